From an optimization exercise on the open Yosys and OpenROAD flow, aimed at small area; shortcuts taken in it are not production practice. In this exercise RTL edits were held to simulation tests only and were not proved equivalent to the original. Order is by start time. A run may have started before the one above it ended, and the first run may already hold edits. Some runs may be left out. An edit can pass the tests and still lose a function that they never use. Power and IR drop assume default switching activity.

**flow/config.mk**
```make
export PLATFORM = sky130hd
export DESIGN_NAME = vga_game_top
export DESIGN_NICKNAME = vga_game_top
export VERILOG_FILES = /design/flow/design.v
export SDC_FILE = /design/flow/constraint.sdc
export NUM_CORES = 4
export LEC_CHECK = 0
export CAP_MARGIN = 20
export CORE_MARGIN = 2
export CORE_UTILIZATION = 40
export SLEW_MARGIN = 20
export SYNTH_MEMORY_MAX_BITS = 65536
```
**flow/constraint.sdc**
```tcl
create_clock -name core_clock -period 10.0 [get_ports {clk}]
set_input_delay 2.0000 -clock core_clock [delete_from_list [all_inputs] [get_ports {clk}]]
set_output_delay 2.0000 -clock core_clock [all_outputs]
set_load 0.01 [all_outputs]
```
**flow/design.v**
```verilog
module SEG7	
 ( input	   logic[3:0]  iDIG, 
    output  logic [6:0]	oSEG	
  ) ;
always_comb
begin
		case(iDIG)
		4'h1: oSEG = 7'b1111001;	 
		4'h2: oSEG = 7'b0100100; 	 
		4'h3: oSEG = 7'b0110000; 	 
		4'h4: oSEG = 7'b0011001; 	 
		4'h5: oSEG = 7'b0010010; 	 
		4'h6: oSEG = 7'b0000010; 	 
		4'h7: oSEG = 7'b1111000; 	 
		4'h8: oSEG = 7'b0000000; 	 
		4'h9: oSEG = 7'b0011000; 	 
		4'ha: oSEG = 7'b0001000;
		4'hb: oSEG = 7'b0000011;
		4'hc: oSEG = 7'b1000110;
		4'hd: oSEG = 7'b0100001;
		4'he: oSEG = 7'b0000110;
		4'hf: oSEG = 7'b0001110;
		4'h0: oSEG = 7'b1000000;
		endcase
end
endmodule
module	VGA_Controller	(	 
					input		logic	[7:0]		RGBIn,
					output	logic	[10:0]	PixelX,
					output	logic	[10:0]	PixelY,
					output	logic			startOfFrame,
						output logic [28:0] oVGA,
						output logic [18:0] address ,
					input		logic	clk,
					input		logic	resetN	);
logic			[10:0]	H_Cont;
logic			[10:0]	V_Cont;
logic      oVGA_HS;
logic      oVGA_HS_d;
logic      oVGA_VS;
const int	H_FRONT	=	24;
const int	H_SYNC	=	40;
const int	H_BACK	=	128;
const int	H_ACT	=	640;
const int	H_BLANK	=	H_FRONT+H_SYNC+H_BACK;
const int	H_TOTAL	=	H_FRONT+H_SYNC+H_BACK+H_ACT;
const int	V_FRONT	=	9;
const int	V_SYNC	=	3;
const int	V_BACK	=	28;
const int	V_ACT	=	480;
const int	V_BLANK	=	V_FRONT+V_SYNC+V_BACK;
const int	V_TOTAL	=	V_FRONT+V_SYNC+V_BACK+V_ACT;
logic VGA_VS_pulse;
logic VGA_VS_d;
int VGA_VS_pulse_cnt;
logic			timer_done;
assign	oVGA		=   	{{~clk},{~((H_Cont<H_BLANK)||(V_Cont<V_BLANK))},{1'b1},{oVGA_VS},{oVGA_HS},
							 {RGBIn[1:0], {6{RGBIn[1]}}},     {RGBIn[4:2], {5{RGBIn[4]}}},      {RGBIn[7:5], {5{RGBIn[7]}}}};  
assign	PixelX	=	(H_Cont>=H_BLANK)	?	H_Cont-H_BLANK	:	11'h0	;
assign	PixelY	=	(V_Cont>=V_BLANK)	?	V_Cont-V_BLANK	:	11'h0	;
assign   address =PixelY*640+PixelX;
always_ff@(posedge clk or negedge resetN)
begin
	if(!resetN)
	begin
		H_Cont		<=	11'b0;
		 oVGA_HS		<=	1'b1;
		oVGA_HS_d		<=	11'b1;
	end
	else
	begin
		if(H_Cont<H_TOTAL) 			
					H_Cont	<=	H_Cont+1'b1;
		else
		H_Cont	<=	11'b0;
		if(H_Cont==H_FRONT-1'b1)			 
			oVGA_HS	<=	1'b0;
		if(H_Cont==H_FRONT+H_SYNC-1'b1)	 
			oVGA_HS	<=	1'b1;
		oVGA_HS_d <= oVGA_HS;
	end
end
always_ff@(posedge clk or negedge resetN)
begin
	if(!resetN)
	begin
		  V_Cont		<=	11'b0;
		  oVGA_VS	<=	1'b1;
		   VGA_VS_d	<= 1'b0;
	end
	else begin
		if (!oVGA_HS_d && oVGA_HS)     
	   begin
			if(V_Cont<V_TOTAL)
				V_Cont	<=	V_Cont+1'b1;
			else
				V_Cont	<=	11'b0;
			if(V_Cont==V_FRONT-1'b1)			 
				oVGA_VS	<=	1'b0;
			if(V_Cont==V_FRONT+V_SYNC-1'b1)	 
				oVGA_VS	<=	1'b1;
	   end
		VGA_VS_d	<= oVGA_VS;
	end
end
assign startOfFrame	= !oVGA_VS && VGA_VS_d; 
endmodule
module keyPad_decoder 	
 ( 
   input	   logic  clk,
	input	   logic  resetN, 
   input  logic [8:0]	keyCode,	
   input  logic 	make,	
   input  logic 	brakee,   
   output  logic [9:0] 	NumberKey,	
   output  logic plus,Back,slash,del,enter,minus , star, num ,
	output  logic [3:0]	key,
   output  logic 	keyIsValid	 
  ) ;
  localparam NUM_OF_KEYS  = 18 ;
 logic[0:(NUM_OF_KEYS-1)][8:0] KEYS_ENCODEING =   
  {9'h070, 9'h069, 9'h072, 9'h07A, 9'h06B, 9'h073, 9'h074, 9'h06C, 9'h075, 9'h07D,  9'h079 , 9'h066, 9'h14A,  9'h071, 9'h15A,  9'h07B , 9'h07C,   9'h077 } ; 
	 logic [NUM_OF_KEYS:0] 	keyIsPressed ;  
always_ff @(posedge clk or negedge resetN) begin
 	if (resetN == 1'b0) begin 
			key <= 4'b0000 ; 	
			keyIsValid	<= 0 ; 
			keyIsPressed <= '0 ; 
		end 
		else begin 
				for(int i = 0 ;i < 10 ; i++) begin  
					if (keyCode  == KEYS_ENCODEING[i] ) begin 
							if (make == 1'b1) begin ;   
							      keyIsPressed[i] <=1'b1;
									keyIsValid <= 1'b1 ;
									key <= i	; 
							end ; 
							if (brakee == 1'b1) begin  
								keyIsPressed[i] <=1'b0;
								keyIsValid <= 1'b0 ;  
							end 
					end 
				for(int i = 10 ;i < NUM_OF_KEYS ; i++) begin  
					if (keyCode  == KEYS_ENCODEING[i] ) begin 
							if (make == 1'b1) begin ;   
							   keyIsPressed[i] <=1'b1;
							end ; 
							if (brakee == 1'b1) begin  
								keyIsPressed[i] <=1'b0;
							end 
					end 
				end
		end 
    end 
end 
assign   plus = keyIsPressed [10] ; 
assign   Back = keyIsPressed [11] ; 
assign   slash = keyIsPressed [12] ; 
assign   del = keyIsPressed [13] ; 
assign   enter = keyIsPressed [14] ; 
assign   minus = keyIsPressed [15] ; 
assign   star = keyIsPressed [16] ; 
assign   num = keyIsPressed [17] ; 
assign   NumberKey [9:0]= keyIsPressed [9:0] ; 
endmodule
module	back_ground_draw	(	
					input	logic	clk,
					input	logic	resetN,
					input 	logic	[10:0]	pixelX,
					input 	logic	[10:0]	pixelY,
					output	logic	[7:0]	BG_RGB,
					output	logic		boardersDrawReq 
);
const int	xFrameSize	=	635;
const int	yFrameSize	=	475;
const int	bracketOffset =	32;
const int   COLOR_MARTIX_SIZE  = 16*8 ;  
logic [2:0] redBits;
logic [2:0] greenBits;
logic [1:0] blueBits;
logic [10:0] shift_pixelX;
localparam logic [2:0] DARK_COLOR = 3'b111 ; 
localparam logic [2:0] LIGHT_COLOR = 3'b000 ; 
localparam  int RED_TOP_Y  = 156 ;
localparam  int RED_LEFT_X  = 256 ;
localparam  int GREEN_RIGHT_X  = 32 ;
localparam  int BLUE_BOTTOM_Y  = 300 ;
localparam  int BLUE_RIGHT_X  = 200 ;
parameter  logic [10:0] COLOR_MATRIX_TOP_Y  = 100 ; 
parameter  logic [10:0] COLOR_MATRIX_LEFT_X = 100 ;
always_ff@(posedge clk or negedge resetN)
begin
	if(!resetN) begin
				redBits <= DARK_COLOR ;	
				greenBits <= DARK_COLOR  ;	
				blueBits <= DARK_COLOR ;	 
				boardersDrawReq <= 1'b0 ;
				shift_pixelX <= 11'b0 ;
	end 
	else begin
		greenBits <= 3'b111 ; 
		redBits <= 3'b000 ;
		blueBits <= 2'b11; 
		boardersDrawReq <= 	1'b0 ; 
		if (        ((pixelX <= bracketOffset) && (pixelX >=(bracketOffset- bracketOffset/4))) ||
						((pixelY <= bracketOffset) && (pixelY >= (bracketOffset- bracketOffset/4))) ||
						((pixelX >= (xFrameSize-bracketOffset))&&(pixelX <= (xFrameSize-(bracketOffset- bracketOffset/4)))) || 
						((pixelY >= (yFrameSize-bracketOffset))&&(pixelY <= (yFrameSize-(bracketOffset- bracketOffset/4))))) 
			begin 
					redBits <= LIGHT_COLOR ;	
					greenBits <= DARK_COLOR  ;	
					blueBits <= DARK_COLOR ;
					 boardersDrawReq <= 	1'b1;
			end
		if (( pixelY > 4 ) && (pixelY < 20 ) && (pixelX >30 )&& (pixelX <542 ))
		 begin
		        shift_pixelX<= pixelX-29;
             blueBits <= shift_pixelX[8:7] ; 
				 greenBits <= shift_pixelX[3:1] ; 
				 redBits <= shift_pixelX[6:4];       
				 boardersDrawReq <= 	1'b1;
		 end 
	BG_RGB <=  { blueBits, redBits, greenBits } ;  
	end; 	
end 
endmodule
module	smiley_move	(	
					input	 logic clk,
					input	 logic resetN,
					input	 logic startOfFrame,       
					input	 logic Y_direction_key,    
					input	 logic toggle_x_key,       
					input  logic collision,          
					input  logic [3:0] HitEdgeCode,  
					output logic signed 	[10:0] topLeftX,  
					output logic signed	[10:0] topLeftY   
);
parameter int INITIAL_X = 280;
parameter int INITIAL_Y = 185;
parameter int INITIAL_X_SPEED = 40;
parameter int INITIAL_Y_SPEED = 20;
parameter int Y_ACCEL = -10;
const int MAX_Y_SPEED = 500;
const int	FIXED_POINT_MULTIPLIER = 64;  
const int   OBJECT_WIDTH_X = 64;
const int   OBJECT_HIGHT_Y = 64;
const int	SafetyMargin   =	2;
const int	x_FRAME_LEFT	=	(SafetyMargin)* FIXED_POINT_MULTIPLIER; 
const int	x_FRAME_RIGHT	=	(639 - SafetyMargin - OBJECT_WIDTH_X)* FIXED_POINT_MULTIPLIER; 
const int	y_FRAME_TOP		=	(SafetyMargin) * FIXED_POINT_MULTIPLIER;
const int	y_FRAME_BOTTOM	=	(479 -SafetyMargin - OBJECT_HIGHT_Y ) * FIXED_POINT_MULTIPLIER;  
enum  logic [2:0] {IDLE_ST,         	 
						 MOVE_ST, 				 
						 START_OF_FRAME_ST, 	           
						 POSITION_CHANGE_ST,  
						 POSITION_LIMITS_ST   
						}  SM_Motion ;
int Xspeed  ;  
int Yspeed  ; 
int Xposition ;  
int Yposition ;  
logic toggle_x_key_D ;
logic [15:0] hit_reg;   
always_ff @(posedge clk or negedge resetN)
begin : fsm_sync_proc
	if (resetN == 1'b0) begin 
		SM_Motion <= IDLE_ST ; 
		Xspeed <= 0   ; 
		Yspeed <= 0  ; 
		Xposition <= 0  ; 
		Yposition <= 0   ; 
		toggle_x_key_D <= 0 ;
		hit_reg <= 16'b0 ;	
	end 	
	else begin
		toggle_x_key_D <= toggle_x_key ;   
		case(SM_Motion)
			IDLE_ST: begin
				Xspeed  <= INITIAL_X_SPEED ; 
				Yspeed  <= INITIAL_Y_SPEED  ; 
				Xposition <= INITIAL_X*FIXED_POINT_MULTIPLIER; 
				Yposition <= INITIAL_Y*FIXED_POINT_MULTIPLIER; 
				if (startOfFrame) 
					SM_Motion <= MOVE_ST ;
			end
			MOVE_ST:  begin      
				if (Y_direction_key && (Yspeed > 0 ) ) 
					Yspeed <= -Yspeed; 
				if (toggle_x_key & !toggle_x_key_D)  
					Xspeed <= -Xspeed ;  
				if (collision) begin
					hit_reg[HitEdgeCode]<=1'b1;
				end
				if (startOfFrame )
					SM_Motion <= START_OF_FRAME_ST ; 
		end 
			START_OF_FRAME_ST:  begin       
			case (hit_reg)
				16'h0000:   
					begin
							Yspeed <= Yspeed ;
							Xspeed <= Xspeed ;
					end
				16'h1000,16'h0040,16'h0008,16'h0200:	 
				  begin
							Yspeed <= -Yspeed ;
							Xspeed <= -Xspeed ;
					end
				16'h0100,16'h1100,16'h0300,16'h1200,16'h1300:   
				  begin
							if (Xspeed < 0)
							  Xspeed <= -Xspeed ;
				  end
				16'h0010,16'h1010,16'h0050, 16'h1040 , 16'h1050 :  
				  begin 
							if (Yspeed < 0)
							  Yspeed <= -Yspeed-1 ;
				  end
				16'h0004,16'h0044,16'h000C, 16'h0048 , 16'h004C:  
				 begin
								if (Xspeed > 0)
									Xspeed <= -Xspeed ;
			  end
				16'h0002,16'h0202,16'h000A,16'h0028 ,16'h002A:  
				  begin
							if (Yspeed > 0)
							  Yspeed <= -Yspeed+1 ;
				  end
				 default:   
				  begin
							Yspeed <= -Yspeed ;
							Xspeed <= -Xspeed ;
					end
				 endcase
				hit_reg <= 16'h0000;   
				SM_Motion <= POSITION_CHANGE_ST ; 
			end 
			POSITION_CHANGE_ST : begin   
				Xposition <= Xposition + Xspeed ; 
				Yposition <= Yposition + Yspeed ;
				if (Yspeed < MAX_Y_SPEED )  
   				Yspeed <= Yspeed - Y_ACCEL ;  
				SM_Motion <= POSITION_LIMITS_ST ; 
			end
			POSITION_LIMITS_ST : begin   
		if (Xposition < x_FRAME_LEFT) 
						Xposition <= x_FRAME_LEFT ; 
		if (Xposition > x_FRAME_RIGHT)
						Xposition <= x_FRAME_RIGHT ; 
		if (Yposition < y_FRAME_TOP) 
						Yposition <= y_FRAME_TOP ; 
		if (Yposition > y_FRAME_BOTTOM) 
						Yposition <= y_FRAME_BOTTOM ; 
				SM_Motion <= MOVE_ST ; 
			end
		endcase   
	end 
end  
assign 	topLeftX = Xposition / FIXED_POINT_MULTIPLIER ;    
assign 	topLeftY = Yposition / FIXED_POINT_MULTIPLIER ;    
endmodule	
module	square_object	(	
					input		logic	clk,
					input		logic	resetN,
					input 	logic signed	[10:0] pixelX, 
					input 	logic signed	[10:0] pixelY,
					input 	logic signed	[10:0] topLeftX,  
					input 	logic	signed [10:0] topLeftY,    
					output 	logic	[10:0] offsetX, 
					output 	logic	[10:0] offsetY,
					output	logic	drawingRequest,  
					output	logic	[7:0]	 RGBout  
);
parameter  int OBJECT_WIDTH_X = 100;
parameter  int OBJECT_HEIGHT_Y = 100;
parameter  logic [7:0] OBJECT_COLOR = 8'h5b ; 
localparam logic [7:0] TRANSPARENT_ENCODING = 8'hFF ; 
int rightX ;  
int bottomY ;
logic insideBracket ; 
assign rightX	= (topLeftX + OBJECT_WIDTH_X);
assign bottomY	= (topLeftY + OBJECT_HEIGHT_Y);
assign	insideBracket  = 	 ( (pixelX  >= topLeftX) &&  (pixelX < rightX)  
						   && (pixelY  >= topLeftY) &&  (pixelY < bottomY) )  ;  
always_ff@(posedge clk or negedge resetN)
begin
	if(!resetN) begin
		RGBout			<=	8'b0;
		drawingRequest	<=	1'b0;
	end
	else begin 
	      RGBout <= TRANSPARENT_ENCODING ;  
			drawingRequest <= 1'b0 ; 
			offsetX	<= 0;  
			offsetY	<= 0;  
		if (insideBracket)  
		begin 
			RGBout  <= OBJECT_COLOR ;	 
			drawingRequest <= 1'b1 ;
			offsetX	<= (pixelX - topLeftX);  
			offsetY	<= (pixelY - topLeftY);
		end 
	end
end 
endmodule 
module	smileyBitMap	(	
					input	logic	clk,
					input	logic	resetN,
					input logic	[10:0] offsetX, 
					input logic	[10:0] offsetY,
					input	logic	InsideRectangle,  
					output	logic	drawingRequest,  
					output	logic	[7:0] RGBout,   
					output   logic	[3:0] HitEdgeCode  
 ) ;
localparam  int OBJECT_NUMBER_OF_Y_BITS = 5;   
localparam  int OBJECT_NUMBER_OF_X_BITS = 6;   
localparam  int OBJECT_HEIGHT_Y = 1 <<  OBJECT_NUMBER_OF_Y_BITS ;
localparam  int OBJECT_WIDTH_X = 1 <<  OBJECT_NUMBER_OF_X_BITS;
localparam  int OBJECT_HEIGHT_Y_DIVIDER = OBJECT_NUMBER_OF_Y_BITS - 3;  
localparam  int OBJECT_WIDTH_X_DIVIDER =  OBJECT_NUMBER_OF_X_BITS - 3;  
localparam logic [7:0] TRANSPARENT_ENCODING = 8'hFF ; 
logic [7:0] object_colors [0:OBJECT_HEIGHT_Y*OBJECT_WIDTH_X-1] ;
initial $readmemh("smiley_bitmap.hex", object_colors) ;
logic [0:7] [0:7] [3:0] hit_colors = 
		  {32'hC4444446,     
			32'h8C444462,    
			32'h88C44622,    
			32'h888C6222,    
			32'h88893222,    
			32'h88911322,    
			32'h89111132,    
			32'h91111113};
logic [OBJECT_NUMBER_OF_Y_BITS-1:0] bm_y ;
logic [0:7] [3:0] hit_row ;
assign bm_y    = OBJECT_NUMBER_OF_Y_BITS'(OBJECT_HEIGHT_Y - 1) - offsetY[OBJECT_NUMBER_OF_Y_BITS-1:0] ;
assign hit_row = hit_colors[offsetY[OBJECT_NUMBER_OF_Y_BITS-1:OBJECT_HEIGHT_Y_DIVIDER]] ;
always_ff@(posedge clk or negedge resetN)
begin
	if(!resetN) begin
		RGBout <=	8'h00;
		HitEdgeCode <= 4'h0;
	end
	else begin
		RGBout <= TRANSPARENT_ENCODING ;  
		HitEdgeCode <= 4'h0;
		if (InsideRectangle == 1'b1 ) 
		begin  
			RGBout <= object_colors[{bm_y, offsetX[OBJECT_NUMBER_OF_X_BITS-1:0]}];
			HitEdgeCode <= hit_row[offsetX[OBJECT_NUMBER_OF_X_BITS-1:OBJECT_WIDTH_X_DIVIDER]];	 
		end  	
	end
end
assign drawingRequest = (RGBout != TRANSPARENT_ENCODING ) ? 1'b1 : 1'b0 ;  
endmodule
module NumbersBitMap	(	
					input		logic	clk,
					input		logic	resetN,
					input 	logic	[10:0] offsetX, 
					input 	logic	[10:0] offsetY,
						input		logic	InsideRectangle,  
					input 	logic	[3:0] digit,  
					output	logic				drawingRequest,  
					output	logic	[7:0]		RGBout
);
parameter  logic	[7:0] digit_color = 8'hff ;  
logic [15:0] number_bitmap [0:511] ;
initial $readmemh("numbers_bitmap.hex", number_bitmap) ; 
logic [15:0] digit_row ;
assign digit_row = number_bitmap[{digit, offsetY[4:0]}] ;
always_ff@(posedge clk or negedge resetN)
begin
	if(!resetN) begin
		drawingRequest <=	1'b0;
	end
	else begin
		drawingRequest <=	1'b0;
		if (InsideRectangle == 1'b1 )
			drawingRequest <= (digit_row[4'd15 - offsetX[3:0]]);	 
	end 
end
assign RGBout = digit_color ;  
endmodule
module random 	
 ( 
	input	logic  clk,
	input	logic  resetN, 
	input	logic	 rise,
	output logic unsigned [SIZE_BITS-1:0] dout	
  ) ;
parameter SIZE_BITS = 8;
parameter unsigned MIN_VAL = 0;   
parameter unsigned MAX_VAL = 255;
	logic unsigned  [SIZE_BITS-1:0] counter ;
	logic rise_d  ;
always_ff @(posedge clk or negedge resetN) begin
		if (!resetN) begin
			dout <= (MAX_VAL+MIN_VAL)/2;
			counter <= MIN_VAL;
			rise_d <= 1'b0;
		end
		else begin
			counter <= counter+1;
			if ( counter >= MAX_VAL )  
				counter <=  MIN_VAL ;  
			rise_d <= rise;
			if (rise && !rise_d)  
				dout <= counter;
		end
	end
endmodule
module	HartsMatrixBitMap	(	
					input	logic	clk,
					input	logic	resetN,
					input logic	[10:0] offsetX, 
					input logic	[10:0] offsetY,
					input	logic	InsideRectangle,  
					input logic random_hart,
					input smiley_hart_collision,
					output	logic	drawingRequest,  
					output	logic	[7:0] RGBout   
 ) ;
localparam logic [7:0] TRANSPARENT_ENCODING = 8'hFF ; 
logic [0:15] [0:15] [3:0]  MazeBitMapMask ;  
logic [0:15] [0:15] [3:0]  MazeDefaultBitMapMask=  
{{64'h0001110000011100},
 {64'h0010002102100010},
 {64'h0010000010000010},
 {64'h0001000000000100},
 {64'h0001000000000100},
 {64'h0000100000001000},
 {64'h0000010000010000},
 {64'h0000001000100000},
 {64'h0000000101000000},
 {64'h0000000010000000},
 {64'h0000000000000000},
 {64'h0002000000002000},
 {64'h0000000000000000},
 {64'h0000000000000000},
 {64'h0000000000000000},
 {64'h0000000000000000}};
 logic [7:0] object_colors [0:2047] ;
 initial $readmemh("hart_bitmap.hex", object_colors) ;
logic [0:15] [3:0] maze_row ;
logic [3:0] maze_cell ;
assign maze_row  = MazeBitMapMask[offsetY[8:5]] ;
assign maze_cell = maze_row[offsetX[8:5]] ;
always_ff@(posedge clk or negedge resetN)
begin
	if(!resetN) begin
		RGBout <=	8'h00;
		MazeBitMapMask  <=  MazeDefaultBitMapMask ;   
	end
	else begin
		RGBout <= TRANSPARENT_ENCODING ;  
             if (smiley_hart_collision == 1'b1)
						for (int i = 0; i < 16; i++)
							for (int j = 0; j < 16; j++)
								if ((offsetY[8:5] == i) && (offsetX[8:5] == j))
									MazeBitMapMask[i][j] <= 4'h0;
		if (InsideRectangle == 1'b1 )	
			begin 
		   	case (maze_cell)
					 4'h0 : RGBout <= TRANSPARENT_ENCODING ;
					 4'h1 : RGBout <= object_colors[{random_hart, offsetY[4:0], offsetX[4:0]}]; 
					 4'h2 : RGBout <= object_colors[{1'b1, offsetY[4:0], offsetX[4:0]}] ; 
					 default:  RGBout <= TRANSPARENT_ENCODING ; 
				endcase
			end 
	end 
end
assign drawingRequest = (RGBout != TRANSPARENT_ENCODING ) ? 1'b1 : 1'b0 ;  
endmodule
module	objects_mux	(	
					input		logic	clk,
					input		logic	resetN,
					input		logic	smileyDrawingRequest,  
					input		logic	[7:0] smileyRGB, 
					input		logic box_drawingRequest,
					input		logic [7:0] boxRGB,
					input    logic HartDrawingRequest,  
					input		logic	[7:0] hartRGB,
					input		logic	[7:0] backGroundRGB, 
					input		logic	BGDrawingRequest, 
					input		logic	[7:0] RGB_MIF, 
				   output	logic	[7:0] RGBOut
);
always_ff@(posedge clk or negedge resetN)
begin
	if(!resetN) begin
			RGBOut	<= 8'b0;
	end
	else begin
		if (smileyDrawingRequest == 1'b1 )   begin
			RGBOut <= smileyRGB;   
		 end
	else if (box_drawingRequest == 1'b1) begin
			RGBOut <= boxRGB;  
		end
 		else if (HartDrawingRequest == 1'b1) begin
				RGBOut <= hartRGB;
		end
		else if (BGDrawingRequest == 1'b1) begin
				RGBOut <= backGroundRGB ;
		end
		else RGBOut <= RGB_MIF ; 
		end ; 
	end
endmodule
module	game_controller	(	
			input	logic	clk,
			input	logic	resetN,
			input	logic	startOfFrame,   
			input	logic	drawing_request_smiley,
			input	logic	drawing_request_boarders,
			input logic numberDrawingRequest,
			input	logic	drawing_request_hart,
			output logic collision,  
			output logic SingleHitPulse,  
			output logic collision_Smiley_Hart  
);
assign collision = (drawing_request_smiley && drawing_request_boarders) || (drawing_request_smiley && numberDrawingRequest) || ( drawing_request_smiley && drawing_request_hart ); 
logic flag ;  
logic collision_smiley_number;
always_ff@(posedge clk or negedge resetN)
begin
	if(!resetN)
	begin 
		flag	<= 1'b0;
		SingleHitPulse <= 1'b0 ; 
		collision_smiley_number <= 1'b0 ;
		collision_Smiley_Hart <= 1'b0 ;
	end 
	else begin 
	collision_smiley_number <= drawing_request_smiley && numberDrawingRequest;
	collision_Smiley_Hart <= drawing_request_smiley && drawing_request_hart;
			SingleHitPulse <= 1'b0 ;  
			if(startOfFrame) 
				flag <= 1'b0 ;  
if ( (collision_smiley_number || collision_Smiley_Hart) && (flag == 1'b0)) begin 
			flag	<= 1'b1;  
			SingleHitPulse <= 1'b1 ; 
		end ; 
	end 
end
endmodule
module vga_game_top (
	input  logic        clk,
	input  logic        resetN,
	input  logic [8:0]  keyCode,
	input  logic        make,
	input  logic        brakee,
	output logic [18:0] bg_address,
	input  logic [7:0]  bg_data,
	output logic [27:0] oVGA,
	output logic [6:0]  HEX0,
	output logic [7:0]  BG_RGB,
	output logic        boardersDrawReq
);
	logic [10:0] pixelX, pixelY;
	logic        startOfFrame;
	logic [28:0] oVGA_full;
	logic [7:0]  RGB;
	logic [3:0]  keyPad;
	logic        keypadValid;
	logic [9:0]  keyIsPressed;
	logic        kp_plus, kp_back, kp_slash, kp_del, kp_enter, kp_minus, kp_star, kp_num;
	logic        collision, singleHit, collision_Smiley_Hart;
	logic        smileyDR, numberDrawingRequest, HartDrawingRequest;
	logic [7:0]  smileyRGB, RGBNum, hartRGB;
	logic [10:0] box_topLeftY;
	VGA_Controller inst (
		.RGBIn(RGB), .PixelX(pixelX), .PixelY(pixelY), .startOfFrame(startOfFrame),
		.oVGA(oVGA_full), .address(bg_address), .clk(clk), .resetN(resetN));
	assign oVGA = oVGA_full[27:0];
	keyPad_decoder kbd (
		.clk(clk), .resetN(resetN), .keyCode(keyCode), .make(make), .brakee(brakee),
		.NumberKey(keyIsPressed), .plus(kp_plus), .Back(kp_back), .slash(kp_slash),
		.del(kp_del), .enter(kp_enter), .minus(kp_minus), .star(kp_star), .num(kp_num),
		.key(keyPad), .keyIsValid(keypadValid));
	SEG7 inst10 (.iDIG(keyPad), .oSEG(HEX0));
	back_ground_draw #(.COLOR_MATRIX_TOP_Y(30), .COLOR_MATRIX_LEFT_X(30)) inst4 (
		.clk(clk), .resetN(resetN), .pixelX(pixelX), .pixelY(pixelY),
		.BG_RGB(BG_RGB), .boardersDrawReq(boardersDrawReq));
	logic [10:0] SmileyTLX, SmileyTLY, smileyOffsetX, smileyOffsetY;
	logic        smileyRecDR;
	logic [7:0]  smiley_sq_rgb;
	logic [3:0]  HitEdgeCode;
	smiley_move #(.INITIAL_X(280), .INITIAL_Y(32), .INITIAL_X_SPEED(60),
	              .INITIAL_Y_SPEED(50), .Y_ACCEL(-2)) smiley_mv (
		.clk(clk), .resetN(resetN), .startOfFrame(startOfFrame),
		.Y_direction_key(keyIsPressed[8]), .toggle_x_key(kp_enter),
		.collision(collision), .HitEdgeCode(HitEdgeCode),
		.topLeftX(SmileyTLX), .topLeftY(SmileyTLY));
	square_object #(.OBJECT_WIDTH_X(64), .OBJECT_HEIGHT_Y(32), .OBJECT_COLOR(8'h00)) smiley_sq (
		.clk(clk), .resetN(resetN), .pixelX(pixelX), .pixelY(pixelY),
		.topLeftX(SmileyTLX), .topLeftY(SmileyTLY),
		.offsetX(smileyOffsetX), .offsetY(smileyOffsetY),
		.drawingRequest(smileyRecDR), .RGBout(smiley_sq_rgb));
	smileyBitMap smiley_bm (
		.clk(clk), .resetN(resetN), .offsetX(smileyOffsetX), .offsetY(smileyOffsetY),
		.InsideRectangle(smileyRecDR), .drawingRequest(smileyDR), .RGBout(smileyRGB),
		.HitEdgeCode(HitEdgeCode));
	logic [10:0] box_offsetX, box_offsetY;
	logic        box_drawingRequest;
	logic [7:0]  box_RGBout;
	square_object #(.OBJECT_WIDTH_X(16), .OBJECT_HEIGHT_Y(32), .OBJECT_COLOR(8'h75)) inst13 (
		.clk(clk), .resetN(resetN), .pixelX(pixelX), .pixelY(pixelY),
		.topLeftX(11'd300), .topLeftY(box_topLeftY),
		.offsetX(box_offsetX), .offsetY(box_offsetY),
		.drawingRequest(box_drawingRequest), .RGBout(box_RGBout));
	NumbersBitMap #(.digit_color(8'he0)) inst15 (
		.clk(clk), .resetN(resetN), .offsetX(box_offsetX), .offsetY(box_offsetY),
		.InsideRectangle(box_drawingRequest), .digit(keyPad),
		.drawingRequest(numberDrawingRequest), .RGBout(RGBNum));
	random #(.SIZE_BITS(11), .MIN_VAL(0), .MAX_VAL(236)) inst17 (
		.clk(clk), .resetN(resetN), .rise(singleHit), .dout(box_topLeftY));
	logic [10:0] hart_offsetX, hart_offsetY;
	logic        boxHartDrawingRequest;
	logic [7:0]  hart_sq_rgb;
	square_object #(.OBJECT_WIDTH_X(512), .OBJECT_HEIGHT_Y(416), .OBJECT_COLOR(8'h5b)) hart_sq (
		.clk(clk), .resetN(resetN), .pixelX(pixelX), .pixelY(pixelY),
		.topLeftX(11'd32), .topLeftY(11'd32),
		.offsetX(hart_offsetX), .offsetY(hart_offsetY),
		.drawingRequest(boxHartDrawingRequest), .RGBout(hart_sq_rgb));
	HartsMatrixBitMap hart_bm (
		.clk(clk), .resetN(resetN), .offsetX(hart_offsetX), .offsetY(hart_offsetY),
		.InsideRectangle(boxHartDrawingRequest), .random_hart(keypadValid),
		.smiley_hart_collision(1'b0),
		.drawingRequest(HartDrawingRequest), .RGBout(hartRGB));
	objects_mux inst19 (
		.clk(clk), .resetN(resetN),
		.smileyDrawingRequest(smileyDR), .smileyRGB(smileyRGB),
		.box_drawingRequest(numberDrawingRequest), .boxRGB(RGBNum),
		.HartDrawingRequest(HartDrawingRequest), .hartRGB(hartRGB),
		.backGroundRGB(BG_RGB), .BGDrawingRequest(boardersDrawReq),
		.RGB_MIF(bg_data), .RGBOut(RGB));
	game_controller inst20 (
		.clk(clk), .resetN(resetN), .startOfFrame(startOfFrame),
		.drawing_request_smiley(smileyDR), .drawing_request_boarders(boardersDrawReq),
		.numberDrawingRequest(numberDrawingRequest), .drawing_request_hart(HartDrawingRequest),
		.collision(collision), .SingleHitPulse(singleHit),
		.collision_Smiley_Hart(collision_Smiley_Hart));
endmodule
```
**flow/hart_bitmap.hex**
```
ff
ff
ff
ff
ff
ff
ff
ff
ff
ff
ff
ff
ff
ff
ff
ff
ff
ff
ff
ff
ff
ff
ff
ff
ff
ff
ff
ff
ff
ff
ff
ff
ff
ff
ff
ff
ff
ff
ff
ff
ff
ff
ff
ff
ff
ff
ff
ff
ff
ff
ff
ff
ff
ff
ff
ff
ff
ff
ff
ff
ff
ff
ff
ff
ff
ff
ff
ff
ff
ff
ff
ff
ff
ff
ff
ff
ff
ff
ff
ff
ff
ff
ff
ff
ff
ff
ff
ff
ff
ff
ff
ff
ff
ff
ff
ff
ff
ff
ff
ff
ff
ff
ff
ff
ff
ff
ff
ff
ff
ff
ff
ff
ff
ff
ff
ff
ff
ff
ff
ff
ff
ff
ff
ff
ff
ff
ff
ff
ff
ff
ff
ff
ff
ff
ff
ff
ff
d6
6d
b2
b6
b6
ff
ff
ff
ff
ff
ff
ff
ff
ff
ff
ff
ff
ff
ff
ff
ff
ff
ff
ff
ff
ff
ff
ff
ff
ff
ff
b6
20
6d
b2
92
92
6d
db
ff
ff
ff
fb
ff
ff
ff
ff
ff
ff
ff
ff
ff
ff
ff
ff
ff
ff
ff
ff
ff
ff
ff
fb
84
60
85
8d
6d
92
69
89
ff
d2
d2
d2
b2
b2
ff
ff
ff
ff
ff
ff
ff
ff
ff
ff
ff
ff
ff
ff
ff
ff
ff
d2
c0
e0
e0
c0
ad
69
49
85
a5
cd
d2
f2
f2
cd
ad
fb
ff
ff
ff
ff
ff
ff
ff
ff
ff
ff
ff
ff
ff
ff
ff
cd
c0
e0
e0
e0
e0
a0
69
cd
a0
a9
ad
cd
cd
f2
cd
ad
ff
ff
ff
ff
ff
ff
ff
ff
ff
ff
ff
ff
ff
ff
ff
a9
c0
e0
e0
e0
e0
e0
cd
c4
c0
a0
a0
a5
a9
84
a4
80
d2
ff
ff
ff
ff
ff
ff
ff
ff
ff
ff
ff
ff
ff
ff
a9
e0
e0
e0
e0
e0
e0
e5
e0
e0
c0
c0
a0
a0
a0
80
a0
a5
ff
ff
ff
ff
ff
ff
ff
ff
ff
ff
ff
ff
ff
ff
cd
e0
e0
e0
e0
e0
c0
c0
e0
e0
e0
e0
e0
c0
c0
c0
a0
a0
fa
ff
ff
ff
ff
ff
ff
ff
ff
ff
ff
ff
ff
ff
d2
e0
e0
e0
e0
e0
e0
e0
e0
e0
e0
e0
e0
e0
c0
e0
e0
c0
b6
ff
ff
ff
ff
ff
ff
ff
ff
ff
ff
ff
ff
ff
fb
a4
e0
e0
e0
e0
e0
e0
e0
e0
e0
e0
e0
e0
c0
e0
e0
80
b6
ff
ff
ff
ff
ff
ff
ff
ff
ff
ff
ff
ff
ff
ff
8d
a0
e0
e0
e0
e0
e0
e0
e0
e0
e0
e0
e0
e0
e0
c0
64
da
ff
ff
ff
ff
ff
ff
ff
ff
ff
ff
ff
ff
ff
ff
d6
64
a0
e0
e0
e0
e0
e0
e0
e0
e0
e0
e0
e0
c0
80
89
ff
ff
ff
ff
ff
ff
ff
ff
ff
ff
ff
ff
ff
ff
ff
ff
cd
60
c0
e0
e0
e0
e0
e0
e0
e0
e0
e0
e0
c0
80
b2
ff
ff
ff
ff
ff
ff
ff
ff
ff
ff
ff
ff
ff
ff
ff
ff
fb
a4
60
c0
e0
e0
e0
e0
e0
e0
e0
e0
e0
c0
a5
db
ff
ff
ff
ff
ff
ff
ff
ff
ff
ff
ff
ff
ff
ff
ff
ff
ff
d6
80
80
e0
e0
e0
e0
e0
e0
e0
e0
e0
c0
d6
ff
ff
ff
ff
ff
ff
ff
ff
ff
ff
ff
ff
ff
ff
ff
ff
ff
ff
ff
ed
80
a0
e0
e0
e0
e0
e0
e0
e0
60
92
ff
ff
ff
ff
ff
ff
ff
ff
ff
ff
ff
ff
ff
ff
ff
ff
ff
ff
fb
fb
f6
a9
60
c0
e0
e0
e0
c0
80
64
92
ff
ff
ff
ff
ff
ff
ff
ff
ff
ff
ff
ff
ff
ff
ff
ff
ff
ff
fb
fb
fa
f6
d2
84
60
a0
c0
80
64
8d
db
ff
ff
ff
ff
ff
ff
ff
ff
ff
ff
ff
ff
ff
ff
ff
ff
ff
ff
ff
fb
fb
f6
f6
d6
8d
40
60
85
ad
f6
fa
fb
fb
fb
ff
ff
ff
ff
ff
ff
ff
ff
ff
ff
ff
ff
ff
ff
ff
ff
ff
fb
fa
f6
d6
d2
b2
89
cd
d2
d2
f2
f6
f6
fa
fb
fb
ff
ff
ff
ff
ff
ff
ff
ff
ff
ff
ff
ff
ff
ff
ff
ff
fb
fb
fa
d6
d6
d2
d2
d2
cd
d2
d2
d2
d6
f6
f6
fb
fb
ff
ff
ff
ff
ff
ff
ff
ff
ff
ff
ff
ff
ff
ff
ff
fb
fb
fa
f6
f6
f6
f2
d2
d2
d2
d2
d2
d2
d6
f6
fa
fb
ff
ff
ff
ff
ff
ff
ff
ff
ff
ff
ff
ff
ff
ff
ff
fb
fb
fb
fa
f6
f6
f6
f6
d2
d2
d2
d2
d6
d6
f6
fa
fb
fb
ff
ff
ff
ff
ff
ff
ff
ff
ff
ff
ff
ff
ff
ff
fb
fb
fb
fa
fa
f6
f6
f6
f6
d6
d6
d6
d6
d6
f6
fa
fb
fb
ff
ff
ff
ff
ff
ff
ff
ff
ff
ff
ff
ff
ff
ff
ff
fb
fb
fb
fa
fa
f6
f6
f6
f6
d6
d6
d6
f6
fa
fb
fb
fb
ff
ff
ff
ff
ff
ff
ff
ff
ff
ff
ff
ff
ff
ff
ff
ff
fb
fb
fb
fb
fa
fa
fa
f6
f6
d6
fa
fa
fb
fb
fb
fb
ff
ff
ff
ff
ff
ff
ff
ff
ff
ff
ff
ff
ff
ff
ff
ff
fb
fb
fb
fb
fb
fb
fb
fa
fa
fa
fb
fb
fb
fb
fb
ff
ff
ff
ff
ff
ff
ff
ff
ff
ff
ff
ff
ff
ff
ff
ff
ff
ff
fb
fb
fb
fb
fb
fb
fb
fb
fb
fb
fb
fb
fb
ff
ff
ff
ff
ff
ff
ff
ff
ff
ff
ff
ff
ff
ff
ff
ff
cd
ac
cd
ff
ff
ff
ff
ff
ff
ff
ff
ff
c5
c1
c1
c5
ff
ff
ff
ff
ff
ff
ff
ff
ff
ff
ff
ff
ff
ff
ff
b0
78
3c
1c
55
cd
ff
ff
ff
ff
ff
a9
62
87
c7
e7
e3
c2
ff
ff
ff
ff
ff
ff
ff
ff
ff
ff
ff
ff
ff
d1
9c
7c
3c
3c
1d
39
ad
ff
ff
ff
a9
26
47
87
c3
e7
e7
e7
c6
ff
ff
ff
ff
ff
ff
ff
ff
ff
ff
ff
ff
d4
bc
7c
3c
1c
3d
1e
3a
ad
ff
ce
26
27
67
83
c7
e7
e7
e3
e2
ff
ff
ff
ff
ff
ff
ff
ff
ff
ff
ff
ff
d8
bc
7c
5c
3c
1d
3e
1e
3a
cd
4e
0b
27
47
87
a3
e7
e7
e7
e6
ee
ff
ff
ff
ff
ff
ff
ff
ff
ff
ff
f1
dc
bc
7c
5c
3c
3d
1d
1e
1f
52
2f
0b
27
47
87
a7
e7
e7
e7
e7
ea
ff
ff
ff
ff
ff
ff
ff
ff
ff
ff
f1
fc
bc
9c
5c
3c
1d
3d
1e
1f
1b
13
0b
27
47
86
a6
e7
e7
e7
e3
e6
ff
ff
ff
ff
ff
ff
ff
ff
ff
ff
f0
fc
bc
9c
5c
3c
3d
1d
1e
1f
1b
13
0f
27
47
a0
a0
c6
e7
e7
e7
e6
ff
ff
ff
ff
ff
ff
ff
ff
ff
ff
f0
fc
bc
9c
5c
3c
1d
3d
3a
3e
3b
13
0f
07
47
a0
c0
c6
e7
e7
e3
e6
ff
ff
ff
ff
ff
ff
ff
ff
ff
ff
f0
fc
dc
9c
5c
3c
1c
68
6d
56
85
4e
0f
07
27
81
a1
c7
e7
e7
e7
e6
ff
ff
ff
ff
ff
ff
ff
ff
ff
ff
f0
fc
dc
9c
7c
3c
6c
c0
84
51
c0
85
0f
0b
27
66
86
a1
c2
e7
e7
ea
ff
ff
ff
ff
ff
ff
ff
ff
ff
ff
d1
f8
dc
9c
7c
3c
50
c0
a4
56
c0
69
2e
26
46
81
82
a0
c1
e7
e3
ea
ff
ff
ff
ff
ff
ff
ff
ff
ff
ff
f1
f8
dc
bc
7c
74
54
84
89
3e
6d
4e
a0
65
61
a0
a0
c0
c1
c7
e7
f2
ff
ff
ff
ff
ff
ff
ff
ff
ff
ff
ff
f4
dc
bc
94
a0
a0
51
39
1e
1f
69
c0
81
80
c0
c0
c0
c1
c7
e2
ff
ff
ff
ff
ff
ff
ff
ff
ff
ff
ff
ff
f4
fc
bc
98
a0
a0
88
1d
3a
4d
69
c0
85
80
c0
c0
c0
c1
c6
e6
ff
ff
ff
ff
ff
ff
ff
ff
ff
ff
ff
ff
d1
fc
ac
88
c0
c0
84
3d
55
c0
69
89
66
80
c0
c0
c0
c1
c3
ea
ff
ff
ff
ff
ff
ff
ff
ff
ff
ff
ff
ff
f1
d8
a0
c0
c0
c0
84
51
69
c0
69
17
2f
65
a0
c0
c0
a1
c2
ff
ff
ff
ff
ff
ff
ff
ff
ff
ff
ff
ff
ff
ff
d0
c4
c0
c0
c0
84
84
c0
c0
89
17
0f
26
80
c0
c0
c6
e6
ff
ff
ff
ff
ff
ff
ff
ff
ff
ff
ff
ff
ff
ff
d1
c8
c0
c0
c0
88
88
c0
c0
89
33
2e
45
61
a0
c0
c2
ee
ff
ff
ff
ff
ff
ff
ff
ff
ff
ff
ff
ff
ff
ff
ff
ac
c4
c0
c0
8c
70
c0
c0
89
69
65
a0
81
66
a1
c6
ff
ff
ff
ff
ff
ff
ff
ff
ff
ff
ff
ff
ff
ff
ff
ff
ad
90
c0
c0
6c
1d
6d
a4
6d
a4
c0
c0
80
47
83
ca
ff
ff
ff
ff
ff
ff
ff
ff
ff
ff
ff
ff
ff
ff
ff
ff
ff
94
74
88
54
1d
1e
3e
3a
85
c0
c0
81
47
82
ff
ff
ff
ff
ff
ff
ff
ff
ff
ff
ff
ff
ff
ff
ff
ff
ff
ff
d1
7c
5c
1c
1d
3d
69
6d
4e
a0
c0
61
43
aa
ff
ff
ff
ff
ff
ff
ff
ff
ff
ff
ff
ff
ff
ff
ff
ff
ff
ff
ff
94
5c
3c
1d
39
c0
89
37
84
c0
46
66
ff
ff
ff
ff
ff
ff
ff
ff
ff
ff
ff
ff
ff
ff
ff
ff
ff
ff
ff
ff
d1
58
3c
1d
3d
a4
6d
1b
52
85
27
aa
ff
ff
ff
ff
ff
ff
ff
ff
ff
ff
ff
ff
ff
ff
ff
ff
ff
ff
ff
ff
ff
90
3c
1d
1d
3a
3a
1b
13
0f
66
ff
ff
ff
ff
ff
ff
ff
ff
ff
ff
ff
ff
ff
ff
ff
ff
ff
ff
ff
ff
ff
ff
ff
54
1c
3d
1e
1e
3b
17
2a
ff
ff
ff
ff
ff
ff
ff
ff
ff
ff
ff
ff
ff
ff
ff
ff
ff
ff
ff
ff
ff
ff
ff
ff
b1
3c
1d
1e
1e
1b
17
8d
ff
ff
ff
ff
ff
ff
ff
ff
ff
ff
ff
ff
ff
ff
ff
ff
ff
ff
ff
ff
ff
ff
ff
ff
ff
70
1d
3e
3e
1f
6e
ff
ff
ff
ff
ff
ff
ff
ff
ff
ff
ff
ff
ff
ff
ff
ff
ff
ff
ff
ff
ff
ff
ff
ff
ff
ff
ff
55
1e
1e
56
ff
ff
ff
ff
ff
ff
ff
ff
ff
ff
ff
ff
ff
ff
ff
ff
ff
ff
ff
ff
ff
ff
ff
ff
ff
ff
ff
ff
d1
39
3a
b1
ff
ff
ff
ff
ff
ff
ff
ff
ff
ff
ff
ff
ff
ff
ff
ff
ff
ff
ff
ff
ff
ff
ff
ff
ff
ff
ff
ff
ff
ad
ad
ff
ff
ff
ff
ff
ff
ff
ff
ff
ff
ff
ff
ff
ff
ff
```
**flow/numbers_bitmap.hex**
```
03e0
0ff8
0ff8
1ffc
3e7c
383e
781e
781e
f81f
f00f
f00f
f00f
f00f
f00f
f00f
f00f
f00f
f00f
f00f
f00f
f00f
f00f
f00f
f01e
f81e
7c3e
7c3c
3e7c
3ff8
1ff8
0ff0
07c0
00e0
01e0
07e0
0fe0
1fe0
3fe0
7ee0
78e0
70e0
20e0
00e0
00e0
00e0
00e0
00e0
00e0
00e0
00e0
00e0
00e0
00e0
00e0
00e0
00e0
00e0
00e0
00e0
00e0
7fff
7fff
7fff
7fff
0fe0
1ff0
7ff8
fff8
fcfc
f0fc
e07e
003e
003e
003e
003c
007c
007c
0078
00f8
00f8
00f8
00f0
00e0
01c0
03c0
0780
0f00
1f00
1f00
3e00
7c01
f803
ffff
ffff
ffff
ffff
0fe0
1ff8
7ff8
fff8
fcfc
f07c
e07c
003e
003c
003c
003c
007c
00f8
00f8
1ff0
1fc0
1ff8
1ff8
00fc
007e
003f
001f
001f
001f
001f
003f
e07e
f8fe
fffc
fff8
7ff8
1fc0
00f8
00f8
00f8
00f8
01f8
03f8
0378
0778
0778
0f78
1f78
1f78
1e78
3e78
3c78
7878
7878
f078
e078
e078
e078
ffff
ffff
ffff
0078
0078
0078
0078
0078
0078
0078
00fc
7fff
7fff
7ffe
7ffc
7800
7800
7800
7800
7800
7800
7800
7fe0
7ff8
7ff8
7ffc
20fe
007e
003f
001f
001f
000f
000f
000f
001f
001f
803e
c07e
f8fc
fff8
fff8
fff0
1fc0
01fc
07fe
0ffe
1fff
1f0f
3f01
3e00
7c00
7800
f800
f000
f000
f000
f3f8
fffc
fffe
ffff
ff7f
f81f
f00f
f007
f007
f007
f007
f80f
f80f
7c1f
7f7e
3ffe
1ffc
1ff8
07e0
ffff
ffff
ffff
ffff
c00f
801f
001f
001e
003e
003c
007c
0078
00f8
00f8
00f8
00f8
00f0
00f0
00e0
00e0
01e0
01e0
03c0
03c0
0780
0780
0f80
0f00
0f00
1f00
1f00
1f00
0ff0
1ff8
3ffc
7ffe
7efe
f83f
f81f
f00f
f00f
f00f
f81e
7c3e
7e7c
3ff8
1ff8
0fe0
0ff0
1ff8
3ffc
7e7e
f83f
f00f
e00f
e007
e007
f00f
f81f
fe7f
fffe
7ffe
3ff8
1ff0
0fe0
1ff8
3ff8
7ffc
fefc
f83e
f01e
f01f
e00f
e00f
e00f
e00f
f00f
f81f
feff
ffff
7fff
3fff
1fcf
000f
000f
000f
001e
001e
003e
007c
80fc
f0f8
fff8
fff0
ffe0
3f00
07e0
07e0
07e0
07e0
0ff0
0c38
0c38
0c38
1c3c
181c
381c
300c
700e
700e
700e
700e
700e
700e
700e
ffff
ffff
ffff
e007
e007
e007
e007
e007
e007
e007
e007
e007
f00f
fff0
fff8
fffc
fffe
70fe
703f
701f
700f
700f
700f
701e
703e
707c
7ff8
7ff8
7fe0
7ff0
7ff8
7ffc
707e
703f
700f
700f
7007
7007
700f
701f
707f
fffe
fffe
fff8
fff0
03f8
0ffc
0ffe
1fff
3e43
3801
7800
7800
f800
f000
f000
f000
f000
f000
f000
f000
f000
f000
f000
f000
f000
f000
f000
f000
f800
7c00
7c01
3e43
3fff
1ffe
0ffc
07f8
ffe0
fff8
fff8
fffc
707c
703e
701e
701e
701f
700f
700f
700f
700f
700f
700f
700f
700f
700f
700f
700f
700f
700f
700f
701e
701e
703e
703c
707c
fff8
fff8
fff0
ffc0
ffff
ffff
ffff
ffff
f003
f000
f000
f000
f000
f000
f000
f000
f000
f001
ffff
ffff
ffff
ffff
f001
f000
f000
f000
f000
f000
f000
f000
f000
f043
ffff
ffff
ffff
ffff
ffff
ffff
ffff
ffff
f003
f000
f000
f000
f000
f000
f000
f000
f000
f001
ffff
ffff
ffff
ffff
f001
f000
f000
f000
f000
f000
f000
f000
f000
f000
f000
f000
f000
f000
```
**flow/smiley_bitmap.hex**
```
ff
ff
ff
ff
ff
ff
ff
ff
ff
ff
ff
ff
ff
ff
ff
ff
ff
ff
f0
ec
fc
f8
f8
f8
f8
f8
f8
f8
f0
f0
ff
ff
ff
ff
ff
ff
ff
ff
ff
ff
ff
ff
ff
ff
ff
ff
ff
ff
ff
ff
ff
ff
f0
f0
f0
f0
ff
ff
ff
ff
ff
ff
ff
ff
ff
ff
ff
ff
ff
ff
ff
ff
ff
ff
ff
ff
ff
ff
f0
f8
f8
f8
f8
fe
ff
ff
ff
ff
ff
ff
ff
ff
ff
f8
f8
f8
fc
f0
ff
ff
ff
ff
ff
ff
ff
ff
ff
ff
ff
ff
ff
ff
ff
ff
f0
fe
fe
fd
fd
fd
f8
f8
ff
ff
ff
ff
ff
ff
ff
ff
ff
ff
ff
ff
ff
ff
ff
ff
ff
f0
f8
f8
f8
ff
ff
ff
ff
ff
ff
ff
ff
ff
ff
ff
ff
f8
00
00
00
00
00
f8
f8
f8
f0
ff
ff
ff
ff
ff
ff
ff
ff
ff
ff
ff
ff
f0
fe
fe
fe
fd
fd
fc
f8
f8
f8
ff
ff
ff
ff
ff
ff
ff
ff
ff
ff
ff
ff
ff
ff
f0
f8
fc
ff
ff
ff
ff
ff
ff
ff
ff
ff
ff
ff
ff
ff
ff
f8
00
da
da
da
da
df
00
f8
ff
fc
fc
f0
ff
ff
ff
ff
ff
ff
ff
ff
ff
ff
f8
fe
fd
fd
fd
fd
fd
fc
f8
f8
ff
ff
ff
ff
ff
ff
ff
ff
ff
ff
ff
ff
fe
fc
f8
ff
ff
fe
f8
f8
fe
ff
ff
ff
ff
ff
ff
ff
ff
ff
f4
00
da
da
da
da
da
da
da
6d
f8
da
da
da
f8
f0
ff
ff
ff
ff
ff
ff
ff
f0
f8
fd
fd
fd
fd
fd
fd
fc
f8
f0
ff
ff
ff
ff
ff
ff
ff
ff
ff
ff
ff
d0
f8
fc
ff
ff
f8
00
00
00
00
f8
ff
ff
ff
ff
ff
ff
ff
ff
f8
da
da
da
da
da
da
da
da
da
20
da
da
da
fe
f8
f0
ff
ff
ff
ff
ff
ff
d0
f8
f8
fc
fd
fd
fd
fc
fc
f8
ff
ff
ff
ff
ff
ff
ff
ff
ff
ff
ff
f8
f8
ff
ff
ff
f9
00
da
da
da
da
00
f8
ff
ff
ff
ff
ff
ff
fe
da
da
da
da
da
da
da
da
da
da
da
f8
da
da
da
da
f8
f8
ff
ff
ff
ff
ff
f0
f8
f8
f8
fc
fc
fc
f8
f8
ec
ff
ff
ff
ff
ff
ff
ff
ff
ff
ff
f8
f8
ff
ff
ff
f8
da
da
da
da
da
da
da
da
f8
ff
ff
ff
ff
ff
f8
da
da
da
da
da
01
33
00
da
da
da
f8
da
da
fe
fe
fe
f8
fc
ff
ff
ff
ff
ff
f8
f8
f8
f8
f8
f8
f8
f8
ff
ff
ff
ff
ff
ff
ff
ff
ff
ff
f8
f8
ff
ff
ff
f8
da
da
da
da
da
da
da
da
da
da
f8
ff
ff
ff
ff
8c
da
da
da
da
da
da
da
bb
6f
da
da
da
fe
fe
fe
fe
fe
fe
f8
f8
ff
ff
d0
f8
f8
fd
fd
fd
f8
f8
f8
f8
fe
ff
ff
ff
ff
ff
ff
ff
ff
f0
f8
fe
ff
ff
fe
f9
da
da
da
da
da
da
da
da
da
da
f8
fe
fe
fe
fe
da
da
da
da
da
da
00
00
00
df
b6
da
da
fe
fe
fe
fe
fe
fe
fe
f8
f8
fe
fe
fd
fd
fd
fc
f8
f8
f8
f8
f8
fe
fe
f0
ff
ff
ff
ff
ff
ff
f8
f8
fe
fe
fe
fe
da
da
da
da
da
da
73
00
da
da
da
df
fe
fe
fe
fe
da
da
da
da
00
da
00
00
00
df
00
da
da
fe
fe
fe
fe
fe
fe
fe
f8
fe
fd
fd
fd
fc
fc
f8
f8
f8
f8
f8
f8
f8
f8
fd
f8
ff
ff
ff
ff
fc
f8
fe
fe
fe
fe
f8
da
da
da
da
da
da
da
bf
2f
da
da
da
fe
fe
fe
fe
00
da
da
da
00
da
00
00
00
da
00
da
df
fe
fe
fe
fe
fe
fe
f8
fd
fd
fd
fd
fc
fc
fc
fc
fc
fc
fc
f8
f8
f8
f8
f8
fd
fc
ff
ff
ff
f8
f8
fe
fe
fe
fe
f8
da
da
da
da
da
da
00
00
df
00
da
da
fe
fe
fe
fe
f9
da
da
da
91
bb
00
00
da
da
da
da
d4
fe
fe
fe
fe
fe
cc
f8
f8
f8
f8
fc
fc
fc
fc
fc
fc
fc
fc
fc
fc
fc
f8
f8
f8
f8
f8
ff
f0
f8
f8
fe
fe
fe
fe
f8
da
da
da
da
da
00
00
00
00
73
da
da
fe
fe
fe
fe
fe
da
da
da
da
2e
97
bb
97
00
da
da
fe
fe
fe
fe
fe
fe
fe
f8
f0
f0
fc
fc
fc
fd
fd
fd
f4
f0
fd
fd
fc
fc
fc
f8
f8
f8
f8
f5
f4
f8
fe
fe
fe
fe
fe
fd
da
da
da
da
df
00
00
00
00
73
da
da
fe
fe
fe
fe
fe
f9
da
da
da
da
91
00
da
da
da
b6
fd
fd
fd
fd
fd
fd
cc
f8
fe
fe
fd
fd
fd
fc
f8
f8
fd
fd
fd
fd
fd
fc
fc
fc
f8
f8
f8
f8
f8
f8
fe
fe
fe
fe
fe
fe
da
da
da
da
97
00
00
da
da
00
da
da
fd
fd
fd
fd
fd
fd
da
da
da
da
da
da
da
da
df
fd
fd
fd
fd
fd
fd
f0
fe
fe
fd
fd
fd
fc
fc
f8
fd
fd
fd
fd
fd
fd
fd
fc
fc
fc
f8
f8
f8
f8
f8
f8
fd
fd
fd
fd
fd
fd
da
da
da
da
00
97
df
df
2f
da
da
b0
fd
fd
fd
fd
fd
fd
fd
da
da
da
da
da
da
ff
fd
fd
fd
fd
fd
fd
fd
f8
fd
fd
fd
fd
fc
fd
fd
fd
fd
fd
fd
fd
fd
fd
fd
fd
fc
fc
f8
f8
f8
f8
fc
f8
fd
fd
fd
fd
fd
fd
fd
da
da
da
da
00
2f
00
da
da
da
fd
fd
fd
fd
fd
fd
fd
fd
fd
fd
f9
96
b0
fd
fd
fd
fd
fd
fd
fd
fd
fd
f8
f8
f8
f8
fc
fc
fc
fd
fd
fd
fd
fd
fd
fd
fd
fd
fc
fc
fc
f8
f8
f8
f8
ec
f8
f8
fd
fd
fd
fd
fd
fd
24
da
da
da
da
da
da
da
da
fd
fd
fd
fd
fd
fd
fd
fd
fd
fd
fd
fd
fd
fd
fd
f0
fd
fd
f9
f0
f0
fd
fd
fd
f8
f8
f8
f8
cc
f0
f0
f0
f0
cc
fd
fd
fd
fd
fd
fc
fc
fc
f8
f8
f8
f0
f5
f8
f8
fd
fd
fd
fd
fd
fd
fd
00
da
da
da
da
da
da
f8
fd
fd
fd
fd
fd
fd
fd
fd
fd
fd
fd
fd
fd
fd
fd
f0
fd
fd
fd
fd
fd
fd
fd
fd
fd
f0
f8
fe
fd
fd
fd
fc
f8
fd
fd
fd
fd
fd
fc
fc
fc
f8
f8
f8
f8
ff
ff
f8
f8
fd
fd
fd
fd
fd
fd
fd
fd
fd
00
df
df
f8
fd
fd
fd
fd
fd
fd
fd
fd
fd
fd
fd
fd
fd
fd
f8
df
ff
80
fd
fd
fd
fc
fc
fc
fc
fc
fc
f8
fd
fd
fd
fc
fc
fc
fc
fc
fc
fc
fc
fc
fc
f8
f8
f8
f8
f8
f0
ff
ff
f0
f8
f8
fd
fd
fd
fd
fd
fd
fd
fd
fd
fd
fd
fd
fd
fd
fd
fd
fd
fd
fc
fc
fc
fc
fc
fc
d0
ff
ff
ff
60
80
fc
fc
fc
fc
fc
fc
fc
fc
fc
f8
f8
f8
f8
f8
f8
f8
fc
fc
fc
fc
fc
f8
f8
f8
f8
f8
f8
f0
ff
ff
ff
ff
fc
f8
f8
fd
fc
fc
fc
fc
fc
fc
fc
fc
fc
fc
fc
fc
fc
fc
fc
fc
fc
fc
fc
f0
ff
ff
ff
ff
ff
20
60
ec
fc
fc
fc
fc
fc
fc
fc
fc
fc
f8
f8
f8
f8
f8
f8
f8
f8
f8
f8
f8
f8
f8
f8
f8
f8
f8
f0
ff
ff
ff
ff
ff
ff
f8
f8
fc
fc
fc
fc
fc
fc
fc
fc
fc
fc
fc
fc
fc
fc
fc
fc
f4
f5
ff
ff
ff
ff
ff
ff
20
80
80
80
fc
fc
fc
fc
f8
f8
f8
f8
fc
f8
f8
d0
f0
f8
f8
f8
f8
f8
f8
f8
f8
f8
f8
f8
f8
ec
ff
ff
ff
ff
ff
ff
ff
ff
f0
f8
f8
fc
fc
fc
fc
fc
fc
fc
fc
fc
f0
80
80
80
80
ff
ff
ff
ff
ff
ff
8d
20
80
f5
f5
f5
ec
f8
f8
f8
f8
f8
f8
f8
f8
f8
f8
f0
ff
ff
ff
fe
f0
f0
f8
f8
f8
f8
f0
f0
fe
ff
ff
ff
ff
ff
ff
ff
ff
ff
ff
ff
f0
f8
f8
f8
fc
f8
fc
f8
f8
f8
f8
f8
80
80
80
80
80
80
60
60
20
e4
f1
ed
f5
f1
f1
ed
f8
f8
f8
f8
f8
f8
f8
f8
f8
f8
f0
ff
ff
ff
ff
ff
ff
ff
ff
ff
ff
ff
ff
ff
ff
ff
ff
ff
ff
ff
ff
ff
ff
ff
ff
ff
ff
ff
f8
f8
f8
f8
f8
f8
f8
f8
f8
f8
f8
80
80
80
80
80
80
60
ed
f5
ed
e4
ed
ec
ec
f0
f8
f8
f8
f8
f8
f8
f8
f8
f8
ff
ff
ff
ff
ff
ff
ff
ff
ff
ff
ff
ff
ff
ff
ff
ff
ff
ff
ff
ff
ff
ff
ff
ff
ff
ff
ff
ff
ff
ff
f8
f8
f8
f8
f8
f8
f8
f8
f8
f8
f8
80
80
80
80
80
c4
f1
e4
ed
ed
ed
ed
ec
f8
f8
f8
f8
f8
f8
f8
f8
f0
ff
ff
ff
ff
ff
ff
ff
ff
ff
ff
ff
ff
ff
ff
ff
ff
ff
ff
ff
ff
ff
ff
ff
ff
ff
ff
ff
ff
ff
ff
ff
ff
ff
f8
f8
f8
f8
f8
f8
f8
f8
f8
f8
80
80
80
80
e4
e4
ed
ed
ed
ed
ec
f8
f8
f8
f8
f8
f8
f8
f8
ff
ff
ff
ff
ff
ff
ff
ff
ff
ff
ff
ff
ff
ff
ff
ff
ff
ff
ff
ff
ff
ff
ff
ff
ff
ff
ff
ff
ff
ff
ff
ff
ff
ff
ff
ff
ff
fc
f8
f8
f8
f8
f8
f8
f8
f8
f0
80
80
ed
ed
ed
ed
ed
fc
f8
f8
f8
f8
f8
f8
f0
ff
ff
ff
ff
ff
ff
ff
ff
ff
ff
ff
ff
ff
ff
ff
ff
ff
ff
ff
ff
ff
ff
ff
ff
ff
ff
ff
ff
ff
ff
ff
ff
ff
ff
ff
ff
ff
ff
ff
ff
ff
f0
f8
f8
f8
f8
f8
f8
f8
f8
f0
ec
ec
f0
f8
f8
f8
f8
f8
f8
f8
ff
ff
ff
ff
ff
ff
ff
ff
ff
ff
ff
ff
ff
ff
ff
ff
ff
ff
ff
ff
ff
ff
ff
ff
ff
ff
ff
ff
ff
ff
ff
ff
ff
ff
ff
ff
ff
ff
ff
ff
ff
ff
ff
ff
ff
ff
ff
ff
f9
f0
fc
f8
f8
f8
f8
f8
f8
f8
f4
f0
ff
ff
ff
ff
ff
ff
ff
ff
ff
ff
ff
ff
ff
ff
ff
ff
ff
ff
ff
ff
ff
ff
ff
ff
ff
ff
ff
ff
ff
ff
ff
ff
ff
ff
ff
```
**flow/run.sh**
```bash
#!/bin/bash
# synth_recipe.tcl (not shown) runs the flow's synth.tcl, then flattens the netlist and writes it again
# the make line also repeats each setting of config.mk as NAME=value (left out here)
make -C /OpenROAD-flow-scripts/flow DESIGN_CONFIG=/design/flow/config.mk WORK_HOME=/design/flow/orfs CLKGATE_MAP_FILE= SYNTH_SCRIPT=/design/flow/synth_recipe.tcl finish
```
==> notes.md, run 1 <==
Status:
- The run finished with no timing, DRC or antenna violations.

STA:
- Dividing the final minimum period by the clock period gives 0.777.
- The minimum clock period is 7770 ps.
- The number of endpoints failing setup at the final stage is 0.
- The worst setup slack after layout is 2230 ps.
- The timing-limited maximum frequency is 129 MHz.
- The max-slew violation total from the final report came to 0.
- The headroom to the max-slew limit is 0.129.
- The final count of hold timing violations came to 0.
- The actual transition at the worst max-transition pin is 1310 ps.
- Summed over all failing endpoints, the final setup total negative slack is 0 ps.
- Setup repair after global routing left no endpoint under its margin.
- On the final layout, the worst clock skew is 45.3 ps.

Clock tree:
- The latest clock arrival within the worst-skew pair is 640 ps.
- The total of cells resized after clock tree synthesis is 0.
- The hold buffer count at cts is 0.
- The H-tree depth is 2.
- Counting the buffers created by CTS gives 41.
- The clock-pin slew on the worst setup and hold paths is 70 ps.
- The maximum count of clock buffers along a single path is 3.
- The number of clock sinks is 310.
- The buffer count from post-CTS setup fixing is 0.
- The library cell used as clock root buffer is clkbuf_16.
- The clock tree from TritonCTS is yes.

Power:
- Of the total power, the share spent switching nets is 0.362.
- For this design the static power due to leakage is 0.0191 uW.
- The power density normalized to cell area is 79.5 nW/um2.
- The overall power consumption is 3910 uW.
- The internal power of the cells totals 2490 uW.
- Of the total power, combinational logic draws 0.251.
- The share of total power dissipated in sequential elements is 0.337.
- Of the total power, the clock network draws 0.412.
- The maximum VDD drop is 0.123 mV.
- The net switching power figure is 1410 uW.

Critical path:
- For this design, the slowest cell found on the critical path is nor2_1.
- In this design, the stage delay of the slowest critical-path cell is 650 ps.
- The most numerous cell on the critical path is inv_1.
- The kind of capture point of the worst setup path is an output pin.
- The worst setup path is of the flop to output pin kind.
- The cell family contributing the most delay on the critical path is simple AND/OR/NAND/NOR gates.
- The critical-path maximum fanout is 10.
- The number of cells on the worst reg-to-reg path is 22.
- Traced cell by cell, the critical path runs through inv_1 -> ha_1 -> nor4bb_1 -> o21ai_1 -> and2_1 -> nor2_1 -> ha_1 -> inv_1 -> ha_1 -> inv_1 -> fa_1 -> inv_1 -> a21oi_1 -> o21ai_0 -> a21oi_1 -> o21bai_1 -> xor2_1 -> nand3b_1 -> xnor2_1 -> clkdlybuf4s50_1.
- The arrival time reported for the critical path endpoint is 5770 ps.
- The total number of cells along the worst setup path is 20.
- Together, buffers and inverters on the worst path number 5.
- STA classifies the critical path startpoint as a flop.
- STA puts the critical path data required time at 8000 ps.

Routing:
- The first-pass iteration count of the detailed router is 10.
- The number of violations reported at the end of detailed-routing iteration 0 is 10,600.
- Wires add up to 257,000 um.
- The total via count after detailed routing is 57,800.
- The via density per instance is 7.19.
- The detail route stage leaves a number of antenna-violating nets equal to 0.
- After detailed routing, the number of remaining DRC violations is 0.
- The post-detailed-route wirelength per cell is 32.0 um.

Synth:
- The most used flip-flop cell after synthesis is dfrtp_1.
- In this run the cell area of the synthesized design comes to 45,700 um2.
- The number of enable flip-flop cells after synthesis is 46.
- The warning count from the yosys run is 14.
- Yosys mapped the design onto 109 distinct sky130hd cell types.
- The share of async-settable or async-resettable flops after synthesis is 0.826.
- The post-synthesis cell count is 6,759.
- The share of the yosys chip area belonging to registers is 0.174.
- Counting flops and latches in the post-synthesis netlist gives 310.
- The per-instance average area after synthesis is 6.76 um2.

Global routing:
- In the global route stage, met3 resource usage came out at 0.177.
- The initial antenna violation count came to 19.
- The maximum number of pins on one net before global-route repair is 135.
- The wire length of the first global-routing pass is 371,000 um.
- The fraction of met2 tracks used by global routing is 0.573.
- In the global route stage, met1 resource usage came out at 0.567.
- The layer flagged by global routing as most heavily used is met2.
- For this run, the total global-route usage over all layers was measured as 0.420.
- The number of global-route vias before repair was 53,200.
- The sum of overflow across all layers after global routing is 0.

Placed design:
- The worst setup slack before clock tree synthesis is 2720 ps.
- The routability-driven placement congestion ratio is 1.09.
- Input and output buffers added on the ports amount to 82.
- The sum of net half-perimeters after detailed placement is 180,000 um.

Floorplan:
- The total die area is 117,000 um2.
- The total area inside the core boundary comes to 113,000 um2.
- The number of primary I/O pins is 84.
- The floorplan step set the die width to 342 um.
- In this run the core area contains 123 standard-cell rows.
- The die is 342 um tall.
- The initial cell density of the core is 0.405.

Final layout:
- The share of layout cells above drive strength 1 is 0.0641.
- Compared with the post-synthesis result, the final layout area differs by 7.60%.
- The largest registers in the layout are smiley_mv.Xposition (32), smiley_mv.Yposition (32), smiley_mv.Yspeed (32).
- Leaving out fill and tap cells, the most frequent cells in the layout are nand2_1, a21oi_1, o21ai_0, nor2_1, ha_1.
- Leaving out fill and tap cells, the most frequent cell in the layout is nand2_1.
- Measured on the finished design, the core utilization comes to 0.436.
- The final net count is 6,830.

Run:
- The tool flagged a number of max-cap violations equal to 0.

Min path:
- The classification of the worst-slack hold path is flop to flop.
- The worst hold path was traced through 0 stages.
-- metrics by stage --
step	instance area, um2	hold slack, ps	cells
detailed placement	47600	383	7950
global placement	47600	357	7949
global route	49100	419	8027
finish	49100	394	8039
CTS	49100	404	8026
floorplan	45700	355	6761
-- cell families (layout without fill, tap and decap cells) --
logic type      Yosys count  after routing  share of synthesized area
simple gates           2353           2353                      0.234
compound gates         2696           2696                      0.373
xor+xnor                237            237                     0.0456
buf+inv                 777            542                     0.0680
other cells               2             17                   0.000164
flops                   310            310                      0.174
fa+ha+maj               317            317                     0.0878
mux                      67             67                     0.0177
-- power by group through the flow --
| stage | Clock (uW) | Sequential [uW] | Combinational, uW |
|---|---|---|---|
| 2_1_floorplan | 0 | 1330 | 530 |
| 3_3_place_gp | 0 | 1340 | 928 |
| 3_5_place_dp | 0 | 1340 | 910 |
| 4_1_cts | 1640 | 1320 | 913 |
| 5_1_grt | 1690 | 1320 | 1000 |
| 6_report | 1610 | 1320 | 979 |
-- worst paths after layout --
kind                       slack (ps)                       to                   from
max                              2230           bg_address[17]         inst.V_Cont[0]
max in group asynchronous        7110               kbd.key[0]                 resetN
min in group asynchronous        1330  smiley_mv.Xposition[20]                 resetN
min reg2reg                       390            inst17.rise_d  inst20.SingleHitPulse
min                               390            inst17.rise_d  inst20.SingleHitPulse
max reg2reg                      2400                     flop         inst.H_Cont[2]
-- cell type report --
cell class              count  area (um2)
diodes                     13        32.5
clock buffers              55        1160
clock inverters            21         282
fillers                 12000       63700
inverters                 193         724
multi-input cells        5674       34800
flip-flops and latches    310        7970
well taps                1500        1880
repair buffers            273        2330
-- synth_stat cells (21+ instances only) --
library cell | n | area [um2]
nand2_1 | 784 | 2940
a21oi_1 | 753 | 3770
o21ai_0 | 714 | 3570
nor2_1 | 705 | 2650
clkbuf_1 | 415 | 1560
ha_1 | 310 | 3880
dfrtp_1 | 240 | 6010
nand3_1 | 227 | 1140
inv_1 | 173 | 649
nor3_1 | 166 | 831
a31oi_1 | 161 | 1010
xnor2_1 | 133 | 1160
xor2_1 | 103 | 902
o211ai_1 | 101 | 758
o22ai_1 | 97 | 607
a211oi_1 | 95 | 713
buf_1 | 89 | 334
nor2b_1 | 80 | 500
a21o_1 | 71 | 533
o31ai_1 | 60 | 450
o221ai_1 | 59 | 517
nand2b_1 | 57 | 357
a221oi_1 | 54 | 473
nand4_1 | 53 | 332
nor4_1 | 51 | 319
o311ai_0 | 50 | 438
buf_2 | 48 | 240
edfxtp_1 | 46 | 1380
and3_1 | 44 | 275
a311oi_1 | 43 | 377
or3_1 | 43 | 269
a22oi_1 | 40 | 300
mux2i_1 | 38 | 380
o2111ai_1 | 34 | 298
and2_1 | 33 | 206
a2111oi_0 | 31 | 272
o21a_1 | 27 | 203
buf_4 | 26 | 195
o21ai_1 | 26 | 130
o21bai_1 | 26 | 195
nor3b_1 | 23 | 173
a21boi_0 | 22 | 165
a221o_1 | 21 | 210
a22o_1 | 21 | 184
a32oi_1 | 21 | 184
-- layer usage --
metal	part of all wire	wire (um)
met1	0.40	104000
met2	0.38	98800
met3	0.15	39200
met4	0.059	15000
met5	0.00044	113
==> run 2: too many edits to list; what changed since run 1 <==
flow/design.v: 744 -> 5636 lines; modules unchanged: 0
  SEG7: edited, 26 -> 25 lines
  VGA_Controller: edited, 81 -> 33 lines
  keyPad_decoder: edited, 58 -> 56 lines
  back_ground_draw: edited, 61 -> 17 lines
  smiley_move: edited, 135 -> 114 lines
  smileyBitMap: edited, 50 -> 2138 lines, shown in part
  NumbersBitMap: edited, 28 -> 851 lines, not shown
  random: edited, 28 -> 18 lines
  HartsMatrixBitMap: edited, 62 -> 2258 lines, not shown
  objects_mux: edited, 36 -> 21 lines
  game_controller: edited, 37 -> 35 lines
  vga_game_top: edited, 98 -> 70 lines
  removed: square_object
==> module SEG7 as of run 2 <==
module SEG7 (
	input  logic [3:0] iDIG,
	output logic [6:0] oSEG
);
	always_comb begin
		case (iDIG)
			4'h1: oSEG = 7'b1111001;
			4'h2: oSEG = 7'b0100100;
			4'h3: oSEG = 7'b0110000;
			4'h4: oSEG = 7'b0011001;
			4'h5: oSEG = 7'b0010010;
			4'h6: oSEG = 7'b0000010;
			4'h7: oSEG = 7'b1111000;
			4'h8: oSEG = 7'b0000000;
			4'h9: oSEG = 7'b0011000;
			4'ha: oSEG = 7'b0001000;
			4'hb: oSEG = 7'b0000011;
			4'hc: oSEG = 7'b1000110;
			4'hd: oSEG = 7'b0100001;
			4'he: oSEG = 7'b0000110;
			4'hf: oSEG = 7'b0001110;
			default: oSEG = 7'b1000000;
		endcase
	end
endmodule
==> module VGA_Controller as of run 2 <==
module VGA_Controller (
	input  logic        clk,
	input  logic        resetN,
	output logic [9:0]  hx,
	output logic [9:0]  vy,
	output logic        startOfFrame,
	output logic        hblank,
	output logic        vblank,
	output logic        HS,
	output logic        VS,
	output logic [18:0] address
);
	assign hblank = hx[9] & hx[8];        
	assign vblank = vy[9];                
	always_ff @(posedge clk or negedge resetN) begin
		if (!resetN) begin
			hx <= 10'd832;
			vy <= 10'd984;
		end else begin
			hx <= (hx == 10'd640) ? 10'd832 : hx + 10'd1;
			if (hx == 10'd896)
				vy <= (vy == 10'd480) ? 10'd984 : vy + 10'd1;
		end
	end
	assign HS = !(hx >= 10'd856 && hx <= 10'd895);         
	assign VS = !(vy >= 10'd993 && vy <= 10'd995);         
	assign startOfFrame = (hx == 10'd897) && (vy == 10'd993);    
	logic [9:0] px;
	logic [8:0] py;
	assign px = hblank ? 10'd0 : hx;
	assign py = vblank ? 9'd0 : vy[8:0];
	assign address = {({3'b0, py} + {1'b0, py, 2'b0} + {9'b0, px[9:7]}), px[6:0]};
endmodule
==> module keyPad_decoder as of run 2 <==
module keyPad_decoder (
	input  logic       clk,
	input  logic       resetN,
	input  logic [8:0] keyCode,
	input  logic       make,
	input  logic       brakee,
	output logic       key8,
	output logic       enter,
	output logic [3:0] key,
	output logic       keyIsValid
);
	logic       isDigit;
	logic [3:0] digit;
	always_comb begin
		isDigit = 1'b1;
		digit = 4'd0;
		case (keyCode)
			9'h070: digit = 4'd0;
			9'h069: digit = 4'd1;
			9'h072: digit = 4'd2;
			9'h07A: digit = 4'd3;
			9'h06B: digit = 4'd4;
			9'h073: digit = 4'd5;
			9'h074: digit = 4'd6;
			9'h06C: digit = 4'd7;
			9'h075: digit = 4'd8;
			9'h07D: digit = 4'd9;
			default: isDigit = 1'b0;
		endcase
	end
	always_ff @(posedge clk or negedge resetN) begin
		if (!resetN) begin
			key <= 4'd0;
			keyIsValid <= 1'b0;
			key8 <= 1'b0;
			enter <= 1'b0;
		end else begin
			if (isDigit) begin
				if (make) begin
					keyIsValid <= 1'b1;
					key <= digit;
				end
				if (brakee)
					keyIsValid <= 1'b0;
			end
			if (keyCode == 9'h075) begin
				if (make)   key8 <= 1'b1;
				if (brakee) key8 <= 1'b0;
			end
			if (keyCode == 9'h15A) begin
				if (make)   enter <= 1'b1;
				if (brakee) enter <= 1'b0;
			end
		end
	end
endmodule
==> module back_ground_draw as of run 2 <==
module back_ground_draw (
	input  logic [9:0] hx,
	input  logic [9:0] vy,
	output logic [7:0] BG_RGB,
	output logic       boardersDrawReq
);
	logic xb, yb, yb_prev, band1, band2;
	assign xb = (hx >= 10'd25 && hx <= 10'd33) || (hx >= 10'd604 && hx <= 10'd612);
	assign yb      = (vy >= 10'd24 && vy <= 10'd32) || (vy >= 10'd443 && vy <= 10'd451);
	assign yb_prev = (vy >= 10'd25 && vy <= 10'd33) || (vy >= 10'd444 && vy <= 10'd452);
	assign band1 = (vy >= 10'd5 && vy <= 10'd19) && (hx >= 10'd32 && hx <= 10'd542);
	assign boardersDrawReq = xb || ((hx == 10'd897) ? yb_prev : yb) || band1;
	assign band2 = (vy >= 10'd5 && vy <= 10'd19) && (hx >= 10'd33 && hx <= 10'd543);
	logic [8:0] sx;
	assign sx = hx[8:0] - 9'd32;    
	assign BG_RGB = band2 ? sx[8:1] : 8'hC7;
endmodule
==> module smiley_move as of run 2 <==
module smiley_move (
	input  logic        clk,
	input  logic        resetN,
	input  logic        startOfFrame,
	input  logic        Y_direction_key,
	input  logic        toggle_x_key,
	input  logic        collision,
	input  logic [3:0]  HitEdgeCode,
	output logic [9:0]  topLeftX,      
	output logic [9:0]  topLeftY       
);
	localparam logic [2:0] IDLE_ST = 3'd0, MOVE_ST = 3'd1, START_OF_FRAME_ST = 3'd2,
	                       POSITION_CHANGE_ST = 3'd3, POSITION_LIMITS_ST = 3'd4;
	localparam int XOFS = 128;
	localparam int XLEFT = (2*64 + XOFS) / 4, XRIGHT = (573*64 + XOFS) / 4;
	logic [2:0]  state;
	logic        xneg;             
	logic signed [10:0] yspeed;
	logic [13:0] xq;
	logic signed [15:0] ypos;
	logic        toggle_d;
	logic h1, h2, h3, h4, h6, h8, h9, hC;
	always_ff @(posedge clk or negedge resetN) begin
		if (!resetN) state <= IDLE_ST;
		else case (state)
			IDLE_ST:            if (startOfFrame) state <= MOVE_ST;
			MOVE_ST:            if (startOfFrame) state <= START_OF_FRAME_ST;
			START_OF_FRAME_ST:  state <= POSITION_CHANGE_ST;
			POSITION_CHANGE_ST: state <= POSITION_LIMITS_ST;
			default:            state <= MOVE_ST;
		endcase
	end
	always_ff @(posedge clk)
		toggle_d <= toggle_x_key;
	always_ff @(posedge clk) begin
		if (state == IDLE_ST || state == START_OF_FRAME_ST)
			{h1, h2, h3, h4, h6, h8, h9, hC} <= 8'b0;
		else if (state == MOVE_ST && collision) begin
			if (HitEdgeCode == 4'h1) h1 <= 1'b1;
			if (HitEdgeCode == 4'h2) h2 <= 1'b1;
			if (HitEdgeCode == 4'h3) h3 <= 1'b1;
			if (HitEdgeCode == 4'h4) h4 <= 1'b1;
			if (HitEdgeCode == 4'h6) h6 <= 1'b1;
			if (HitEdgeCode == 4'h8) h8 <= 1'b1;
			if (HitEdgeCode == 4'h9) h9 <= 1'b1;
			if (HitEdgeCode == 4'hC) hC <= 1'b1;
		end
	end
	logic [7:0] hits;
	assign hits = {hC, h9, h8, h6, h4, h3, h2, h1};
	logic b_none, b_left, b_top, b_right, b_bottom, b_both;
	always_comb begin
		b_none = 1'b0; b_left = 1'b0; b_top = 1'b0; b_right = 1'b0; b_bottom = 1'b0; b_both = 1'b0;
		case (hits)
			8'b00000000: b_none = 1'b1;
			8'b10000000, 8'b00010000, 8'b00000100, 8'b01000000: b_both = 1'b1;
			8'b00100000, 8'b10100000, 8'b01100000, 8'b11000000, 8'b11100000: b_left = 1'b1;
			8'b00001000, 8'b10001000, 8'b00011000, 8'b10010000, 8'b10011000: b_top = 1'b1;
			8'b00000010, 8'b00010010, 8'b00000110, 8'b00010100, 8'b00010110: b_right = 1'b1;
			8'b00000001, 8'b01000001, 8'b00000101: b_bottom = 1'b1;
			default: b_both = 1'b1;
		endcase
	end
	logic        yneg, yload;
	logic [1:0]  yk;
	always_comb begin
		yneg = 1'b0; yk = 2'd0; yload = 1'b0;
		case (state)
			MOVE_ST:
				if (Y_direction_key && yspeed > 0) begin yneg = 1'b1; yk = 2'd1; yload = 1'b1; end
			START_OF_FRAME_ST: begin
				if (b_both) begin yneg = 1'b1; yk = 2'd1; yload = 1'b1; end
				if (b_top && yspeed < 0) begin yneg = 1'b1; yk = 2'd0; yload = 1'b1; end
				if (b_bottom && yspeed > 0) begin yneg = 1'b1; yk = 2'd2; yload = 1'b1; end
			end
			POSITION_CHANGE_ST:
				if (yspeed < 11'sd500) begin yk = 2'd2; yload = 1'b1; end
			default: ;
		endcase
	end
	logic signed [15:0] ysum16;
	assign ysum16 = ypos + {{5{yspeed[10]}}, yspeed};
	logic signed [10:0] ysum;
	assign ysum = (yneg ? ~yspeed : yspeed) + {9'b0, yk};
	always_ff @(posedge clk) begin
		case (state)
			IDLE_ST: begin
				xneg <= 1'b0;
				yspeed <= 11'sd50;
				xq <= 14'((280*64 + XOFS) / 4);
				ypos <= 16'sd2048;
			end
			MOVE_ST: begin
				if (yload) yspeed <= ysum;
				if (toggle_x_key && !toggle_d) xneg <= !xneg;
			end
			START_OF_FRAME_ST: begin
				if (yload) yspeed <= ysum;
				if (b_both || (b_left && xneg) || (b_right && !xneg)) xneg <= !xneg;
			end
			POSITION_CHANGE_ST: begin
				if (yload) yspeed <= ysum;
				if (xneg) xq <= (xq < 14'(XLEFT + 15))  ? 14'(XLEFT)  : xq - 14'd15;
				else      xq <= (xq > 14'(XRIGHT - 15)) ? 14'(XRIGHT) : xq + 14'd15;
				if (ysum16 < 16'sd128)        ypos <= 16'sd128;
				else if (ysum16 > 16'sd26432) ypos <= 16'sd26432;
				else                          ypos <= ysum16;
			end
			default: ;
		endcase
	end
	assign topLeftX = xq[13:4];
	assign topLeftY = ypos[15:6];
endmodule
==> module smileyBitMap as of run 2, first 22 of 2138 lines <==
module smileyBitMap (
	input  logic [5:0] offsetX,
	input  logic [4:0] offsetY,
	output logic [7:0] RGB,
	output logic       transparent,
	output logic [3:0] HitEdgeCode
);
	logic sm_new_n21, sm_new_n22, sm_new_n23, sm_new_n24, sm_new_n25, sm_new_n26, sm_new_n27, sm_new_n28;
	logic sm_new_n29, sm_new_n30, sm_new_n31, sm_new_n32, sm_new_n33, sm_new_n34, sm_new_n35, sm_new_n36;
	logic sm_new_n37, sm_new_n38, sm_new_n39, sm_new_n40, sm_new_n41, sm_new_n42, sm_new_n43, sm_new_n44;
	logic sm_new_n45, sm_new_n46, sm_new_n47, sm_new_n48, sm_new_n49, sm_new_n50, sm_new_n51, sm_new_n52;
	logic sm_new_n53, sm_new_n54, sm_new_n55, sm_new_n56, sm_new_n57, sm_new_n58, sm_new_n59, sm_new_n60;
	logic sm_new_n61, sm_new_n62, sm_new_n63, sm_new_n64, sm_new_n65, sm_new_n66, sm_new_n67, sm_new_n68;
	logic sm_new_n69, sm_new_n70, sm_new_n71, sm_new_n72, sm_new_n73, sm_new_n74, sm_new_n75, sm_new_n76;
	logic sm_new_n77, sm_new_n78, sm_new_n79, sm_new_n80, sm_new_n81, sm_new_n82, sm_new_n83, sm_new_n84;
	logic sm_new_n85, sm_new_n86, sm_new_n87, sm_new_n88, sm_new_n89, sm_new_n90, sm_new_n91, sm_new_n92;
	logic sm_new_n93, sm_new_n94, sm_new_n95, sm_new_n96, sm_new_n97, sm_new_n98, sm_new_n99, sm_new_n100;
	logic sm_new_n101, sm_new_n102, sm_new_n103, sm_new_n104, sm_new_n105, sm_new_n106, sm_new_n107, sm_new_n108;
	logic sm_new_n109, sm_new_n110, sm_new_n111, sm_new_n112, sm_new_n113, sm_new_n114, sm_new_n115, sm_new_n116;
	logic sm_new_n117, sm_new_n118, sm_new_n119, sm_new_n120, sm_new_n121, sm_new_n122, sm_new_n123, sm_new_n124;
	logic sm_new_n125, sm_new_n126, sm_new_n127, sm_new_n128, sm_new_n129, sm_new_n130, sm_new_n131, sm_new_n132;
	logic sm_new_n133, sm_new_n134, sm_new_n135, sm_new_n136, sm_new_n137, sm_new_n138, sm_new_n139, sm_new_n140;
==> module random as of run 2 <==
module random (
	input  logic       clk,
	input  logic       resetN,
	input  logic       rise,
	output logic [7:0] dout
);
	logic [7:0] counter;
	always_ff @(posedge clk or negedge resetN) begin
		if (!resetN) begin
			dout <= 8'd2;
			counter <= 8'd235;
		end else begin
			counter <= (counter >= 8'd236) ? 8'd0 : counter + 8'd1;
			if (rise)
				dout <= counter;
		end
	end
endmodule
==> module objects_mux as of run 2 <==
module objects_mux (
	input  logic       clk,
	input  logic       smileyDrawingRequest,
	input  logic [7:0] smileyRGB,
	input  logic       box_drawingRequest,
	input  logic [7:0] boxRGB,
	input  logic       HartDrawingRequest,
	input  logic [7:0] hartRGB,
	input  logic [7:0] backGroundRGB,
	input  logic       BGDrawingRequest,
	input  logic [7:0] RGB_MIF,
	output logic [7:0] RGBOut
);
	always_ff @(posedge clk) begin
		if (smileyDrawingRequest)    RGBOut <= smileyRGB;
		else if (box_drawingRequest) RGBOut <= boxRGB;
		else if (HartDrawingRequest) RGBOut <= hartRGB;
		else if (BGDrawingRequest)   RGBOut <= backGroundRGB;
		else                         RGBOut <= RGB_MIF;
	end
endmodule
==> module game_controller as of run 2 <==
module game_controller (
	input  logic clk,
	input  logic resetN,
	input  logic startOfFrame,
	input  logic drawing_request_smiley,
	input  logic drawing_request_boarders,
	input  logic numberDrawingRequest,
	input  logic drawing_request_hart,
	output logic collision,
	output logic SingleHitPulse      
);
	assign collision = drawing_request_smiley &&
		(drawing_request_boarders || numberDrawingRequest || drawing_request_hart);
	logic hit_d, flag, pulse, pulse_d;
	always_ff @(posedge clk)
		hit_d <= drawing_request_smiley && (numberDrawingRequest || drawing_request_hart);
	always_ff @(posedge clk or negedge resetN) begin
		if (!resetN) begin
			flag <= 1'b1;
			pulse <= 1'b0;
			pulse_d <= 1'b0;
			SingleHitPulse <= 1'b0;
		end else begin
			pulse <= 1'b0;
			if (startOfFrame)
				flag <= 1'b0;
			if (hit_d && !flag) begin
				flag <= 1'b1;
				pulse <= 1'b1;
			end
			pulse_d <= pulse;
			SingleHitPulse <= pulse_d;
		end
	end
endmodule
==> module vga_game_top as of run 2 <==
module vga_game_top (
	input  logic        clk,
	input  logic        resetN,
	input  logic [8:0]  keyCode,
	input  logic        make,
	input  logic        brakee,
	output logic [18:0] bg_address,
	input  logic [7:0]  bg_data,
	output logic [27:0] oVGA,
	output logic [6:0]  HEX0,
	output logic [7:0]  BG_RGB,
	output logic        boardersDrawReq
);
	logic [9:0] hx, vy;
	logic       startOfFrame, hblank, vblank, HS, VS;
	VGA_Controller vga (.clk(clk), .resetN(resetN), .hx(hx), .vy(vy),
		.startOfFrame(startOfFrame), .hblank(hblank), .vblank(vblank),
		.HS(HS), .VS(VS), .address(bg_address));
	logic [7:0] RGB;
	assign oVGA = {!(hblank || vblank), 1'b1, VS, HS,
	               RGB[1:0], {6{RGB[1]}}, RGB[4:2], {5{RGB[4]}}, RGB[7:5], {5{RGB[7]}}};
	logic [3:0] key, key_d;
	logic       keyValid, keyValid_d, key8, enter;
	keyPad_decoder kbd (.clk(clk), .resetN(resetN), .keyCode(keyCode), .make(make),
		.brakee(brakee), .key8(key8), .enter(enter), .key(key), .keyIsValid(keyValid));
	always_ff @(posedge clk) begin
		key_d <= key;
		keyValid_d <= keyValid;
	end
	SEG7 seg (.iDIG(key), .oSEG(HEX0));
	back_ground_draw bg (.hx(hx), .vy(vy), .BG_RGB(BG_RGB), .boardersDrawReq(boardersDrawReq));
	logic [9:0]  smTLX, smTLY;
	logic        collision, singleHit;
	logic [3:0]  HitEdgeCode;
	smiley_move smv (.clk(clk), .resetN(resetN), .startOfFrame(startOfFrame),
		.Y_direction_key(key8), .toggle_x_key(enter), .collision(collision),
		.HitEdgeCode(HitEdgeCode), .topLeftX(smTLX), .topLeftY(smTLY));
	logic [10:0] sdx, sdy;
	logic        smInside, smileyDR;
	logic [7:0]  smileyRGB;
	assign sdx = {1'b0, hx} - {1'b0, smTLX};
	assign sdy = {1'b0, vy} - {1'b0, smTLY};
	assign smInside = (sdx[10:6] == 5'd0) && (sdy[10:5] == 6'd0);
	logic        smT;
	smileyBitMap smb (.offsetX(sdx[5:0]), .offsetY(sdy[4:0]), .RGB(smileyRGB),
		.transparent(smT), .HitEdgeCode(HitEdgeCode));
	assign smileyDR = smInside && !smT;
	logic [7:0]  boxY;
	logic [9:0]  bdy;
	logic        boxInside, numPixel, numberDR;
	random rnd (.clk(clk), .resetN(resetN), .rise(singleHit), .dout(boxY));
	assign bdy = vy - {2'b0, boxY};
	assign boxInside = (hx >= 10'd302) && (hx <= 10'd317) && (bdy[9:5] == 5'd0);
	NumbersBitMap nbm (.offsetX(hx[3:0] + 4'd2), .offsetY(bdy[4:0]), .digit(key_d), .pixel(numPixel));
	assign numberDR = boxInside && numPixel;
	logic        hartDR, hartT;
	logic [7:0]  hartRGB;
	HartsMatrixBitMap hbm (.hx(hx), .vy(vy), .random_hart(keyValid_d), .RGB(hartRGB), .transparent(hartT));
	assign hartDR = !hartT;
	objects_mux mux (.clk(clk),
		.smileyDrawingRequest(smileyDR), .smileyRGB(smileyRGB),
		.box_drawingRequest(numberDR), .boxRGB(8'hE0),
		.HartDrawingRequest(hartDR), .hartRGB(hartRGB),
		.backGroundRGB(BG_RGB), .BGDrawingRequest(boardersDrawReq),
		.RGB_MIF(bg_data), .RGBOut(RGB));
	game_controller gc (.clk(clk), .resetN(resetN), .startOfFrame(startOfFrame),
		.drawing_request_smiley(smileyDR), .drawing_request_boarders(boardersDrawReq),
		.numberDrawingRequest(numberDR), .drawing_request_hart(hartDR),
		.collision(collision), .SingleHitPulse(singleHit));
endmodule
removed: flow/hart_bitmap.hex
removed: flow/numbers_bitmap.hex
removed: flow/smiley_bitmap.hex
--- a/flow/config.mk
+++ b/flow/config.mk
@@ -7,2 +7,3 @@
 export LEC_CHECK = 0
+export ABC_AREA = 1
 export CAP_MARGIN = 20
==> notes.md, run 2 <==
Critical path:
- The arrival time reported for the critical path endpoint is 4750 ps (-1020 ps).
- The critical path in this run is classified as flop to output pin.
- The kind of capture point of the worst setup path is an output pin.
- The kind of start point of the critical path is a flop.
- The critical-path maximum fanout is 47 (+37).
- The required time at the endpoint of the critical path is 8000 ps (about the same).

Power:
- The static power due to leakage is 0.0117 uW (-39%).
- The maximum VDD drop is 0.122 mV (-0.51%).
- The power density normalized to cell area is 54.8 nW/um2 (-31%).

Synth:
- The top-area cell type share of the netlist area is 0.164 (+0.0322).
- The area of the mapped netlist came to 23,600 um2 (-48%).
- The biggest area contributor in the post-synthesis netlist is nand2_1.
- The adder-cell share of the synthesized area is 0.0734 (-0.0144).
- The post-synthesis share of cell area spent on xor and xnor gates was 0.0231 (-0.0226).
- The number of enable flip-flop cells after synthesis is 42 (-8.7%).
- The warning count from the yosys run is 4,591 (+4,577).
- The most common cell in the synthesized netlist is nand2_1.
- The simple-gate portion of the synthesized area is 0.373 (+0.139).
- The post-synthesis sequential element count is 115 (-63%).
- The share of async-settable or async-resettable flops after synthesis is 0.435 (-0.391).
- By area the synthesized netlist is led by nand2_1, nor2_1, o21ai_0, nand3_1, inv_1.
- The most used flip-flop cell after synthesis is edfxtp_1.
- The synthesized-area fraction occupied by ao, oa, aoi and oai cells was 0.276 (-0.0965).
- The proportion of synthesized area in mux cells is 0.000425 (-0.0173).
- The per-instance average area after synthesis is 5.60 um2 (-17%).
- The commonest cells after synthesis are nand2_1, nor2_1, inv_1.
- The main combinational cell family by area after synthesis is simple AND/OR/NAND/NOR gates.
- The share of the yosys chip area belonging to registers was 0.127 (-0.0473).
- The post-synthesis cell count is 4,210 (-38%).
- The number of distinct library cells after synthesis is 75 (-31%).

Routing:
- The length of routed met3 wiring is 22,700 um (-42%).
- The first-pass iteration count of the detailed router is 8 (-2).
- The number of routed nets with antenna violations is 0 (unchanged).
- The via density per instance is 6.77 (-5.8%).
- The sum of routed wire segments on met1 is 53,800 um (-48%).
- The post-detailed-route DRC marker count is 0 (unchanged).
- The amount of wire on met2 after detailed routing is 58,000 um (-41%).
- The post-detailed-route wirelength per cell is 29.9 um (-6.6%).
- The total via count after detailed routing is 33,400 (-42%).
- In this run the top signal layer used is met5.
- The number of violations reported at the end of detailed-routing iteration 0 is 6,123 (-42%).
- The routed wire length was 147,000 um (-43%).

Global routing:
- The maximum number of pins on one net before global-route repair is 66 (-51%).
- The initial antenna violation count came to 13 (-6).
- The sum of overflow across all layers after global routing was 0 (unchanged).
- The wire length of the first global-routing pass came to 211,000 um (-43%).
- The number of global-route vias before repair is 30,400 (-43%).
- The total track usage is 0.474 (+0.0530).

Clock tree:
- The tree is rooted in a clkbuf_16.
- TritonCTS built the clock tree.
- The number of CTS-inserted buffers is 17 (-59%).
- The total of cells resized after clock tree synthesis is 0 (unchanged).
- The buffer count from post-CTS setup fixing came to 0 (unchanged).
- The maximum count of clock buffers along a single path was 2 (-1).
- The H-tree depth is 4 (+2).
- The number of clock sinks is 115 (-63%).
- The latest clock arrival within the worst-skew pair was 460 ps (-180 ps).
- The hold buffer count at cts is 0 (unchanged).
- The clock-pin slew on the worst setup and hold paths is 60 ps (about the same).

STA:
- Setup repair after global routing left no endpoint under its margin.
- The number of endpoints failing setup at the final stage came to 0 (unchanged).
- The summed negative setup slack over all endpoints is 0 ps (unchanged).
- The post-route clock period utilization is 0.675 (-0.102).
- The clock tree skew after final layout is 9.56 ps (-35.7 ps).
- The timing-limited maximum frequency was 148 MHz (+15%).
- The minimum clock period is 6750 ps (-1020 ps).
- The max-slew violation total from the final report was 0 (unchanged).
- The post-route worst hold slack is 349 ps (-45.1 ps).
- The headroom to the max-slew limit is 0.208 (+0.0793).
- The actual transition at the worst max-transition pin is 1170 ps (-134 ps).
- The final count of hold timing violations is 0 (unchanged).

Placed design:
- The port buffer count came to 82 (unchanged).
- The sum of net half-perimeters after detailed placement is 108,000 um (-40%).
- The routability-driven placement congestion ratio came to 1.17 (+8.0%).

Final layout:
- The register with the most flip-flops in the layout has 16 of them.
- The share of layout cells above drive strength 1 is 0.0498 (-0.0143).
- The library cell used most frequently in the layout, excluding fill and tap cells, is nand2_1.
- The final net count is 4,300 (-37%).
- The largest registers in the layout are smv.ypos (16), smv.xq (14), smv.yspeed (11).
- The most flop-heavy register is smv.ypos.
- The library cells used most frequently in the layout, excluding fill and tap cells, are nand2_1, nor2_1, inv_1, o21ai_0, nand3_1.
- The area growth from synthesis to layout is 7.39%.

Floorplan:
- The area of the core is 57,900 um2 (-49%).
- The total die area is 60,800 um2 (-48%).
- The initial cell density of the core is 0.407 (+0.00186).
- The die width is 247 um (-28%).
- The number of primary I/O pins is 84 (unchanged).
- The die height came to 247 um (-28%).
- The number of rows created at floorplan is 88 (-28%).

Min path:
- The classification of the worst-slack hold path is flop to flop.

Run:
- The reported max-cap violation count came to 0 (unchanged).

Status:
- The run finished with no timing, DRC or antenna violations.
==> run 2: cell types whose count changed after synthesis, moves of 104 or more <==
cell | before | now
o21ai_0 | 714 | 365
inv_1 | 173 | 451
nand3_1 | 227 | 343
nor2_1 | 705 | 497
ha_1 | 310 | 127
xnor2_1 | 133 | 12
a31oi_1 | 161 | 57
a21oi_1 | 753 | 333
clkbuf_1 | 415 | 70
dfrtp_1 | 240 | 33
nand2_1 | 784 | 1027
==> run 2: where the power goes <==
part	switching, uW	total, uW	internal, uW
logic	136	214	77.6
clock network	281	654	373
registers	22.2	517	495
total	439	1390	946
==> run 2: cells by family after synthesis <==
| group | after synthesis |
|---|---|
| other | 2 |
| adder cells (fa/ha/maj) | 134 |
| multiplexers | 1 |
| buffers and inverters | 719 |
| AND/OR/NAND/NOR | 2083 |
| AO/OA/AOI/OAI | 1097 |
| XOR/XNOR | 59 |
| flip-flops | 115 |
==> run 2: path summary, 6_finish.rpt <==
check / startpoint / to / slack [ps] / cells past startpoint
max: vga.vy[2] / bg_address[17] / 3250 / 19
min: gc.pulse_d / gc.SingleHitPulse / 350 / 0
max reg2reg: vga.vy[0] / mux.RGBOut[1] / 3920 / 18
min reg2reg: gc.pulse_d / gc.SingleHitPulse / 350 / 0
max in group asynchronous: resetN / vga.hx[0] / 7760 / 2
min in group asynchronous: resetN / rnd.dout[3] / 1680 / 2
==> run 2: cell type report <==
type / count / area, um2
diodes: 6 / 15.0
repair buffers: 145 / 1290
well taps: 765 / 957
multi-input cells: 3376 / 17600
flip-flops and latches: 115 / 3000
fillers: 6525 / 32600
clock buffers: 17 / 425
inverters: 490 / 1850
clock inverters: 15 / 169
==> run 2: critical path, stage by stage, from the launching register on <==
cell and delay, ps:
dfrtp_2 660, inv_1 130, buf_4 540, nor2_1 180, fa_1 440, ha_1 340
a21oi_1 160, nand2_1 100, a21oi_1 130, inv_1 50, a21oi_1 200, inv_1 60
a21oi_1 120, nor2_1 70, nor2_1 80, nor2_1 60, o21ai_0 170, nand2_1 80
xor2_1 140, clkdlybuf4s50_1 560
==> run 2: stage by stage <==
| step | setup WS (ps) | instance area, um2 | power [uW] | std cells | utilization |
|---|---|---|---|---|---|
| after floorplan | 4500 | 23600 | 636 | 4210 | - |
| after detailed placement | 3830 | 24700 | 730 | 4890 | 0.426 |
| after CTS | 3310 | 25300 | 1370 | 4922 | 0.436 |
| final | 3250 | 25300 | 1390 | 4929 | 0.437 |
| after global placement | 3770 | 24700 | 732 | 4890 | 0.426 |
| after global routing | 2940 | 25300 | 1420 | 4923 | 0.437 |
==> run 2: routing by layer <==
| layer | vias up | GRT usage |
|---|---|---|
| met4 | 14 | 0.302 |
| met5 | - | 0 |
| met1 | 15200 | 0.588 |
| met3 | 834 | 0.194 |
| li1 | 14200 | - |
| met2 | 3132 | 0.673 |
==> inputs of run 3 (changes only) <==
--- a/flow/design.v
+++ b/flow/design.v
@@ -15,8 +15,8 @@
 			4'h9: oSEG = 7'b0011000;
-			4'ha: oSEG = 7'b0001000;
-			4'hb: oSEG = 7'b0000011;
-			4'hc: oSEG = 7'b1000110;
-			4'hd: oSEG = 7'b0100001;
-			4'he: oSEG = 7'b0000110;
-			4'hf: oSEG = 7'b0001110;
+			4'ha: oSEG = 7'b0000100;
+			4'hb: oSEG = 7'b0010000;
+			4'hc: oSEG = 7'b0011000;
+			4'hd: oSEG = 7'b0010010;
+			4'he: oSEG = 7'b0000010;
+			4'hf: oSEG = 7'b0011000;
 			default: oSEG = 7'b1000000;
@@ -140,6 +140,12 @@
 	output logic [9:0]  topLeftX,      
-	output logic [9:0]  topLeftY       
+	output logic [9:0]  topLeftY,      
+	output logic        hide,          
+	input  logic [9:0]  hx             
 );
 	localparam logic [2:0] IDLE_ST = 3'd0, MOVE_ST = 3'd1, START_OF_FRAME_ST = 3'd2,
-	                       POSITION_CHANGE_ST = 3'd3, POSITION_LIMITS_ST = 3'd4;
+	                       PRE_ST = 3'd3,      
+	                       WAIT_ST = 3'd4,     
+	                       SER_ST = 3'd5,      
+	                       FIN1_ST = 3'd6,     
+	                       FIN2_ST = 3'd7;     
 	localparam int XOFS = 128;
@@ -158,4 +164,7 @@
 			MOVE_ST:            if (startOfFrame) state <= START_OF_FRAME_ST;
-			START_OF_FRAME_ST:  state <= POSITION_CHANGE_ST;
-			POSITION_CHANGE_ST: state <= POSITION_LIMITS_ST;
+			START_OF_FRAME_ST:  state <= PRE_ST;
+			PRE_ST:             if (hx == 10'd900) state <= WAIT_ST;
+			WAIT_ST:            if (hx == 10'd927) state <= SER_ST;
+			SER_ST:             if (hx == 10'd943) state <= FIN1_ST;
+			FIN1_ST:            state <= FIN2_ST;
 			default:            state <= MOVE_ST;
@@ -165,2 +174,9 @@
 		toggle_d <= toggle_x_key;
+	logic seen8, tpar, recording;
+	assign recording = (state == WAIT_ST) || (state == SER_ST) || (state == FIN1_ST);
+	always_ff @(posedge clk) begin
+		seen8 <= recording && (seen8 || Y_direction_key);
+		tpar  <= recording && (tpar ^ (toggle_x_key && !toggle_d));
+	end
+	assign hide = (state == SER_ST) || (state == FIN1_ST);
 	always_ff @(posedge clk) begin
@@ -206,4 +222,6 @@
 			end
-			POSITION_CHANGE_ST:
+			FIN1_ST:
 				if (yspeed < 11'sd500) begin yk = 2'd2; yload = 1'b1; end
+			FIN2_ST:
+				if ((seen8 || Y_direction_key) && yspeed > 0) begin yneg = 1'b1; yk = 2'd1; yload = 1'b1; end
 			default: ;
@@ -211,4 +229,15 @@
 	end
-	logic signed [15:0] ysum16;
-	assign ysum16 = ypos + {{5{yspeed[10]}}, yspeed};
+	logic [3:0] k;
+	logic       cy, cx, yb, xb, ys_bit, xs_bit, cy_in, cx_in;
+	assign k = hx[3:0];
+	assign cy_in = (k != 4'd0) && cy;
+	assign cx_in = (k != 4'd0) && cx;
+	assign yb = (k < 4'd11) ? yspeed[0] : yspeed[10];      
+	assign xb = (k < 4'd4) ? (!xneg || k == 4'd0) : xneg;   
+	assign ys_bit = ypos[0] ^ yb ^ cy_in;
+	assign xs_bit = xq[0] ^ xb ^ cx_in;
+	always_ff @(posedge clk) begin
+		cy <= (ypos[0] & yb) | (cy_in & (ypos[0] ^ yb));
+		cx <= (xq[0] & xb) | (cx_in & (xq[0] ^ xb));
+	end
 	logic signed [10:0] ysum;
@@ -231,9 +260,17 @@
 			end
-			POSITION_CHANGE_ST: begin
+			SER_ST: begin
+				ypos <= {ys_bit, ypos[15:1]};
+				if (k < 4'd14) xq <= {xs_bit, xq[13:1]};
+				if (k < 4'd11) yspeed <= {yspeed[0], yspeed[10:1]};
+			end
+			FIN1_ST: begin
+				if (yload) yspeed <= ysum;
+				if (xq < 14'(XLEFT))  xq <= 14'(XLEFT);
+				if (xq > 14'(XRIGHT)) xq <= 14'(XRIGHT);
+				if (ypos < 16'sd128)   ypos <= 16'sd128;
+				if (ypos > 16'sd26432) ypos <= 16'sd26432;
+			end
+			FIN2_ST: begin
 				if (yload) yspeed <= ysum;
-				if (xneg) xq <= (xq < 14'(XLEFT + 15))  ? 14'(XLEFT)  : xq - 14'd15;
-				else      xq <= (xq > 14'(XRIGHT - 15)) ? 14'(XRIGHT) : xq + 14'd15;
-				if (ysum16 < 16'sd128)        ypos <= 16'sd128;
-				else if (ysum16 > 16'sd26432) ypos <= 16'sd26432;
-				else                          ypos <= ysum16;
+				if (tpar ^ (toggle_x_key && !toggle_d)) xneg <= !xneg;
 			end
@@ -5598,3 +5635,3 @@
 	logic [9:0]  smTLX, smTLY;
-	logic        collision, singleHit;
+	logic        collision, singleHit, smHide;
 	logic [3:0]  HitEdgeCode;
@@ -5602,3 +5639,4 @@
 		.Y_direction_key(key8), .toggle_x_key(enter), .collision(collision),
-		.HitEdgeCode(HitEdgeCode), .topLeftX(smTLX), .topLeftY(smTLY));
+		.HitEdgeCode(HitEdgeCode), .topLeftX(smTLX), .topLeftY(smTLY),
+		.hide(smHide), .hx(hx));
 	logic [10:0] sdx, sdy;
@@ -5608,3 +5646,3 @@
 	assign sdy = {1'b0, vy} - {1'b0, smTLY};
-	assign smInside = (sdx[10:6] == 5'd0) && (sdy[10:5] == 6'd0);
+	assign smInside = (sdx[10:6] == 5'd0) && (sdy[10:5] == 6'd0) && !smHide;
 	logic        smT;
==> flow/flow/run.sh (new file) <==
#!/bin/bash
# The standard layout with two changes:
#  - synthesis: synth_recipe.tcl unchanged, except that its ABC technology
#    mapping runs flow/strong_area.abc (deep AIG resynthesis, then iterated area-recovering mapping)
#    instead of ORFS's abc_area.script; registers are mapped before ABC runs,
#    so they are the standard synthesis's;
#  - the port buffers use the smallest buffer cell (buf_1) instead of the
#    default clkdlybuf4s50_1; every port still gets a buffer.
# Each tool's full output goes to the ORFS logs under orfs/logs and to
# standard_flow.log here.
set -euo pipefail
WORK=$(pwd)
cat > "$WORK/strong_synth.tcl" <<EOT
proc abc {args} {
  set i [lsearch \$args -script]
  if {\$i >= 0} { lset args [expr {\$i + 1}] $WORK/flow/strong_area.abc }
  yosys abc {*}\$args
}
source $WORK/synth_recipe.tcl
EOT
grep -q "SYNTH_SCRIPT=$WORK/synth_recipe.tcl" standard.sh
sed "s#SYNTH_SCRIPT=$WORK/synth_recipe.tcl#SYNTH_SCRIPT=$WORK/strong_synth.tcl#" standard.sh > strong_standard.sh
export BUFFER_PORTS_ARGS="-buffer_cell sky130_fd_sc_hd__buf_1"
bash strong_standard.sh > standard_flow.log 2>&1
==> flow/flow/strong_area.abc (new file) <==
strash
&get -n
&deepsyn -T 300
&dch
&nf -R 1000
&st
&dch
&nf -R 1000
&put
topo
==> flow/standard.sh (new file) <==
#!/bin/bash
# synth_recipe.tcl (not shown) runs the flow's synth.tcl, then flattens the netlist and writes it again
# the make line also repeats each setting of config.mk as NAME=value (left out here)
make -C /OpenROAD-flow-scripts/flow DESIGN_CONFIG=/design/flow/config.mk WORK_HOME=/design/flow/orfs CLKGATE_MAP_FILE= SYNTH_SCRIPT=/design/flow/synth_recipe.tcl "${@:-finish}"
removed: flow/run.sh
==> notes.md, run 3 <==
Status:
- The run finished with no timing, DRC or antenna violations.

Final layout:
- From synthesis to final layout, the design area changed by 13.3%.
- The fraction of the core area covered by cells at the end of the flow is 0.459 (+0.0224).
- Leaving out fill and tap cells, the most frequent cell in the layout is nand2_1.
- The non-filler instance count after layout is 3,690 (-25%).
- More flip-flops sit in one register than any other, and that register is smv.ypos.
- Leaving out fill and tap cells, the most frequent cells in the layout are nand2_1, a21oi_1, nor2_1, o21ai_0, ha_1.
- The number of flip-flops under the largest register name is 16 (unchanged).
- The final net count came to 3,201 (-26%).
- The largest registers in the layout are smv.ypos (16), smv.xq (14), smv.yspeed (11).
- The share of layout cells above drive strength 1 is 0.0599 (+0.0102).

Synth:
- The proportion of synthesized area in mux cells came to 0.00219 (+0.00176).
- The main combinational cell family by area after synthesis is compound AO/OA/AOI/OAI gates.
- By count the netlist is led by nand2_1, nor2_1, a21oi_1.
- The most used flip-flop cell after synthesis is edfxtp_1.
- The number of distinct library cells after synthesis is 67 (-11%).
- The simple-gate portion of the synthesized area is 0.303 (-0.0697).
- The number of enable flip-flop cells after synthesis was 42 (unchanged).
- The post-synthesis cell count is 2,863 (-32%).
- The synthesized-area fraction occupied by ao, oa, aoi and oai cells was 0.396 (+0.120).
- The adder-cell share of the synthesized area is 0.0847 (+0.0113).
- The area of the mapped netlist came to 18,900 um2 (-20%).
- The share of the yosys chip area belonging to registers is 0.163 (+0.0358).
- The top-area cell type share of the netlist area is 0.0949 (-0.0687).
- The biggest area consumer among synthesized cells is a21oi_1.
- The post-synthesis sequential element count is 119 (+3.5%).
- By area the synthesized netlist is led by a21oi_1, nand2_1, o21ai_0, ha_1, nor2_1.
- The most common cell in the netlist is nand2_1.
- The post-synthesis share of cell area spent on xor and xnor gates came to 0.0274 (+0.00433).
- The warning count from the yosys run came to 4,591 (unchanged).
- The share of async-settable or async-resettable flops after synthesis came to 0.420 (-0.0146).
- The per-instance average area after synthesis is 6.59 um2 (+18%).

Routing:
- The via density per instance is 8.11 (+20%).
- The number of routed nets with antenna violations is 0 (unchanged).
- The routed wire length was 133,000 um (-9.6%).
- The number of violations reported at the end of detailed-routing iteration 0 is 7,722 (+26%).
- The post-detailed-route wirelength per cell is 36.1 um (+21%).
- The total via count after detailed routing was 29,900 (-10%).
- The first-pass iteration count of the detailed router is 23 (+15).
- The post-detailed-route DRC marker count is 0 (unchanged).

Global routing:
- The sum of overflow across all layers after global routing was 0 (unchanged).
- The initial antenna violation count was 9 (-4).
- The maximum number of pins on one net before global-route repair is 55 (-17%).
- The number of global-route vias before repair is 27,600 (-9.0%).
- The total track usage is 0.517 (+0.0435).
- The wire length of the first global-routing pass is 191,000 um (-9.6%).

STA:
- The clock tree skew after final layout is 12.5 ps (+2.92 ps).
- The post-route clock period utilization is 0.729 (+0.0541).
- The number of endpoints failing setup at the final stage came to 0 (unchanged).
- The headroom to the max-slew limit was 0.166 (-0.0423).
- The final count of hold timing violations is 0 (unchanged).
- The summed negative setup slack over all endpoints came to 0 ps (unchanged).
- The post-route worst hold slack is 362 ps (+12.6 ps).
- The minimum clock period is 7290 ps (+541 ps).
- The timing-limited maximum frequency was 137 MHz (-7.4%).
- The max-slew violation total from the final report is 0 (unchanged).
- Setup repair after global routing left no endpoint under its margin.
- The actual transition at the worst max-transition pin came to 1250 ps (+73.8 ps).

Critical path:
- The cell at the slowest stage of the critical path is ha_2.
- The required time at the endpoint of the critical path is 10,300 ps (+2300 ps).
- Among cell families on the critical path, the largest total delay comes from compound AO/OA/AOI/OAI gates.
- The critical-path maximum fanout is 27 (-43%).
- The arrival time reported for the critical path endpoint is 7600 ps (+2850 ps).
- The biggest cell delay along the critical path is 860 ps (+200 ps).
- STA classifies the critical path startpoint as a flop.
- The worst setup path is of the flop to flop kind.
- The number of buffers and inverters on the critical path is 2 (-3).
- The critical path goes through clkinv_1 -> ha_2 -> buf_4 -> nand2_1 -> nand2_1 -> nor2_1 -> or3_1 -> a21oi_1 -> nand4_1 -> a31oi_1 -> a21oi_1 -> o221ai_1 -> a21oi_1 -> a32oi_1 -> nor2_1 -> a2111oi_1 -> nand2_1 -> nand2_1 -> nor3_1 -> o311ai_0 -> o21ai_0 -> a2111oi_0.
- The worst setup path is captured at a flop.
- The most numerous cell on the critical path is nand2_1.

Floorplan:
- The total die area is 48,900 um2 (-20%).
- The initial cell density of the core is 0.405 (-0.00138).
- The number of primary I/O pins came to 84 (unchanged).
- The area of the core came to 46,600 um2 (-20%).
- The die width is 221 um (-10%).
- The die height was 221 um (-10%).
- The number of rows created at floorplan is 79 (-10%).

Power:
- The part of the power in registers came to 0.406 (+0.033).
- The share of power burned in combinational logic is 0.114 (-0.040).
- The internal cell power came to 934 uW (-1.3%).
- The switching fraction of total power came to 0.287 (-0.0298).
- The static power due to leakage is 0.00780 uW (-33%).
- The power density normalized to cell area is 61.3 nW/um2 (+12%).
- The net switching power figure is 377 uW (-14%).
- The proportion of power drawn by the clock network came to 0.480 (+0.008).
- The overall power consumption came to 1310 uW (-5.4%).
- The maximum VDD drop is 0.154 mV (+27%).

Clock tree:
- The buffer count from post-CTS setup fixing is 0 (unchanged).
- The number of CTS-inserted buffers is 17 (unchanged).
- The hold buffer count at cts is 0 (unchanged).
- The number of clock sinks is 119 (+3.5%).
- The H-tree depth is 4 (unchanged).
- The maximum count of clock buffers along a single path is 2 (unchanged).
- The latest clock arrival within the worst-skew pair came to 440 ps (-20 ps).
- TritonCTS built the clock tree.
- The total of cells resized after clock tree synthesis was 0 (unchanged).
- The clock-pin slew on the worst setup and hold paths was 60 ps (about the same).
- The library cell used as clock root buffer is clkbuf_16.

Placed design:
- The cell count after placement is 3,642 (-26%).
- The port buffer count is 82 (unchanged).
- The routability-driven placement congestion ratio was 1.24 (+6.2%).
- The sum of net half-perimeters after detailed placement came to 91,600 um (-15%).

Run:
- The reported max-cap violation count is 0 (unchanged).

Min path:
- The min-delay analysis places its worst path in the category flop to flop.
-- run 3: cell count changes after synthesis, moves of 33 or more --
cell,delta
nand2_1,-618
inv_1,-451
nand3_1,-233
nor2_1,-133
buf_2,-104
clkinv_1,+71
clkbuf_1,-70
o21ai_0,-63
nor2b_1,+51
a31oi_1,+45
nand2b_1,+45
xnor2_1,+36
xor2_1,-34
nand4_1,-33
-- run 3: power groups by stage --
stage / clock (uW) / combinational (uW) / sequential (uW)
after global placement: 0 / 144 / 539
after detailed placement: 0 / 142 / 539
after CTS: 629 / 142 / 530
after global routing: 649 / 158 / 532
final: 629 / 149 / 531
after floorplan: 0 / 82.0 / 540
-- run 3: layout make-up --
class	instances	area [um2]
antenna	13	32.5
clock buffer	17	425
clock inverter	15	166
fill	4841	25200
inverter	82	308
multi-input combinational	2643	15500
sequential	119	3080
tap	607	759
timing repair buffer	194	1150
-- run 3: kinds of logic after synthesis --
logic type | after synthesis
xor gates and xnor gates | 59
and+or+nand+nor | 1255
AOI/OAI and AO/OA | 1201
DFF | 119
adders and majority gates | 123
other | 1
muxes | 4
buffers and inverters | 101
-- run 3: path summary, 6_finish.rpt --
check,from,depth (start not counted),endpoint,slack [ps]
worst min-delay path,gc.pulse,0,gc.pulse_d,360
max in group asynchronous,resetN,2,vga.hx[1],7840
min in group asynchronous,resetN,2,kbd.key[3],1690
worst min register to register,gc.pulse,0,gc.pulse_d,360
worst max-delay path,vga.hx[2],22,mux.RGBOut[6],2710
worst max register to register,vga.hx[2],22,mux.RGBOut[6],2710
-- run 3: metrics by stage --
step	setup WS, ps	cell area, um2
after floorplan	1480	18900
after global placement	3110	20700
after detailed placement	2980	20700
after CTS	2950	21300
after global routing	2330	21400
final	2710	21400
-- run 3: metal layers --
metal | routed length (um) | GRT usage | share of wire
met5 | 204 | 0.0459 | 0.0015
met4 | 12500 | 0.315 | 0.094
met3 | 25600 | 0.318 | 0.19
met2 | 48700 | 0.688 | 0.37
met1 | 46100 | 0.617 | 0.35
-- run 3: worst reg2reg max path: stages (launching register included) --
cell       delay (ps)
dfrtp_1           620
clkinv_1          340
ha_2              870
buf_4             420
nand2_1           410
nand2_1           520
nor2_1            120
or3_1             370
a21oi_1           240
nand4_1           150
a31oi_1           210
a21oi_1            90
o221ai_1          200
a21oi_1           120
a32oi_1           300
nor2_1            100
a2111oi_1         780
nand2_1           230
nand2_1           260
nor3_1            150
o311ai_0          160
o21ai_0           170
a2111oi_0         340
==> inputs of run 4 (changes only) <==
--- a/flow/flow/run.sh
+++ b/flow/flow/run.sh
@@ -7,3 +7,5 @@
 #  - the port buffers use the smallest buffer cell (buf_1) instead of the
-#    default clkdlybuf4s50_1; every port still gets a buffer.
+#    default clkdlybuf4s50_1; every port still gets a buffer;
+#  - clock tree synthesis runs with ORFS's default arguments plus
+#    -dont_use_dummy_load (no dummy load cells for balancing).
 # Each tool's full output goes to the ORFS logs under orfs/logs and to
@@ -23,2 +25,3 @@
 export BUFFER_PORTS_ARGS="-buffer_cell sky130_fd_sc_hd__buf_1"
+export CTS_ARGS="-sink_clustering_enable -repair_clock_nets -dont_use_dummy_load"
 bash strong_standard.sh > standard_flow.log 2>&1
--- a/flow/config.mk
+++ b/flow/config.mk
@@ -10,3 +10,3 @@
 export CORE_MARGIN = 2
-export CORE_UTILIZATION = 40
+export CORE_UTILIZATION = 30
 export SLEW_MARGIN = 20
==> notes.md, run 4 <==
Status:
- The flow ran to the end and the layout has no timing, DRC or antenna violations.

Clock tree:
- The hold buffer count at cts was 0 (unchanged).
- The total of cells resized after clock tree synthesis is 0 (unchanged).
- The maximum count of clock buffers along a single path is 2 (unchanged).
- The cell sitting at the root of the clock tree is a clkbuf_16.
- The clock-pin slew on the worst setup and hold paths is 50 ps (about the same).
- The clock tree from TritonCTS is yes.
- The number of clock sinks is 119 (unchanged).
- The buffer count from post-CTS setup fixing came to 0 (unchanged).
- The latest clock arrival within the worst-skew pair is 420 ps (-20 ps).
- The number of CTS-inserted buffers came to 17 (unchanged).
- The H-tree depth is 4 (unchanged).

Global routing:
- The initial antenna violation count is 15 (+6).
- The total track usage is 0.405 (-0.112).
- The sum of overflow across all layers after global routing is 0 (unchanged).
- The maximum number of pins on one net before global-route repair is 51 (-7.3%).
- The wire length of the first global-routing pass is 191,000 um (+0.47%).
- The number of global-route vias before repair is 26,500 (-4.3%).

STA:
- The minimum clock period is 7100 ps (-189 ps).
- The post-route clock period utilization is 0.710 (-0.0189).
- The final count of hold timing violations is 0 (unchanged).
- The post-route worst hold slack came to 348 ps (-13.9 ps).
- The max-slew violation total from the final report was 0 (unchanged).
- The headroom to the max-slew limit came to 0.0895 (-0.0761).
- The timing-limited maximum frequency came to 141 MHz (+2.7%).
- Setup repair after global routing left no endpoint under its margin.
- The summed negative setup slack over all endpoints is 0 ps (unchanged).
- The actual transition at the worst max-transition pin is 1360 ps (+114 ps).
- The number of endpoints failing setup at the final stage is 0 (unchanged).
- The clock tree skew after final layout came to 16.0 ps (+3.48 ps).

Critical path:
- The worst setup path category is flop to flop.
- The required time at the endpoint of the critical path is 10,280 ps (-20 ps).
- The kind of capture point of the worst setup path is a flop.
- The biggest cell delay along the critical path came to 770 ps (-90 ps).
- The critical-path maximum fanout came to 34 (+26%).
- Among the stages of the critical path, the cell type that occurs most often is nand2_1.
- The signal on the critical path passes through clkinv_1 -> buf_4 -> ha_2 -> buf_4 -> nand2_1 -> nand2_1 -> nor2_1 -> or3_1 -> a21oi_1 -> nand4_1 -> a31oi_1 -> a21oi_1 -> o221ai_1 -> a21oi_1 -> a32oi_1 -> nor2_1 -> a2111oi_1 -> nand2_1 -> nand2_1 -> nor3_1 -> o311ai_0 -> o21ai_0 -> a2111oi_0.
- Among all stages on the critical path, the largest delay is contributed by a2111oi_1.
- The arrival time reported for the critical path endpoint is 7390 ps (-210 ps).
- STA classifies the critical path startpoint as a flop.

Synth:
- The number of distinct library cells after synthesis is 67 (unchanged).
- By count the netlist is led by nand2_1, nor2_1, a21oi_1.
- The share of the yosys chip area belonging to registers is 0.163 (unchanged).
- The post-synthesis cell count came to 2,863 (unchanged).
- The post-synthesis sequential element count came to 119 (unchanged).
- The share of async-settable or async-resettable flops after synthesis is 0.420 (unchanged).
- The area of the mapped netlist is 18,900 um2 (unchanged).
- The most used flip-flop cell after synthesis is edfxtp_1.
- In the post-synthesis netlist, the biggest area contributors are a21oi_1, nand2_1, o21ai_0, ha_1, nor2_1.
- Among all cell types in the netlist, the one instantiated most often is nand2_1.
- The warning count from the yosys run is 4,591 (unchanged).
- The biggest area consumer among synthesized cells is a21oi_1.
- The per-instance average area after synthesis is 6.59 um2 (unchanged).
- The top-area cell type share of the netlist area is 0.0949 (unchanged).
- The number of enable flip-flop cells after synthesis was 42 (unchanged).

Routing:
- The post-detailed-route wirelength per cell is 34.7 um (-3.7%).
- The via density per instance is 7.26 (-11%).
- The post-detailed-route DRC marker count is 0 (unchanged).
- The number of violations reported at the end of detailed-routing iteration 0 came to 6,464 (-16%).
- The routed wire length is 136,000 um (+2.0%).
- The total via count after detailed routing came to 28,400 (-5.3%).
- The first-pass iteration count of the detailed router is 11 (-52%).
- The number of routed nets with antenna violations is 0 (unchanged).

Power:
- The power density normalized to cell area is 54.7 nW/um2 (-11%).
- The maximum VDD drop was 0.132 mV (-14%).
- The static power due to leakage is 0.00777 uW (-0.37%).

Final layout:
- Leaving out fill and tap cells, the most frequent cells in the layout are nand2_1, nor2_1, a21oi_1, o21ai_0, buf_4.
- The final net count came to 3,212 (+0.34%).
- The largest registers in the layout are smv.ypos (16), smv.xq (14), smv.yspeed (11).
- The number of flip-flops under the largest register name is 16 (unchanged).
- The share of layout cells above drive strength 1 is 0.0574 (-0.00253).
- The growth of design area from synthesis to finish is 14.2%.
- Leaving out fill and tap cells, the most frequent cell in the layout is nand2_1.
- The most flop-heavy register is smv.ypos.

Placed design:
- The routability-driven placement congestion ratio is 1.17 (-6.3%).
- The sum of net half-perimeters after detailed placement is 96,400 um (+5.2%).
- The port buffer count was 82 (unchanged).

Floorplan:
- The area of the core is 61,900 um2 (+33%).
- The number of primary I/O pins was 84 (unchanged).
- The initial cell density of the core came to 0.305 (-0.101).
- The total die area is 64,900 um2 (+33%).
- The die height was 255 um (+15%).
- The number of rows created at floorplan is 91 (+15%).
- The die width was 255 um (+15%).

Min path:
- The min-delay analysis places its worst path in the category flop to flop.

Run:
- The reported max-cap violation count was 0 (unchanged).
-- run 4: cell types whose count changed in the layout (fill, tap and decap cells not counted), sizes merged --
| cell | change |
|---|---|
| buf | +11 |
| inv | -6 |
| bufinv | -2 |
| clkinvlp | -2 |
| clkinv | -5 |
| diode | -9 |
-- run 4: worst max-delay path, delay by kind of cell, from the launching register on --
kind	cells	cell delay (ps)
flip-flops	1	590
AO/OA/AOI/OAI	10	2550
buffers and inverters	3	980
adder cells (fa/ha/maj)	1	660
AND/OR/NAND/NOR	9	2190
-- run 4: where the power goes --
part	switching (uW)	internal (uW)	leakage, uW	total [uW]
registers	23.3	513	0.00131	536
clock network	194	293	0.000210	486
logic	106	49.7	0.00625	156
-- run 4: cells by family after synthesis --
family                     synth area share
muxes                               0.00219
AOI/OAI and AO/OA                     0.396
DFF                                   0.163
and+or+nand+nor                       0.303
other                              0.000199
buffers and inverters                0.0239
xor gates and xnor gates             0.0274
adders and majority gates            0.0847
-- run 4: per-stage QoR --
step | std cells | setup slack (ps) | util | total power [uW] | area (um2)
6_report | 3907 | 2900 | 0.348 | 1180 | 21600
3_3_place_gp | 3886 | 2980 | 0.341 | 701 | 21100
5_1_grt | 3903 | 2490 | 0.348 | 1220 | 21500
2_1_floorplan | 2863 | 1480 | - | 622 | 18900
3_5_place_dp | 3886 | 3230 | 0.341 | 695 | 21100
4_1_cts | 3903 | 3190 | 0.348 | 1180 | 21500
-- run 4: layout make-up --
cell class | instances | area (um2)
fill | 6920 | 40400
inverter | 82 | 308
sequential | 119 | 3080
tap | 837 | 1050
multi-input combinational | 2643 | 15500
timing repair buffer | 205 | 1230
clock buffer | 17 | 425
antenna | 4 | 10.0
-- run 4: final timing paths --
kind | end | from | depth (start not counted) | slack [ps]
worst max-delay path | mux.RGBOut[6] | vga.hx[1] | 23 | 2900
worst min-delay path | gc.pulse_d | gc.pulse | 0 | 350
worst max register to register | mux.RGBOut[6] | vga.hx[1] | 23 | 2900
worst min register to register | gc.pulse_d | gc.pulse | 0 | 350
max in group asynchronous | vga.hx[0] | resetN | 2 | 7790
min in group asynchronous | rnd.counter[2] | resetN | 2 | 1700
-- run 4: per-layer routing --
metal	vias to the layer above	routed length [um]	global-route usage
met5	-	152	0
met4	18	11000	0.222
met3	889	22300	0.194
met2	2846	51100	0.557
met1	13100	51100	0.514
li1	11500	-	-

re-timing with driven ports:
The flow's constraints put no driver on any port. The routed layouts listed below were extracted and timed again, unchanged, in two steps. Step 1 sets driving cells, clkbuf_16 on the clock port and buf_2 on the other inputs (assumed; they add their load-dependent delay and slew). Step 2 also shifts input and output timing later by t, the mid clock arrival at the registers, as if the neighbouring blocks saw the same clock. Three values: ideal, step 1, step 2; two values: the first two.
run	t, ns	setup slack, ns	hold WS [ns]	worst data-port slew with drivers (ns)	cell pins on the clock port's net
run 1	0.689	2.231 / 2.161 / 2.403	0.394 / 0.394 / 0.394	0.06	1
run 2	0.524	3.248 / 3.180 / 3.704	0.349 / 0.349 / 0.349	0.06	1
run 3	0.473	2.707 / 2.707 / 2.707	0.362 / 0.362 / 0.362	0.12	1
run 4	0.464	2.896 / 2.896 / 2.896	0.348 / 0.348 / 0.348	0.10	1
After both steps setup and hold are still met in every run listed.
